What follows belongs to an exercise in optimizing a design on an open flow for a short achievable clock period and few clock cycles; a production flow would make more cautious choices.
At most, simulation tests tie the RTL to the original design; equivalence was not proved.
Runs are listed by start time; runs that overlapped did not see each other's results, and the first one shown may already differ from the original design.
Some runs may be left out. An edit can pass the tests and still lose a function that they never use.
Function not checked in run 1: the RTL went through the layout flow alone.
Power and IR drop assume default switching activity.

**run.sh**
```bash
#!/bin/bash
# synth_recipe.tcl (not shown) runs the flow's synth.tcl, then flattens the netlist and writes it again
# the make line also repeats each setting of config.mk as NAME=value (left out here)
make -C /OpenROAD-flow-scripts/flow DESIGN_CONFIG=/design/flow/config.mk WORK_HOME=/design/flow/orfs CLKGATE_MAP_FILE= SYNTH_SCRIPT=/design/flow/synth_recipe.tcl finish
```
**config.mk**
```make
export PLATFORM = sky130hd
export DESIGN_NAME = toplevel
export DESIGN_NICKNAME = toplevel
export VERILOG_FILES = /design/flow/design.v
export SDC_FILE = /design/flow/constraint.sdc
export NUM_CORES = 4
export LEC_CHECK = 0
export ABC_CLOCK_PERIOD_IN_PS = 4000
export CAP_MARGIN = 20
export CORE_MARGIN = 2
export CORE_UTILIZATION = 40
export SETUP_SLACK_MARGIN = 5.0
export SLEW_MARGIN = 20
```
**constraint.sdc**
```tcl
create_clock -name core_clock -period 10.5 [get_ports {clk}]
set_input_delay 2.1000 -clock core_clock [delete_from_list [all_inputs] [get_ports {clk}]]
set_output_delay 2.1000 -clock core_clock [all_outputs]
set_load 0.01 [all_outputs]
```
**design.v**
```verilog
module alu(
    input [31:0] a, b,
    input [3:0] op,
    output logic [31:0] res
);
    wire [32:0] intermediate_addsub = a + {(b^{32{op[0]}})} + {31'b0, op[0]};
    always_comb begin : operation
        case(op[2:0])
        3'h0: res = op[3] ? {31'b0, intermediate_addsub[32]} : intermediate_addsub[31:0];
        3'h1: res = op[3] ? {31'b0, !intermediate_addsub[32]} : intermediate_addsub[31:0];
        3'h2: res = a & b;
        3'h3: res = a | b;
        3'h4: res = a ^ b;
        3'h5: res = a >> b[4:0];
        3'h6: res = $signed(a) >>> b[4:0];
        3'h7: res = a << b[4:0];
        endcase
    end
endmodule
module inst_rom(
    input [2:0] opcode,
    output is_alu, is_alui, is_lui, is_st, is_ld, is_jal, is_jalr, is_br,
    output writes_rd, uses_rs1, uses_rs2
);
    assign is_alu  = opcode == 3'd0;
    assign is_alui = opcode == 3'd1;
    assign is_lui  = opcode == 3'd2;
    assign is_st   = opcode == 3'd3;
    assign is_ld   = opcode == 3'd4;
    assign is_jal  = opcode == 3'd5;
    assign is_jalr = opcode == 3'd6;
    assign is_br   = opcode == 3'd7;
    assign writes_rd = !(is_st || is_br);
    assign uses_rs1 = is_alu || is_alui || is_st || is_ld || is_jalr || is_br;
    assign uses_rs2 = is_alu || is_st || is_br;
endmodule
module regfile(
    input clk, we,
    input [31:0] din,
    input [4:0] rs1_addr, rs2_addr, rd_addr,
    output [31:0] rs1, rs2
);
    reg [31:0] memory [31:0];
    always_ff @(posedge clk) if(we && rd_addr != 0) memory[rd_addr] <= din;
    assign rs1 = (rs1_addr != 0) ? memory[rs1_addr] : 32'h0;
    assign rs2 = (rs2_addr != 0) ? memory[rs2_addr] : 32'h0;
endmodule
module mem_adj(
    input [31:0] from_reg,
    input [3:0] fn4,
    input [1:0] addr_low,
    output logic [31:0] to_mem,
    output logic [3:0] mask
);
always_comb begin : OutputAdj_and_Mask
    to_mem = 32'h0;
    mask = 4'h0;
    if(fn4 == 0) begin
        to_mem = {4{from_reg[7:0]}};
        case(addr_low)
        2'h0: mask = 4'b1000;
        2'h1: mask = 4'b0100;
        2'h2: mask = 4'b0010;
        2'h3: mask = 4'b0001;
        endcase
    end else if(fn4 == 1) begin
        to_mem = {2{from_reg[15:0]}};
        mask = addr_low[1] ? 4'b0011 : 4'b1100;
    end else if((fn4 == 2) || (fn4 == 3)) begin to_mem = from_reg; mask = 4'b1111; end
end
endmodule
module fetch_stage(
    input clk, rst, clk_en,
    input [29:0] pc,
    output hit, taken,
    output [1:0] ctr,
    output [29:0] target,
    input we,
    input [29:0] w_pc, w_target,
    input [1:0] w_ctr
);
    reg        v   [0:31];
    reg [7:0]  tag [0:31];
    reg [29:0] tgt [0:31];
    reg [1:0]  cnt [0:31];
    wire [4:0] idx = pc[4:0];
    assign hit = v[idx] && (tag[idx] == pc[12:5]);
    assign ctr = cnt[idx];
    assign taken = hit && cnt[idx][1];
    assign target = tgt[idx];
    integer i;
    always_ff @(posedge clk) begin
        if(clk_en) begin
            if(rst) begin
                for(i = 0; i < 32; i = i + 1) v[i] <= 1'b0;
            end else if(we) begin
                v[w_pc[4:0]] <= 1'b1;
                tag[w_pc[4:0]] <= w_pc[12:5];
                tgt[w_pc[4:0]] <= w_target;
                cnt[w_pc[4:0]] <= w_ctr;
            end
        end
    end
endmodule
module decode_stage(
    input [31:0] inst,
    output [31:0] i12, s12,
    output [29:0] b10, j19, r10
);
    assign i12 = {{20{inst[11]}}, inst[11:0]};
    assign s12 = {{20{inst[25]}}, inst[25:21], inst[6:0]};
    assign b10 = {{20{inst[25]}}, inst[25:21], inst[6:2]};
    assign j19 = {{11{inst[20]}}, inst[20:2]};
    assign r10 = {{20{inst[11]}}, inst[11:2]};
endmodule
module exe_stage(
    input [31:0] a, b,
    input [3:0] fn4,
    output logic taken
);
    always_comb begin
        case(fn4[1:0])
        2'h0: taken = fn4[2] ^ (a == b);
        2'h1: taken = fn4[2] ^ (a < b);
        2'h2: taken = fn4[2] ^ ($signed(a) < $signed(b));
        default: taken = 1'b0;
        endcase
    end
endmodule
module writeback_stage(
    input [31:0] from_mem,
    input [3:0] ld_fn4,
    input [1:0] ld_addr_low,
    output logic [31:0] to_reg
);
logic [7:0] adj_byte;
logic [15:0] adj_word;
always_comb begin
    case(ld_addr_low)
    2'h0: adj_byte = from_mem[31:24];
    2'h1: adj_byte = from_mem[23:16];
    2'h2: adj_byte = from_mem[15:8];
    2'h3: adj_byte = from_mem[7:0];
    endcase
    adj_word = ld_addr_low[1] ? from_mem[15:0] : from_mem[31:16];
    case(ld_fn4[1:0])
    2'h0: to_reg = {{24{adj_byte[7] & ld_fn4[3]}}, adj_byte};
    2'h1: to_reg = {{16{adj_word[15] & ld_fn4[3]}}, adj_word};
    default: to_reg = from_mem;
    endcase
end
endmodule
module toplevel(
    input clk, clk_en, rst,
    input [31:0] inst_in, data_in,
    output mem_we, mem_req,
    output [3:0] mask,
    output [31:0] data_out,
    output [29:0] inst_addr, data_addr
);
    reg  [29:0] fpc;
    reg         dv, dbh, dbt, hold;
    reg  [1:0]  dctr;
    reg  [29:0] dpc;
    reg  [31:0] dir_h;
    reg         ev, efa, efb, efs;
    reg         e_ld, e_st, e_jal, e_jalr, e_br, e_wr, e_const, e_bh;
    reg  [1:0]  e_ctr;
    reg  [4:0]  erd;
    reg  [3:0]  efn;
    reg  [31:0] ea, eb, es, eimm, econst;
    reg  [29:0] epc, epc1, etgt, ejr, epred;
    reg         mv, mwr, mld;
    reg  [4:0]  mrd;
    reg  [31:0] mres;
    reg  [3:0]  mfn;
    reg  [1:0]  malow;
    reg         mreq_r, mwe_r;
    reg  [29:0] daddr_r;
    reg  [3:0]  mask_r;
    reg  [31:0] dout_r;
    reg         wv, wwr, wld;
    reg  [4:0]  wrd;
    reg  [31:0] wres;
    reg  [3:0]  wfn;
    reg  [1:0]  walow;
    assign inst_addr = fpc;
    assign mem_req = mreq_r & clk_en;
    assign mem_we = mwe_r & clk_en;
    assign data_addr = daddr_r;
    assign mask = mask_r;
    assign data_out = dout_r;
    wire [31:0] ld_val;
    writeback_stage wb(.from_mem(data_in), .ld_fn4(wfn), .ld_addr_low(walow), .to_reg(ld_val));
    wire [31:0] wdata = wld ? ld_val : wres;
    wire        wwe = wv & wwr;
    wire [31:0] dinst = hold ? dir_h : inst_in;
    wire [4:0]  rd  = dinst[25:21];
    wire [4:0]  rs1 = dinst[20:16];
    wire [4:0]  rs2 = dinst[11:7];
    wire [3:0]  fn4 = dinst[15:12];
    wire is_alu, is_alui, is_lui, is_st, is_ld, is_jal, is_jalr, is_br, writes_rd, uses_rs1, uses_rs2;
    inst_rom dec(.opcode(dinst[28:26]), .is_alu(is_alu), .is_alui(is_alui), .is_lui(is_lui),
        .is_st(is_st), .is_ld(is_ld), .is_jal(is_jal), .is_jalr(is_jalr), .is_br(is_br),
        .writes_rd(writes_rd), .uses_rs1(uses_rs1), .uses_rs2(uses_rs2));
    wire [31:0] i12, s12;
    wire [29:0] b10, j19, r10;
    decode_stage imm(.inst(dinst), .i12(i12), .s12(s12), .b10(b10), .j19(j19), .r10(r10));
    wire [31:0] rf1, rf2;
    regfile rf(.clk(clk), .we(wwe), .din(wdata), .rs1_addr(rs1), .rs2_addr(rs2),
               .rd_addr(wrd), .rs1(rf1), .rs2(rf2));
    wire hitE1 = ev & e_wr & (erd == rs1);
    wire hitM1 = mv & mwr & (mrd == rs1);
    wire hitW1 = wv & wwr & (wrd == rs1);
    wire hitE2 = ev & e_wr & (erd == rs2);
    wire hitM2 = mv & mwr & (mrd == rs2);
    wire hitW2 = wv & wwr & (wrd == rs2);
    wire [31:0] opa = hitM1 ? mres : hitW1 ? wdata : rf1;
    wire [31:0] opb = hitM2 ? mres : hitW2 ? wdata : rf2;
    wire stall = dv & ((uses_rs1 & ((hitE1 & e_ld) | (!hitE1 & hitM1 & mld))) |
                       (uses_rs2 & ((hitE2 & e_ld) | (!hitE2 & hitM2 & mld))));
    wire [29:0] dpc1 = dpc + 30'd1;
    wire [29:0] dtgt = dpc + (is_jal ? j19 : b10);
    wire is_ctrl = is_jal | is_jalr | is_br;
    wire static_taken = is_jal | (is_br & dinst[25]);
    wire dr_tgt = !dbh & static_taken;
    wire dr_seq = dbt & !is_ctrl;
    wire [29:0] dpred = dr_tgt ? dtgt : dr_seq ? dpc1 : fpc;
    wire [31:0] a  = efa ? mres : ea;
    wire [31:0] bb = efb ? mres : eb;    
    wire [31:0] sd = efs ? mres : es;    
    wire [31:0] alu_out;
    alu alu_inst(.a(a), .b(bb), .op(efn), .res(alu_out));
    wire [31:0] eres = e_const ? econst : alu_out;
    wire [31:0] addr = a + eimm;
    wire br_taken;
    exe_stage bc(.a(a), .b(sd), .fn4(efn), .taken(br_taken));
    wire [29:0] jr_tgt = ejr + a[31:2];
    wire taken = e_jal | e_jalr | (e_br & br_taken);
    wire [29:0] enext = e_jalr ? jr_tgt : (e_jal | (e_br & br_taken)) ? etgt : epc1;
    wire mis_tgt = etgt != epred;
    wire mis_seq = epc1 != epred;
    wire mis_jr  = jr_tgt != epred;
    wire mispred = e_jalr ? mis_jr : (e_jal | (e_br & br_taken)) ? mis_tgt : mis_seq;
    wire eredir = ev & mispred;
    wire [31:0] st_data;
    wire [3:0]  st_mask;
    mem_adj sadj(.from_reg(sd), .fn4(efn), .addr_low(addr[1:0]), .to_mem(st_data), .mask(st_mask));
    wire bt_hit, bt_taken;
    wire [1:0] bt_ctr;
    wire [29:0] bt_target;
    wire btb_we = ev & (e_jal | e_jalr | e_br) & (taken | e_bh);
    wire [1:0] btb_wctr = taken ? (e_bh ? ((e_ctr == 2'd3) ? 2'd3 : e_ctr + 2'd1) : 2'd3)
                                : ((e_ctr == 2'd0) ? 2'd0 : e_ctr - 2'd1);
    fetch_stage btb(.clk(clk), .rst(rst), .clk_en(clk_en), .pc(fpc),
        .hit(bt_hit), .taken(bt_taken), .ctr(bt_ctr), .target(bt_target),
        .we(btb_we), .w_pc(epc), .w_target(enext), .w_ctr(btb_wctr));
    wire [29:0] fnext = bt_taken ? bt_target : fpc + 30'd1;
    wire d_go = dv & !stall & !eredir;
    always_ff @(posedge clk) begin
        if(clk_en) begin
            if(rst) begin
                fpc <= 30'h0;
                dv <= 1'b0;
                hold <= 1'b0;
            end else if(eredir) begin
                fpc <= enext;
                dv <= 1'b0;
                hold <= 1'b0;
            end else if(stall) begin
                hold <= 1'b1;
                dir_h <= dinst;
            end else if(dv & (dr_tgt | dr_seq)) begin
                fpc <= dpred;
                dv <= 1'b0;
                hold <= 1'b0;
            end else begin
                fpc <= fnext;
                dv <= 1'b1;
                hold <= 1'b0;
                dpc <= fpc;
                dbh <= bt_hit;
                dbt <= bt_taken;
                dctr <= bt_ctr;
            end
            ev <= !rst & d_go;
            efa <= hitE1;
            efb <= hitE2 & is_alu;
            efs <= hitE2;
            e_ld <= is_ld;
            e_st <= is_st;
            e_jal <= is_jal;
            e_jalr <= is_jalr;
            e_br <= is_br;
            e_wr <= writes_rd & (rd != 5'd0);
            e_const <= is_lui | is_jal | is_jalr;
            e_bh <= dbh;
            e_ctr <= dctr;
            erd <= rd;
            efn <= (is_alu | is_alui | is_st | is_ld | is_br) ? fn4 : 4'h0;
            ea <= opa;
            eb <= is_alui ? i12 : opb;
            es <= opb;
            eimm <= is_st ? s12 : i12;
            econst <= is_lui ? {dinst[20:0], 11'h0} : {dpc1, 2'b00};
            epc <= dpc;
            epc1 <= dpc1;
            etgt <= dtgt;
            ejr <= dpc + r10;
            epred <= dpred;
            mv <= !rst & ev;
            mwr <= e_wr;
            mld <= e_ld;
            mrd <= erd;
            mres <= eres;
            mfn <= efn;
            malow <= addr[1:0];
            mreq_r <= !rst & ev & e_ld;
            mwe_r <= !rst & ev & e_st;
            daddr_r <= addr[31:2];
            mask_r <= st_mask;
            dout_r <= st_data;
            wv <= !rst & mv;
            wwr <= mwr;
            wld <= mld;
            wrd <= mrd;
            wres <= mres;
            wfn <= mfn;
            walow <= malow;
        end
    end
endmodule
```
==> results.yml, run 1 <==
yosys:
  synth_compound_area_share_pct: 8.45
  ys_top_cells_by_area: "edfxtp_1 (62%), mux4_2 (6.7%), nand2_1 (6.6%), nand3_1 (4.0%), a311oi_1 (2.3%)"
  synthArstFlopShare_pct: 0
  synth_top_family_by_area: "simple AND/OR/NAND/NOR gates"
  synth_flop_cell: "edfxtp_1"
  ys.warnings.count: 7
  yosys.area_share.simple_pct: 14.0
  synth_top_area_cell: "edfxtp_1"
  synth_edf_count: 2846
  syn_inst: 11300
  avgSynthCellArea_um2: 12.3
  netlist_area_mm2: 0.139
  synth-adder-area-share_pct: 2.29
  seq_area_frac_synth_pct: 62.1
  ys_ff_latch: 2883
  netlist.area_leader.share_pct: 61.6
  synthXorXnorAreaFrac_pct: 1.91
  synthMuxAreaShare_pct: 8.53
  synth.distinct_cells: 94
final_layout:
  areaGrowthSynthToFinish_pct: 16.8
  final_cell_mix: "edfxtp_1 (2846), nand2_1 (2440), nand3_1 (1106), mux4_2 (411), nor2_1 (380)"
  final_util_pct: 46.9
  layout-drive-gt1-share_pct: 16.0
  final_common_cell: "edfxtp_1"
  layout.nets: 11900
global_route:
  track_usage_pct: 27.6
  use_met1_pct: 36.2
  grtUsageMet2_pct: 43.6
  grt_max_degree: 157
  grt_overflow_total: 0
  met3_usage_pct: 5.25
  antenna_found_initial: 19
  top_usage_layer: "met2"
  grt_pass1_vias: 97700
  grt_pass1_wl_um: 703000
critical_path:
  critPathMaxStageDelay_ps: 440
  r2r-start: "efa"
  start_kind: "register"
  critPathRequiredTime_ps: 11150
  worstPathArrival_ps: 6810
  critPathMostFrequentCell: "buf_8"
  path_class: "reg -> reg"
  crit_slowest_cell: "a211o_4"
  worstPathMaxFanout: 8
  endpoint_kind: "register"
  path_delay_family: "buffers and inverters"
  crit_buf_inv: 12
  startpoint: "efa"
timing:
  fmax_mhz: 162
  min_period_ps: 6160
  finalMaxSlewViolations: 0
  fin_crit_sh_pct: 58.7
  hold_violations: 0
  max_slew_margin_pct: 15.3
  fin_tns_setup_ps: 0
  finalWorstSetupSlack_ps: 4340
  worstMarginPinSlew_ps: 1240
  rsz0062_at_grt: "yes"
  finalSetupViolCount: 0
  skew_ps: 95.6
floorplan:
  dieHeight_um: 593
  core_area_mm2: 0.346
  initial_utilization_pct: 40.1
  io_pins: 165
  die_width_um: 593
  dieArea_mm2: 0.352
  fp-row-count: 216
place:
  hpwlAfterDp_um: 299000
  routabilityCongestion: 0.910
  portBuffers: 161
  pre_cts_ws_ps: 1870
route:
  ant_nets: 0
  wl_per_cell_um: 30.8
  drt_pre_antenna_iters: 9
  wirelength_um: 505000
  drt_iter0_drc: 14200
  drc_errors: 0
  avgViaCountPerCell: 6.20
  vias: 102000
clocking:
  cts_inserted_buffers: 311
  cts_hold_buf: 0
  clk-insertion-delay-late_ps: 950
  clock-sinks: 2883
  clk_pin_slew_ps: 60
  cts-root-buf: "clkbuf_16"
  tritoncts: "built"
  clock_path_buffers: 4
  cts.htree.levels: 5
run_status:
  status: "finished clean"
min_path:
  worstHoldPathType: "reg -> reg"
  hp-start: "mfn[3]"
power:
  p_leak_nw: 56.3
  ir_drop_uv: 141
  power_density_mw_per_mm2: 182
run:
  cap_violations: 0
## power breakdown
| part | switching [mW] | internal, mW |
|---|---|---|
| Sequential | 0.294 | 13.2 |
| Clock | 4.68 | 6.10 |
| Combinational | 3.29 | 1.83 |
## Yosys cell counts, types with 101 or more instances
| master | count |
|---|---|
| nand3_1 | 1112 |
| ha_1 | 248 |
| a21o_1 | 109 |
| inv_1 | 224 |
| a31oi_1 | 108 |
| and3_1 | 168 |
| mux4_2 | 411 |
| edfxtp_1 | 2846 |
| a21oi_1 | 384 |
| o21ai_0 | 251 |
| nor2_1 | 454 |
| a311oi_1 | 362 |
| mux2i_1 | 190 |
| buf_1 | 101 |
| clkbuf_1 | 631 |
| xnor2_1 | 214 |
| nand2_1 | 2447 |
## sequential cells by signal (all words and copies together), names as in the netlist, 25 cells and up, named ones only
name	flops
rf.memory	1024
dout_r	32
fpc	30
dir_h	29
epred	30
etgt	30
ea	32
wres	32
btb.cnt	64
epc1	30
eb	32
mres	32
daddr_r	30
ejr	25
dpc	30
econst	30
btb.v	32
es	32
btb.tgt	960
btb.tag	256
## worst paths after layout
kind	end	slack, ps	depth (start not counted)
min	wfn[3]	420	0
min reg2reg	wfn[3]	420	0
max reg2reg	fpc[23]	4340	28
max	fpc[23]	4340	28
## per-stage QoR
step / instances / cell area, um^2 / power (mW) / hold WS [ps]
final: 16400 / 162000 / 29.4 / 421
after global placement: 15600 / 147000 / 18.3 / 402
after detailed placement: 15600 / 147000 / 18.4 / 409
after global routing: 16400 / 162000 / 30.3 / 437
after floorplan: 11300 / 140000 / 16.5 / 400
after CTS: 16300 / 161000 / 29.4 / 422
## cell families (layout without fill, tap and decap cells)
family,count (synthesis),after routing
AO/OA/AOI/OAI,1698,1699
other,1,39
buffers and inverters,983,1488
adder cells (fa/ha/maj),252,252
XOR/XNOR,298,298
multiplexers,660,661
AND/OR/NAND/NOR,4481,4497
flip-flops,2883,2883
## metal layers
| metal | up-vias | share of wire [%] |
|---|---|---|
| li1 | 43100 | - |
| met1 | 51000 | 38 |
| met5 | - | 0.0091 |
| met3 | 1248 | 10 |
| met2 | 6329 | 46 |
| met4 | 8 | 6.4 |
## what timing repair did
action	CTS	global route
endpoints found under the setup margin	2614	1358
pin swaps	76	75
cloned	39	13
resized for setup	377	154
setup buffers	134	72
## cell type report
cell class                 count  area (um^2)
tap                         4578         5730
clock inverter               184         1660
fill                       29900       184000
timing repair buffer         691         7400
inverter                     235          997
multi-input combinational   7439        51800
antenna                        7         17.5
clock buffer                 374         8190
timing repair inverter         4         40.0
sequential                  2883        86200
==> run 2: changes to the inputs <==
--- a/design.v
+++ b/design.v
@@ -73,31 +73,50 @@
     input clk, rst, clk_en,
     input [29:0] pc,
     output hit, taken,
-    output [1:0] ctr,
     output [29:0] target,
-    input we,
     input [29:0] w_pc, w_target,
-    input [1:0] w_ctr
+    input w_valid, w_taken
 );
-    reg        v   [0:31];
-    reg [7:0]  tag [0:31];
-    reg [29:0] tgt [0:31];
-    reg [1:0]  cnt [0:31];
+    reg        v    [0:31];
+    reg [7:0]  tag  [0:31];
+    reg [29:0] tgt  [0:31];
+    reg [1:0]  cnt  [0:31];
+    reg [3:0]  cur  [0:31];
+    reg [3:0]  last [0:31];
+    reg        lv   [0:31];
     wire [4:0] idx = pc[4:0];
     assign hit = v[idx] && (tag[idx] == pc[12:5]);
-    assign ctr = cnt[idx];
-    assign taken = hit && cnt[idx][1];
+    wire exit_f = lv[idx] && (cur[idx] == last[idx]);
+    assign taken = hit && cnt[idx][1] && !exit_f;
     assign target = tgt[idx];
+    wire [4:0] wi = w_pc[4:0];
+    wire w_hit = v[wi] && (tag[wi] == w_pc[12:5]);
+    wire [1:0] c = cnt[wi];
+    wire w_exit = lv[wi] && (cur[wi] == last[wi]) && c[1];
     integer i;
     always_ff @(posedge clk) begin
         if(clk_en) begin
             if(rst) begin
                 for(i = 0; i < 32; i = i + 1) v[i] <= 1'b0;
-            end else if(we) begin
-                v[w_pc[4:0]] <= 1'b1;
-                tag[w_pc[4:0]] <= w_pc[12:5];
-                tgt[w_pc[4:0]] <= w_target;
-                cnt[w_pc[4:0]] <= w_ctr;
+            end else if(w_valid) begin
+                if(w_taken) begin
+                    v[wi] <= 1'b1;
+                    tag[wi] <= w_pc[12:5];
+                    tgt[wi] <= w_target;
+                    if(w_hit) begin
+                        cnt[wi] <= (c == 2'd3) ? 2'd3 : c + 2'd1;
+                        cur[wi] <= (cur[wi] == 4'hf) ? 4'hf : cur[wi] + 4'd1;
+                    end else begin
+                        cnt[wi] <= 2'd3;
+                        cur[wi] <= 4'd1;
+                        lv[wi] <= 1'b0;
+                    end
+                end else if(w_hit) begin
+                    if(!w_exit) cnt[wi] <= (c == 2'd0) ? 2'd0 : c - 2'd1;
+                    last[wi] <= cur[wi];
+                    lv[wi] <= 1'b1;
+                    cur[wi] <= 4'd0;
+                end
             end
         end
     end
@@ -160,12 +179,10 @@
 );
     reg  [29:0] fpc;
     reg         dv, dbh, dbt, hold;
-    reg  [1:0]  dctr;
     reg  [29:0] dpc;
     reg  [31:0] dir_h;
     reg         ev, efa, efb, efs;
-    reg         e_ld, e_st, e_jal, e_jalr, e_br, e_wr, e_const, e_bh;
-    reg  [1:0]  e_ctr;
+    reg         e_ld, e_st, e_jal, e_jalr, e_br, e_wr, e_const;
     reg  [4:0]  erd;
     reg  [3:0]  efn;
     reg  [31:0] ea, eb, es, eimm, econst;
@@ -240,21 +257,18 @@
     wire [29:0] enext = e_jalr ? jr_tgt : (e_jal | (e_br & br_taken)) ? etgt : epc1;
     wire mis_tgt = etgt != epred;
     wire mis_seq = epc1 != epred;
-    wire mis_jr  = jr_tgt != epred;
+    wire [29:0] jcmp = epred - ejr;
+    wire mis_jr  = a[31:2] != jcmp;
     wire mispred = e_jalr ? mis_jr : (e_jal | (e_br & br_taken)) ? mis_tgt : mis_seq;
     wire eredir = ev & mispred;
     wire [31:0] st_data;
     wire [3:0]  st_mask;
     mem_adj sadj(.from_reg(sd), .fn4(efn), .addr_low(addr[1:0]), .to_mem(st_data), .mask(st_mask));
     wire bt_hit, bt_taken;
-    wire [1:0] bt_ctr;
     wire [29:0] bt_target;
-    wire btb_we = ev & (e_jal | e_jalr | e_br) & (taken | e_bh);
-    wire [1:0] btb_wctr = taken ? (e_bh ? ((e_ctr == 2'd3) ? 2'd3 : e_ctr + 2'd1) : 2'd3)
-                                : ((e_ctr == 2'd0) ? 2'd0 : e_ctr - 2'd1);
     fetch_stage btb(.clk(clk), .rst(rst), .clk_en(clk_en), .pc(fpc),
-        .hit(bt_hit), .taken(bt_taken), .ctr(bt_ctr), .target(bt_target),
-        .we(btb_we), .w_pc(epc), .w_target(enext), .w_ctr(btb_wctr));
+        .hit(bt_hit), .taken(bt_taken), .target(bt_target),
+        .w_pc(epc), .w_target(enext), .w_valid(ev & (e_jal | e_jalr | e_br)), .w_taken(taken));
     wire [29:0] fnext = bt_taken ? bt_target : fpc + 30'd1;
     wire d_go = dv & !stall & !eredir;
     always_ff @(posedge clk) begin
@@ -269,7 +283,6 @@
                 hold <= 1'b0;
             end else if(stall) begin
                 hold <= 1'b1;
-                dir_h <= dinst;
             end else if(dv & (dr_tgt | dr_seq)) begin
                 fpc <= dpred;
                 dv <= 1'b0;
@@ -278,10 +291,12 @@
                 fpc <= fnext;
                 dv <= 1'b1;
                 hold <= 1'b0;
+            end
+            dir_h <= dinst;
+            if(!stall) begin
                 dpc <= fpc;
                 dbh <= bt_hit;
                 dbt <= bt_taken;
-                dctr <= bt_ctr;
             end
             ev <= !rst & d_go;
             efa <= hitE1;
@@ -294,8 +309,6 @@
             e_br <= is_br;
             e_wr <= writes_rd & (rd != 5'd0);
             e_const <= is_lui | is_jal | is_jalr;
-            e_bh <= dbh;
-            e_ctr <= dctr;
             erd <= rd;
             efn <= (is_alu | is_alui | is_st | is_ld | is_br) ? fn4 : 4'h0;
             ea <= opa;
==> run 2 against run 1 <==
Clock skew decreased by 1.8 ps. Area after synthesis up 13%. Global-route usage fell by 0.47 points. Critical endpoint is now fpc[1]. Critical path type unchanged. Combinational power up 46%. Wire length up 11%. Sequential share of layout area is 0.98 points lower. Register-to-register slack improved by 500 ps. Synthesized cell count increased by 9.3%. Core utilization is 0.35 points lower.
==> results.yml, run 2 <==
run_status:
  status: "finished clean"
place:
  routabilityCongestion: 0.967
  placed_area_mm2: 0.165
  hpwlAfterDp_um: 341000
  dp.cells: 17200
  portBuffers: 161
yosys:
  seq_area_frac_synth_pct: 60.5
  netlist_area_mm2: 0.156
  synth_flop_cell: "edfxtp_1"
  synth.distinct_cells: 86
  ys_top_cells_by_area: "edfxtp_1 (60%), mux4_2 (10%), nand2_1 (5.9%), nand3_1 (3.6%), ha_1 (2.2%)"
  ys_ff_latch: 3159
  ys.warnings.count: 7
  syn_inst: 12300
  synth_top_area_cell: "edfxtp_1"
  avgSynthCellArea_um2: 12.7
  synth_edf_count: 3117
  yosysMostFrequentCell: "edfxtp_1"
  synthTopCellsByCount: "edfxtp_1 (3117), nand2_1 (2447), nand3_1 (1121)"
  netlist.area_leader.share_pct: 59.9
  synthArstFlopShare_pct: 0
global_route:
  track_usage_pct: 27.2
  grt_overflow_total: 0
  grt_max_degree: 124
  grt_pass1_wl_um: 779000
  grt_pass1_vias: 105000
  antenna_found_initial: 19
route:
  ant_nets: 0
  drt_pre_antenna_iters: 7
  wirelength_um: 559000
  drt_iter0_drc: 15900
  vias: 112000
  drc_errors: 0
  avgViaCountPerCell: 6.19
  wl_per_cell_um: 31.0
critical_path:
  path_class: "reg -> reg"
  worstPathMaxFanout: 5
  endpoint_kind: "register"
  worstPathArrival_ps: 6380
  critPathRequiredTime_ps: 11220
  start_kind: "register"
timing:
  skew_ps: 93.9
  worstMarginPinSlew_ps: 1310
  hold-worst-slack_ps: 437
  finalSetupViolCount: 0
  finalMaxSlewViolations: 0
  min_period_ps: 5660
  max_slew_margin_pct: 11.7
  fin_tns_setup_ps: 0
  hold_violations: 0
  fmax_mhz: 177
  fin_crit_sh_pct: 53.9
  rsz0062_at_grt: "yes"
floorplan:
  dieArea_mm2: 0.395
  initial_utilization_pct: 40.2
  die_width_um: 629
  fp-row-count: 229
  dieHeight_um: 629
  io_pins: 165
  core_area_mm2: 0.389
final_layout:
  multi_input_area_mm2: 0.0604
  layout-drive-gt1-share_pct: 17.6
  areaGrowthSynthToFinish_pct: 15.8
  seqCellArea_mm2: 0.0945
  stdcell_count: 18000
  fin_area_mm2: 0.181
  fillers: 34200
  final_common_cell: "edfxtp_1"
  final_cell_mix: "edfxtp_1 (3117), nand2_1 (2443), nand3_1 (1116), mux4_2 (691), nor2_1 (447)"
  layout.nets: 12900
  regMostFlops: "rf.memory"
  largest_register_ffs: 1024
power:
  power_frac_comb_pct: 21.5
  swShare_pct: 29.9
  p_leak_nw: 62.0
  switching_power_mw: 10.4
  p_total_mw: 34.9
  power_density_mw_per_mm2: 193
  p_int_mw: 24.4
  ir_drop_uv: 160
  seqPwrFrac_pct: 43.6
  pwr-share-clk_pct: 34.9
clocking:
  clk_pin_slew_ps: 60
  clock-sinks: 3159
  cts.htree.levels: 5
  cts-root-buf: "clkbuf_16"
  cts_inserted_buffers: 344
  cts_hold_buf: 0
  clock_path_buffers: 4
  tritoncts: "built"
  clk-insertion-delay-late_ps: 980
min_path:
  worstHoldPathType: "reg -> reg"
run:
  cap_violations: 0
run 2: power by group through the flow:
stage	Combinational (mW)	Sequential [mW]	Clock, mW
3_5_place_dp	6.90	15.4	0
3_3_place_gp	6.89	15.4	0
6_report	7.48	15.2	12.2
2_1_floorplan	4.32	15.2	0
5_1_grt	7.89	15.2	12.8
4_1_cts	7.18	15.2	12.3
run 2: path summary, 6_finish.rpt:
| check | cells past startpoint | slack [ps] | to | from |
|---|---|---|---|---|
| setup / recovery | 25 | 4840 | fpc[1] | efa |
| hold / removal | 0 | 440 | wfn[3] | mfn[3] |
| setup reg to reg | 25 | 4840 | fpc[1] | efa |
| hold reg to reg | 0 | 440 | wfn[3] | mfn[3] |
run 2: area by class of cell:
| type | instances | area share (%) |
|---|---|---|
| flip-flops and latches | 3159 | 52.2 |
| repair inverters | 2 | 0.00692 |
| clock buffers | 412 | 4.99 |
| clock inverters | 209 | 1.15 |
| inverters | 268 | 0.632 |
| multi-input cells | 8077 | 33.4 |
| repair buffers | 711 | 4.02 |
| well taps | 5197 | 3.59 |
| diodes | 11 | 0.0152 |
run 2: what timing repair did:
item | 4_1_cts | 5_1_grt
setup endpoints to repair | 3002 | 1265
buffers inserted | 120 | 74
cloned | 17 | 13
pin swaps | 41 | 68
gates resized for setup | 254 | 220
run 2: layer usage:
layer,GRT usage [%],routed length (um),up-vias
li1,-,-,47400
met1,36.3,214000,56200
met2,41.7,251000,6730
met3,5.36,59100,1356
met4,15.0,35800,6
met5,0,42,-
run 2: logic make-up after synthesis:
group                    count (synthesis)  share of synthesized area, %
multiplexers                           971                          11.8
flip-flops                            3159                          60.5
other                                    1                       0.00240
XOR/XNOR                               352                          1.97
buffers and inverters                 1102                          2.70
AND/OR/NAND/NOR                       4643                          12.8
adder cells (fa/ha/maj)                283                          2.29
AO/OA/AOI/OAI                         1789                          7.88
run 2: stage by stage:
stage	setup WS [ps]	utilization [%]
6_report	4840	46.5
3_5_place_dp	2150	42.5
5_1_grt	4720	46.5
3_3_place_gp	2230	42.5
2_1_floorplan	4700	-
4_1_cts	4800	46.0
run 2: critical path, cell delays in order (launching register included):
cell	delay (ps)
edfxtp_1	410
buf_6	180
buf_6	130
buf_6	120
mux2i_1	160
buf_4	180
clkinvlp_4	170
ha_4	250
nand4_1	110
nor2_1	60
a22o_1	240
or4_4	590
a221o_2	420
nand4_1	170
nand3_4	170
buf_12	190
mux2_4	330
a221oi_2	260
nand4_1	150
buf_6	160
o21a_4	220
o31ai_4	200
buf_4	150
buf_6	100
clkinvlp_4	130
clkbuf_16	190
Testbench counts for the RTL of run 2, summed over its fixed seeds: cycles 116,940.
==> run 3: changes to the inputs <==
--- a/design.v
+++ b/design.v
@@ -1,13 +1,44 @@
+module pfx_add #(parameter W = 32) (
+    input [W-1:0] a, b,
+    input cin,
+    output [W-1:0] s,
+    output cout
+);
+    localparam L = (W > 32) ? 6 : (W > 16) ? 5 : (W > 8) ? 4 : (W > 4) ? 3 : 2;
+    wire [W-1:0] g [0:L];
+    wire [W-1:0] p [0:L];
+    wire [W-1:0] hp = a ^ b;
+    assign g[0] = (a & b) | {{(W-1){1'b0}}, hp[0] & cin};
+    assign p[0] = hp;
+    genvar k, i;
+    generate
+        for(k = 0; k < L; k = k + 1) begin : lvl
+            for(i = 0; i < W; i = i + 1) begin : bit_
+                if(i >= (1 << k)) begin : pg
+                    assign g[k+1][i] = g[k][i] | (p[k][i] & g[k][i-(1<<k)]);
+                    assign p[k+1][i] = p[k][i] & p[k][i-(1<<k)];
+                end else begin : pass
+                    assign g[k+1][i] = g[k][i];
+                    assign p[k+1][i] = p[k][i];
+                end
+            end
+        end
+    endgenerate
+    assign s = hp ^ {g[L][W-2:0], cin};
+    assign cout = g[L][W-1];
+endmodule
 module alu(
     input [31:0] a, b,
     input [3:0] op,
     output logic [31:0] res
 );
-    wire [32:0] intermediate_addsub = a + {(b^{32{op[0]}})} + {31'b0, op[0]};
+    wire [31:0] sum;
+    wire carry;
+    pfx_add #(32) addsub(.a(a), .b(b ^ {32{op[0]}}), .cin(op[0]), .s(sum), .cout(carry));
     always_comb begin : operation
         case(op[2:0])
-        3'h0: res = op[3] ? {31'b0, intermediate_addsub[32]} : intermediate_addsub[31:0];
-        3'h1: res = op[3] ? {31'b0, !intermediate_addsub[32]} : intermediate_addsub[31:0];
+        3'h0: res = op[3] ? {31'b0, carry} : sum;
+        3'h1: res = op[3] ? {31'b0, !carry} : sum;
         3'h2: res = a & b;
         3'h3: res = a | b;
         3'h4: res = a ^ b;
@@ -137,11 +168,17 @@
     input [3:0] fn4,
     output logic taken
 );
+    wire [31:0] diff;
+    wire nborrow;    
+    pfx_add #(32) sub(.a(a), .b(~b), .cin(1'b1), .s(diff), .cout(nborrow));
+    wire eq = (a == b);
+    wire ltu = !nborrow;
+    wire lts = (a[31] ^ b[31]) ? a[31] : ltu;
     always_comb begin
         case(fn4[1:0])
-        2'h0: taken = fn4[2] ^ (a == b);
-        2'h1: taken = fn4[2] ^ (a < b);
-        2'h2: taken = fn4[2] ^ ($signed(a) < $signed(b));
+        2'h0: taken = fn4[2] ^ eq;
+        2'h1: taken = fn4[2] ^ ltu;
+        2'h2: taken = fn4[2] ^ lts;
         default: taken = 1'b0;
         endcase
     end
@@ -182,6 +219,8 @@
     reg  [29:0] dpc;
     reg  [31:0] dir_h;
     reg         ev, efa, efb, efs;
+    reg         r_redir;         
+    reg  [29:0] r_tgt;           
     reg         e_ld, e_st, e_jal, e_jalr, e_br, e_wr, e_const;
     reg  [4:0]  erd;
     reg  [3:0]  efn;
@@ -234,10 +273,39 @@
     wire hitW2 = wv & wwr & (wrd == rs2);
     wire [31:0] opa = hitM1 ? mres : hitW1 ? wdata : rf1;
     wire [31:0] opb = hitM2 ? mres : hitW2 ? wdata : rf2;
-    wire stall = dv & ((uses_rs1 & ((hitE1 & e_ld) | (!hitE1 & hitM1 & mld))) |
-                       (uses_rs2 & ((hitE2 & e_ld) | (!hitE2 & hitM2 & mld))));
-    wire [29:0] dpc1 = dpc + 30'd1;
-    wire [29:0] dtgt = dpc + (is_jal ? j19 : b10);
+    function automatic stall_of(input [31:0] ins, input ev_, e_wr_, e_ld_, mv_, mwr_, mld_,
+                                input [4:0] erd_, mrd_);
+        logic [2:0] op;
+        logic u1, u2, e1, e2, m1, m2;
+        op = ins[28:26];
+        u1 = (op != 3'd2) && (op != 3'd5);
+        u2 = (op == 3'd0) || (op == 3'd3) || (op == 3'd7);
+        e1 = ev_ & e_wr_ & (erd_ == ins[20:16]);
+        e2 = ev_ & e_wr_ & (erd_ == ins[11:7]);
+        m1 = mv_ & mwr_ & (mrd_ == ins[20:16]) & mld_;
+        m2 = mv_ & mwr_ & (mrd_ == ins[11:7]) & mld_;
+        stall_of = (u1 & ((e1 & e_ld_) | (!e1 & m1))) |
+                   (u2 & ((e2 & e_ld_) | (!e2 & m2)));
+    endfunction
+    wire stall_h = stall_of(dir_h, ev, e_wr, e_ld, mv, mwr, mld, erd, mrd);
+    wire stall_i = stall_of(inst_in, ev, e_wr, e_ld, mv, mwr, mld, erd, mrd);
+    wire stall = dv & (hold ? stall_h : stall_i);
+    wire [29:0] dpc1;
+    pfx_add #(30) a_dpc1(.a(dpc), .b(30'd0), .cin(1'b1), .s(dpc1), .cout());
+    wire [29:0] j19_i = {{11{inst_in[20]}}, inst_in[20:2]};
+    wire [29:0] b10_i = {{20{inst_in[25]}}, inst_in[25:21], inst_in[6:2]};
+    wire [29:0] j19_h = {{11{dir_h[20]}}, dir_h[20:2]};
+    wire [29:0] b10_h = {{20{dir_h[25]}}, dir_h[25:21], dir_h[6:2]};
+    wire [29:0] dtgt_ji, dtgt_bi, dtgt_jh, dtgt_bh;
+    pfx_add #(30) a_tji(.a(dpc), .b(j19_i), .cin(1'b0), .s(dtgt_ji), .cout());
+    pfx_add #(30) a_tbi(.a(dpc), .b(b10_i), .cin(1'b0), .s(dtgt_bi), .cout());
+    pfx_add #(30) a_tjh(.a(dpc), .b(j19_h), .cin(1'b0), .s(dtgt_jh), .cout());
+    pfx_add #(30) a_tbh(.a(dpc), .b(b10_h), .cin(1'b0), .s(dtgt_bh), .cout());
+    wire [29:0] dtgt_i = (inst_in[28:26] == 3'd5) ? dtgt_ji : dtgt_bi;
+    wire [29:0] dtgt_h = (dir_h[28:26] == 3'd5) ? dtgt_jh : dtgt_bh;
+    wire [29:0] dpc_r10;
+    pfx_add #(30) a_r10(.a(dpc), .b(r10), .cin(1'b0), .s(dpc_r10), .cout());
+    wire [29:0] dtgt = hold ? dtgt_h : dtgt_i;
     wire is_ctrl = is_jal | is_jalr | is_br;
     wire static_taken = is_jal | (is_br & dinst[25]);
     wire dr_tgt = !dbh & static_taken;
@@ -249,18 +317,28 @@
     wire [31:0] alu_out;
     alu alu_inst(.a(a), .b(bb), .op(efn), .res(alu_out));
     wire [31:0] eres = e_const ? econst : alu_out;
-    wire [31:0] addr = a + eimm;
-    wire br_taken;
-    exe_stage bc(.a(a), .b(sd), .fn4(efn), .taken(br_taken));
-    wire [29:0] jr_tgt = ejr + a[31:2];
+    wire [31:0] addr;
+    pfx_add #(32) a_addr(.a(a), .b(eimm), .cin(1'b0), .s(addr), .cout());
+    wire bt_rr, bt_mr, bt_rm;
+    exe_stage bc_rr(.a(ea), .b(es), .fn4(efn), .taken(bt_rr));
+    exe_stage bc_mr(.a(mres), .b(es), .fn4(efn), .taken(bt_mr));
+    exe_stage bc_rm(.a(ea), .b(mres), .fn4(efn), .taken(bt_rm));
+    wire bt_mm = (efn[1:0] == 2'h3) ? 1'b0 : efn[2] ^ (efn[1:0] == 2'h0);
+    wire br_taken = efa ? (efs ? bt_mm : bt_mr) : (efs ? bt_rm : bt_rr);
+    wire [29:0] jr_tgt_r, jr_tgt_m;
+    pfx_add #(30) a_jr(.a(ejr), .b(ea[31:2]), .cin(1'b0), .s(jr_tgt_r), .cout());
+    pfx_add #(30) a_jm(.a(ejr), .b(mres[31:2]), .cin(1'b0), .s(jr_tgt_m), .cout());
+    wire [29:0] jr_tgt = efa ? jr_tgt_m : jr_tgt_r;
     wire taken = e_jal | e_jalr | (e_br & br_taken);
     wire [29:0] enext = e_jalr ? jr_tgt : (e_jal | (e_br & br_taken)) ? etgt : epc1;
     wire mis_tgt = etgt != epred;
     wire mis_seq = epc1 != epred;
-    wire [29:0] jcmp = epred - ejr;
-    wire mis_jr  = a[31:2] != jcmp;
+    wire [29:0] jcmp;
+    pfx_add #(30) a_jc(.a(epred), .b(~ejr), .cin(1'b1), .s(jcmp), .cout());
+    wire mis_jr  = efa ? (mres[31:2] != jcmp) : (ea[31:2] != jcmp);
     wire mispred = e_jalr ? mis_jr : (e_jal | (e_br & br_taken)) ? mis_tgt : mis_seq;
-    wire eredir = ev & mispred;
+    wire ev_e = ev & !r_redir;
+    wire eredir = ev_e & mispred;
     wire [31:0] st_data;
     wire [3:0]  st_mask;
     mem_adj sadj(.from_reg(sd), .fn4(efn), .addr_low(addr[1:0]), .to_mem(st_data), .mask(st_mask));
@@ -268,30 +346,22 @@
     wire [29:0] bt_target;
     fetch_stage btb(.clk(clk), .rst(rst), .clk_en(clk_en), .pc(fpc),
         .hit(bt_hit), .taken(bt_taken), .target(bt_target),
-        .w_pc(epc), .w_target(enext), .w_valid(ev & (e_jal | e_jalr | e_br)), .w_taken(taken));
-    wire [29:0] fnext = bt_taken ? bt_target : fpc + 30'd1;
-    wire d_go = dv & !stall & !eredir;
+        .w_pc(epc), .w_target(enext), .w_valid(ev_e & (e_jal | e_jalr | e_br)), .w_taken(taken));
+    wire [29:0] fpc1;
+    pfx_add #(30) a_fpc1(.a(fpc), .b(30'd0), .cin(1'b1), .s(fpc1), .cout());
+    wire [29:0] fnext = bt_taken ? bt_target : fpc1;
+    wire d_go = dv & !stall & !r_redir;
+    wire d_redir = dv & (dr_tgt | dr_seq);
+    wire f_adv = !stall | r_redir;
+    wire [29:0] fpc_adv = r_redir ? r_tgt : d_redir ? dpred : fnext;
+    wire dv_n = !rst & !r_redir & (stall | !d_redir);
+    wire hold_n = !rst & !r_redir & stall;
     always_ff @(posedge clk) begin
         if(clk_en) begin
-            if(rst) begin
-                fpc <= 30'h0;
-                dv <= 1'b0;
-                hold <= 1'b0;
-            end else if(eredir) begin
-                fpc <= enext;
-                dv <= 1'b0;
-                hold <= 1'b0;
-            end else if(stall) begin
-                hold <= 1'b1;
-            end else if(dv & (dr_tgt | dr_seq)) begin
-                fpc <= dpred;
-                dv <= 1'b0;
-                hold <= 1'b0;
-            end else begin
-                fpc <= fnext;
-                dv <= 1'b1;
-                hold <= 1'b0;
-            end
+            if(rst) fpc <= 30'h0;
+            else if(f_adv) fpc <= fpc_adv;
+            dv <= dv_n;
+            hold <= hold_n;
             dir_h <= dinst;
             if(!stall) begin
                 dpc <= fpc;
@@ -299,6 +369,8 @@
                 dbt <= bt_taken;
             end
             ev <= !rst & d_go;
+            r_redir <= !rst & eredir;
+            r_tgt <= enext;
             efa <= hitE1;
             efb <= hitE2 & is_alu;
             efs <= hitE2;
@@ -319,17 +391,17 @@
             epc <= dpc;
             epc1 <= dpc1;
             etgt <= dtgt;
-            ejr <= dpc + r10;
+            ejr <= dpc_r10;
             epred <= dpred;
-            mv <= !rst & ev;
+            mv <= !rst & ev_e;
             mwr <= e_wr;
             mld <= e_ld;
             mrd <= erd;
             mres <= eres;
             mfn <= efn;
             malow <= addr[1:0];
-            mreq_r <= !rst & ev & e_ld;
-            mwe_r <= !rst & ev & e_st;
+            mreq_r <= !rst & ev_e & e_ld;
+            mwe_r <= !rst & ev_e & e_st;
             daddr_r <= addr[31:2];
             mask_r <= st_mask;
             dout_r <= st_data;
==> flow/run.sh (new file) <==
#!/bin/bash
# The standard layout, with repair_timing asked for a larger setup margin
# (it stops at the target otherwise) and limited to the worst endpoints.
set -o pipefail
bash standard.sh SETUP_SLACK_MARGIN=5.9 TNS_END_PERCENT=20 finish 2>&1 | tee standard_flow.log
==> standard.sh (new file) <==
#!/bin/bash
# synth_recipe.tcl (not shown) runs the flow's synth.tcl, then flattens the netlist and writes it again
# the make line also repeats each setting of config.mk as NAME=value (left out here)
make -C /OpenROAD-flow-scripts/flow DESIGN_CONFIG=/design/flow/config.mk WORK_HOME=/design/flow/orfs CLKGATE_MAP_FILE= SYNTH_SCRIPT=/design/flow/synth_recipe.tcl "${@:-finish}"
--- a/config.mk
+++ b/config.mk
@@ -5,7 +5,6 @@
 export SDC_FILE = /design/flow/constraint.sdc
 export NUM_CORES = 4
 export LEC_CHECK = 0
-export ABC_CLOCK_PERIOD_IN_PS = 4000
 export CAP_MARGIN = 20
 export CORE_MARGIN = 2
 export CORE_UTILIZATION = 40
removed: run.sh
==> run 3 against run 2 <==
Global-route usage is 1.2 points higher. Wire length is 12% higher. Worst hold slack worse by 15 ps. First-iteration DRC count is 18% higher. Area after synthesis is 6.3% higher. Clock-buffer cell count is 11 higher. Register-to-register slack better by 890 ps. Largest cell class unchanged. Largest power group unchanged. Highest routed layer unchanged.
==> results.yml, run 3 <==
place:
  pre_cts_ws_ps: 3090
  dp.cells: 18800
  placed_area_mm2: 0.175
  hpwlAfterDp_um: 364000
  routabilityCongestion: 0.965
  portBuffers: 161
global_route:
  track_usage_pct: 28.4
  antenna_found_initial: 48
  grt_max_degree: 145
  grt_pass1_vias: 115000
  grt_pass1_wl_um: 858000
  grt_overflow_total: 0
critical_path:
  endpoint_kind: "primary output"
  start_kind: "register"
  cp.depth: 1
  r2r-end: "btb.cnt[27][0]"
  worstPathCellList: "clkdlybuf4s50_1"
  startpoint: "fpc[7]"
  critPathMaxStageDelay_ps: 1060
  crit_slowest_cell: "edfxtp_1"
  path_delay_family: "flip-flops"
  worstPathArrival_ps: 2800
  crit_buf_inv: 1
  rr_worst_depth: 17
  rrSetupSlack_ps: 5730
  worstPathMaxFanout: 9
  critPathRequiredTime_ps: 8400
  path_class: "reg -> out"
  crit_path_end: "inst_addr[7]"
route:
  avgViaCountPerCell: 6.33
  wirelength_um: 624000
  drt_pre_antenna_iters: 7
  wl_per_cell_um: 31.5
  drt_iter0_drc: 18700
  ant_nets: 0
  vias: 126000
  drc_errors: 0
final_layout:
  areaGrowthSynthToFinish_pct: 17.0
  stdcell_count: 19800
  largest_register_ffs: 1024
  final_util_pct: 47.0
  final_common_cell: "edfxtp_1"
  fin_area_mm2: 0.194
  layout.nets: 14600
  regMostFlops: "rf.memory"
  final_cell_mix: "edfxtp_1 (3153), nand2_1 (2550), nand3_1 (1143), mux4_2 (652), nor2_1 (526)"
  layout-drive-gt1-share_pct: 17.4
clocking:
  clk-insertion-delay-late_ps: 1010
  cts_hold_buf: 0
  cts_inserted_buffers: 346
  cts-root-buf: "clkbuf_16"
  tritoncts: "built"
  clock-sinks: 3195
  clk_pin_slew_ps: 60
  clock_path_buffers: 4
  cts.htree.levels: 5
timing:
  max_slew_margin_pct: 15.8
  fin_tns_setup_ps: 0
  worstMarginPinSlew_ps: 1250
  hold_violations: 0
  fmax_mhz: 204
  finalSetupViolCount: 0
  fin_crit_sh_pct: 46.7
  rsz0062_at_grt: "yes"
  hold-worst-slack_ps: 422
  skew_ps: 79.9
  finalMaxSlewViolations: 0
  min_period_ps: 4900
  finalWorstSetupSlack_ps: 5600
floorplan:
  fp-row-count: 236
  io_pins: 165
  initial_utilization_pct: 40.2
  die_width_um: 648
  dieHeight_um: 648
  dieArea_mm2: 0.420
  core_area_mm2: 0.413
yosys:
  seq_area_frac_synth_pct: 57.5
  ys_top_cells_by_area: "edfxtp_1 (57%), mux4_2 (8.8%), nand2_1 (5.8%), nand3_1 (3.5%), ha_1 (3.4%)"
  synthArstFlopShare_pct: 0
  netlist_area_mm2: 0.166
  synth_flop_cell: "edfxtp_1"
  synth_edf_count: 3153
  ys.warnings.count: 9
  syn_inst: 13700
  ys_ff_latch: 3195
  yosysMostFrequentCell: "edfxtp_1"
  synth.distinct_cells: 94
  synth_top_area_cell: "edfxtp_1"
  netlist.area_leader.share_pct: 57.0
  synthTopCellsByCount: "edfxtp_1 (3153), nand2_1 (2554), nand3_1 (1145)"
  avgSynthCellArea_um2: 12.1
min_path:
  worstHoldPathType: "reg -> reg"
power:
  p_total_mw: 36.0
  ir_drop_uv: 185
  power_density_mw_per_mm2: 185
  p_leak_nw: 68.2
run_status:
  status: "finished clean"
run:
  cap_violations: 0
-- run 3: cell count changes after synthesis, sizes merged, moves of 75 or more --
cell / delta
o21ai: +134
nor2: +101
ha: +175
a21oi: +133
xor2: +90
nand2: +107
a21o: +75
-- run 3: logic make-up after synthesis --
family	after synthesis	share of synthesized area [%]
buffers and inverters	1214	2.87
other	1	0.00226
DFF	3195	57.5
xor gates and xnor gates	463	2.44
adders and majority gates	461	3.51
and+or+nand+nor	5023	13.2
muxes	947	10.7
AOI/OAI and AO/OA	2384	9.75
-- run 3: where the power goes --
group	internal (mW)	switching (mW)	leakage [nW]	total, mW
combinational	3.05	5.31	33.4	8.36
sequential	14.9	0.370	29.3	15.2
clock	7.13	5.23	5.48	12.4
total	25.0	10.9	68.2	36.0
-- run 3: worst min path at each step --
stage / startpoint / slack, ps / endpoint / cells after the start
floorplan: malow[0] / 400 / walow[0] / 0
global placement: mfn[3] / 410 / wfn[3] / 0
detailed placement: mfn[3] / 420 / wfn[3] / 0
CTS: mfn[3] / 420 / wfn[3] / 0
global route: mfn[3] / 440 / wfn[3] / 0
finish: mfn[3] / 420 / wfn[3] / 0
-- run 3: layout make-up --
class	count	area, um^2
Timing Repair Buffer	838	9570
Timing Repair inverter	8	66.3
Multi-Input combinational cell	9318	69500
Tap cell	5474	6850
Inverter	342	1430
Clock inverter	206	2140
Sequential cell	3195	95600
Antenna cell	35	87.6
Clock buffer	423	9140
Fill cell	36400	219000
-- run 3: what timing repair did --
item / in CTS / in global routing
gates resized for setup: 569 / 330
pin swaps: 50 / 82
endpoints found under the setup margin: 3184 / 3038
setup buffers: 154 / 126
gates cloned: 48 / 22
hold endpoints to repair: 0 / 0
-- run 3: layer usage --
metal / global-route usage [%] / part of all wire [%] / up-vias
met5: 0 / 0.015 / -
met1: 38.5 / 38 / 62900
met4: 15.1 / 6.4 / 12
li1: - / - / 53000
met2: 43.3 / 44 / 8151
met3: 5.45 / 11 / 1498
Testbench counts for the RTL of run 3, summed over its fixed seeds: cycles 118,853.
==> run 4: changes to the inputs <==
--- a/design.v
+++ b/design.v
@@ -214,7 +214,9 @@
     output [31:0] data_out,
     output [29:0] inst_addr, data_addr
 );
-    reg  [29:0] fpc;
+    reg  [29:0] fpc;       
+    reg  [29:0] fpc_inv;   
+    wire [29:0] pc_f = ~fpc_inv;
     reg         dv, dbh, dbt, hold;
     reg  [29:0] dpc;
     reg  [31:0] dir_h;
@@ -310,7 +312,7 @@
     wire static_taken = is_jal | (is_br & dinst[25]);
     wire dr_tgt = !dbh & static_taken;
     wire dr_seq = dbt & !is_ctrl;
-    wire [29:0] dpred = dr_tgt ? dtgt : dr_seq ? dpc1 : fpc;
+    wire [29:0] dpred = dr_tgt ? dtgt : dr_seq ? dpc1 : pc_f;
     wire [31:0] a  = efa ? mres : ea;
     wire [31:0] bb = efb ? mres : eb;    
     wire [31:0] sd = efs ? mres : es;    
@@ -344,11 +346,11 @@
     mem_adj sadj(.from_reg(sd), .fn4(efn), .addr_low(addr[1:0]), .to_mem(st_data), .mask(st_mask));
     wire bt_hit, bt_taken;
     wire [29:0] bt_target;
-    fetch_stage btb(.clk(clk), .rst(rst), .clk_en(clk_en), .pc(fpc),
+    fetch_stage btb(.clk(clk), .rst(rst), .clk_en(clk_en), .pc(pc_f),
         .hit(bt_hit), .taken(bt_taken), .target(bt_target),
         .w_pc(epc), .w_target(enext), .w_valid(ev_e & (e_jal | e_jalr | e_br)), .w_taken(taken));
     wire [29:0] fpc1;
-    pfx_add #(30) a_fpc1(.a(fpc), .b(30'd0), .cin(1'b1), .s(fpc1), .cout());
+    pfx_add #(30) a_fpc1(.a(pc_f), .b(30'd0), .cin(1'b1), .s(fpc1), .cout());
     wire [29:0] fnext = bt_taken ? bt_target : fpc1;
     wire d_go = dv & !stall & !r_redir;
     wire d_redir = dv & (dr_tgt | dr_seq);
@@ -358,13 +360,18 @@
     wire hold_n = !rst & !r_redir & stall;
     always_ff @(posedge clk) begin
         if(clk_en) begin
-            if(rst) fpc <= 30'h0;
-            else if(f_adv) fpc <= fpc_adv;
+            if(rst) begin
+                fpc <= 30'h0;
+                fpc_inv <= ~30'h0;
+            end else if(f_adv) begin
+                fpc <= fpc_adv;
+                fpc_inv <= ~fpc_adv;
+            end
             dv <= dv_n;
             hold <= hold_n;
             dir_h <= dinst;
             if(!stall) begin
-                dpc <= fpc;
+                dpc <= pc_f;
                 dbh <= bt_hit;
                 dbt <= bt_taken;
             end
==> run 4 against run 3 <==
Sequential share of layout area increased by 0.15 points. Highest routed layer unchanged. Critical path depth increased by 9. Clock-buffer cell count increased by 8. Area after synthesis increased by 0.20%. Power decreased by 1.8%. Cell area increased by 0.51%. Still clean on timing, DRC and antenna. Worst setup slack improved by 37 ps. Via count decreased by 0.13%. Final cell count decreased by 0.42%.
==> results.yml, run 4 <==
timing:
  skew_ps: 93.9
  finalSetupViolCount: 0
  hold_violations: 0
  hold-worst-slack_ps: 435
  max_slew_margin_pct: 22.0
  finalMaxSlewViolations: 0
  rsz0062_at_grt: "yes"
  fin_crit_sh_pct: 46.3
  worstMarginPinSlew_ps: 1140
  fin_tns_setup_ps: 0
  min_period_ps: 4860
  fmax_mhz: 206
min_path:
  hold_depth: 0
  hp-start: "mfn[3]"
  hold-path-endpoint: "wfn[3]"
  worstHoldPathType: "reg -> reg"
yosys:
  yosys.area_share.simple_pct: 13.0
  netlist.area_leader.share_pct: 57.4
  seq_area_frac_synth_pct: 57.9
  synthMuxAreaShare_pct: 10.9
  synthArstFlopShare_pct: 0
  ys_ff_latch: 3220
  avgSynthCellArea_um2: 12.3
  yosysMostFrequentCell: "edfxtp_1"
  synth-adder-area-share_pct: 3.50
  synth_edf_count: 3183
  synth.distinct_cells: 94
  synth_top_family_by_area: "simple AND/OR/NAND/NOR gates"
  synthTopCellsByCount: "edfxtp_1 (3183), nand2_1 (2517), nand3_1 (1153)"
  syn_inst: 13500
  ys.warnings.count: 9
  ys_top_cells_by_area: "edfxtp_1 (57%), mux4_2 (9.4%), nand2_1 (5.7%), nand3_1 (3.5%), ha_1 (3.4%)"
  netlist_area_mm2: 0.166
  synth_flop_cell: "edfxtp_1"
  synthXorXnorAreaFrac_pct: 2.37
  synth_compound_area_share_pct: 9.41
  synth_top_area_cell: "edfxtp_1"
global_route:
  grt_overflow_total: 0
  grt_pass1_vias: 116000
  grtUsageMet2_pct: 42.9
  met3_usage_pct: 5.18
  top_usage_layer: "met2"
  track_usage_pct: 28.6
  grt_max_degree: 127
  use_met1_pct: 38.7
  grt_pass1_wl_um: 871000
  antenna_found_initial: 41
critical_path:
  critPathRequiredTime_ps: 11190
  rr_worst_depth: 17
  r2r-end: "btb.tgt[8][0]"
  start_kind: "input port"
  startpoint: "data_in[31]"
  path_class: "in -> reg"
  r2r-start: "efn[0]"
  worstPathMaxFanout: 16
  rrSetupSlack_ps: 5730
  worstPathArrival_ps: 5550
  endpoint_kind: "register"
final_layout:
  areaGrowthSynthToFinish_pct: 17.4
  final_common_cell: "edfxtp_1"
  regMostFlops: "rf.memory"
  layout.nets: 14500
  largest_register_ffs: 1024
  layout-drive-gt1-share_pct: 18.4
  final_cell_mix: "edfxtp_1 (3183), nand2_1 (2515), nand3_1 (1143), mux4_2 (692), nor2_1 (537)"
route:
  vias: 125000
  drt_pre_antenna_iters: 6
  avgViaCountPerCell: 6.35
  wirelength_um: 635000
  wl_per_cell_um: 32.1
  drc_errors: 0
  drt_iter0_drc: 19800
  ant_nets: 0
place:
  portBuffers: 161
  routabilityCongestion: 0.979
  hpwlAfterDp_um: 374000
clocking:
  cts.htree.levels: 5
  cts-root-buf: "clkbuf_16"
  clk-insertion-delay-late_ps: 1000
  cts_inserted_buffers: 348
  tritoncts: "built"
  clk_pin_slew_ps: 60
  cts_hold_buf: 0
  clock_path_buffers: 4
  clock-sinks: 3220
floorplan:
  io_pins: 165
  dieArea_mm2: 0.421
  core_area_mm2: 0.414
  initial_utilization_pct: 40.2
  die_width_um: 649
  dieHeight_um: 649
  fp-row-count: 236
run_status:
  status: "finished clean"
power:
  p_leak_nw: 68.5
  power_density_mw_per_mm2: 181
  ir_drop_uv: 150
run:
  cap_violations: 0
## run 4: repair_timing
item	in CTS	in global routing
buffers inserted	192	124
gates cloned	45	34
pin swaps	72	115
endpoints found under the setup margin	3334	3313
resized for setup	452	429
## run 4: cell type report
| class | instances | area, um^2 |
|---|---|---|
| antenna | 34 | 85.1 |
| clock buffer | 431 | 9100 |
| clock inverter | 191 | 1750 |
| fill | 36200 | 218000 |
| inverter | 365 | 1630 |
| multi-input combinational | 9137 | 69300 |
| sequential | 3220 | 96300 |
| tap | 5474 | 6850 |
| timing repair buffer | 886 | 10200 |
| timing repair inverter | 17 | 125 |
## run 4: cells by family after synthesis
logic type | count (synthesis)
AND/OR/NAND/NOR | 4961
flip-flops | 3220
AO/OA/AOI/OAI | 2284
buffers and inverters | 1229
multiplexers | 941
adder cells (fa/ha/maj) | 461
XOR/XNOR | 451
other | 1
## run 4: worst max path at each step
stage	endpoint	depth (start not counted)	slack, ps
after floorplan	ejr[29]	18	5290
after global placement	btb.cur[11][1]	17	3000
after detailed placement	btb.cur[24][3]	17	3020
after CTS	mem_req	4	5650
after global routing	fpc[26]	15	5650
final	eb[30]	10	5640
## run 4: report_power, final
group	switching [mW]	internal (mW)	total, mW
clock	5.32	6.68	12.0
combinational	5.10	2.88	7.98
sequential	0.358	15.0	15.3
## run 4: metal layers
metal	share of wire, %	wire length (um)
met1	37	238000
met2	44	280000
met3	11	72600
met4	7.0	44400
met5	0.011	72
## run 4: worst max-delay path, cell delays in order
cell and delay [ps]:
clkdlybuf4s50_1 630, mux4_2 540, nor3b_1 180, o21ai_0 270
nand2_2 250, a21o_1 240, o21ai_1 540, o221ai_2 360
o21a_1 250, a21o_1 160
## run 4: metrics by stage
| stage | area [um^2] | cells | setup slack [ps] | utilization, % | power, mW |
|---|---|---|---|---|---|
| floorplan | 167000 | 13600 | 5290 | - | 19.8 |
| global placement | 176000 | 18700 | 3000 | 42.5 | 22.5 |
| detailed placement | 176000 | 18700 | 3020 | 42.5 | 22.5 |
| CTS | 192000 | 19600 | 5650 | 46.3 | 34.8 |
| global route | 195000 | 19800 | 5650 | 47.2 | 36.3 |
| finish | 195000 | 19800 | 5640 | 47.2 | 35.3 |
Testbench counts for the RTL of run 4, summed over its fixed seeds: cycles 118,853.
==> run 5: changes to the inputs <==
--- a/design.v
+++ b/design.v
@@ -220,7 +220,7 @@
     reg         dv, dbh, dbt, hold;
     reg  [29:0] dpc;
     reg  [31:0] dir_h;
-    reg         ev, efa, efb, efs;
+    reg         ev, efa, efb, efs, efs_w;
     reg         r_redir;         
     reg  [29:0] r_tgt;           
     reg         e_ld, e_st, e_jal, e_jalr, e_br, e_wr, e_const;
@@ -287,7 +287,7 @@
         m1 = mv_ & mwr_ & (mrd_ == ins[20:16]) & mld_;
         m2 = mv_ & mwr_ & (mrd_ == ins[11:7]) & mld_;
         stall_of = (u1 & ((e1 & e_ld_) | (!e1 & m1))) |
-                   (u2 & ((e2 & e_ld_) | (!e2 & m2)));
+                   (u2 & ((e2 & e_ld_) | (!e2 & m2 & (op != 3'd3))));
     endfunction
     wire stall_h = stall_of(dir_h, ev, e_wr, e_ld, mv, mwr, mld, erd, mrd);
     wire stall_i = stall_of(inst_in, ev, e_wr, e_ld, mv, mwr, mld, erd, mrd);
@@ -315,7 +315,7 @@
     wire [29:0] dpred = dr_tgt ? dtgt : dr_seq ? dpc1 : pc_f;
     wire [31:0] a  = efa ? mres : ea;
     wire [31:0] bb = efb ? mres : eb;    
-    wire [31:0] sd = efs ? mres : es;    
+    wire [31:0] sd = efs ? mres : efs_w ? ld_val : es;    
     wire [31:0] alu_out;
     alu alu_inst(.a(a), .b(bb), .op(efn), .res(alu_out));
     wire [31:0] eres = e_const ? econst : alu_out;
@@ -381,6 +381,7 @@
             efa <= hitE1;
             efb <= hitE2 & is_alu;
             efs <= hitE2;
+            efs_w <= !hitE2 & hitM2 & mld;
             e_ld <= is_ld;
             e_st <= is_st;
             e_jal <= is_jal;
==> run 5 against run 4 <==
Worst hold slack worse by 15 ps. Power is essentially flat. Core utilization decreased by 0.31 points. Area after synthesis up 0.34%. Critical path depth increased by 5. Highest routed layer unchanged. Largest cell class unchanged. Still clean on timing, DRC and antenna. Fmax is 3.2% lower. Via count down 0.50%. Worst setup slack lost 160 ps. Non-clock buffer count fell by 58. Final cell count is 0.33% higher.
==> results.yml, run 5 <==
clocking:
  clock_path_buffers: 4
  cts_hold_buf: 0
  clk_pin_slew_ps: 60
  clk-insertion-delay-late_ps: 980
  clock-sinks: 3221
  tritoncts: "built"
  cts.htree.levels: 5
  cts-root-buf: "clkbuf_16"
  cts_inserted_buffers: 343
power:
  p_leak_nw: 68.5
  seqPwrFrac_pct: 43.6
  power_frac_comb_pct: 22.2
  power_density_mw_per_mm2: 181
  ir_drop_uv: 139
  swShare_pct: 30.3
  pwr-share-clk_pct: 34.3
  switching_power_mw: 10.7
  p_int_mw: 24.6
  p_total_mw: 35.3
global_route:
  grt_max_degree: 139
  grt_pass1_wl_um: 861000
  track_usage_pct: 27.9
  grt_overflow_total: 0
  grt_pass1_vias: 117000
  antenna_found_initial: 32
critical_path:
  rrSetupSlack_ps: 5530
  critPathMostFrequentCell: "a21o_1"
  endpoint_kind: "register"
  worstPathCellList: "buf_12 > ha_4 > fa_2 > a21o_1 > a21o_4 > a21o_1 > o41a_1 > o211ai_1 > o21ai_2 > o41ai_2 > xnor2_1 > a21oi_2 > a32oi_4 > o221a_4 > a221o_1"
  start_kind: "input port"
  rr_worst_depth: 14
  critPathRequiredTime_ps: 11190
  critPathMaxStageDelay_ps: 420
  path_class: "in -> reg"
  worstPathMaxFanout: 3
  worstPathArrival_ps: 5710
  crit_slowest_cell: "a221o_1"
yosys:
  avgSynthCellArea_um2: 12.2
  synth.distinct_cells: 93
  netlist.area_leader.share_pct: 57.3
  synthArstFlopShare_pct: 0
  yosysMostFrequentCell: "edfxtp_1"
  synth_edf_count: 3184
  synthTopCellsByCount: "edfxtp_1 (3184), nand2_1 (2526), nand3_1 (1134)"
  ys_top_cells_by_area: "edfxtp_1 (57%), mux4_2 (9.4%), nand2_1 (5.7%), nand3_1 (3.4%), ha_1 (3.4%)"
  synth_top_area_cell: "edfxtp_1"
  ys_ff_latch: 3221
  netlist_area_mm2: 0.167
  synth_flop_cell: "edfxtp_1"
  syn_inst: 13700
  seq_area_frac_synth_pct: 57.7
  ys.warnings.count: 9
timing:
  worstMarginPinSlew_ps: 1310
  fmax_mhz: 199
  skew_ps: 97.8
  max_slew_margin_pct: 12.5
  finalWorstSetupSlack_ps: 5480
  finalMaxSlewViolations: 0
  fin_crit_sh_pct: 47.8
  hold-worst-slack_ps: 420
  min_period_ps: 5020
  rsz0062_at_grt: "yes"
  hold_violations: 0
  finalSetupViolCount: 0
  fin_tns_setup_ps: 0
final_layout:
  final_common_cell: "edfxtp_1"
  layout-drive-gt1-share_pct: 17.8
  final_cell_mix: "edfxtp_1 (3184), nand2_1 (2521), nand3_1 (1131), mux4_2 (698), a21oi_1 (541)"
  layout.nets: 14500
  fillers: 36500
  multi_input_area_mm2: 0.0695
  largest_register_ffs: 1024
  areaGrowthSynthToFinish_pct: 16.9
  final_util_pct: 46.9
  seqCellArea_mm2: 0.0964
  regMostFlops: "rf.memory"
route:
  wl_per_cell_um: 31.1
  drc_errors: 0
  drt_iter0_drc: 18700
  drt_pre_antenna_iters: 9
  vias: 125000
  avgViaCountPerCell: 6.29
  ant_nets: 0
  wirelength_um: 617000
min_path:
  worstHoldPathType: "reg -> reg"
  hold_depth: 0
floorplan:
  initial_utilization_pct: 40.1
  core_area_mm2: 0.416
  dieArea_mm2: 0.423
  die_width_um: 650
  io_pins: 165
  fp-row-count: 237
  dieHeight_um: 650
place:
  hpwlAfterDp_um: 356000
  routabilityCongestion: 0.972
  portBuffers: 161
  pre_cts_ws_ps: 3060
run:
  cap_violations: 0
run_status:
  status: "finished clean"
## run 5: cell types whose count changed after synthesis, sizes merged, moves of 20 or more
cell    delta
a21oi    +137
clkbuf    +47
nor3      -38
a31oi     -36
inv       +33
o21a      +28
a311oi    -26
o221ai    +20
or2       -20
## run 5: cells by family after synthesis
kind of cell	after synthesis	synth area share, %
AND/OR/NAND/NOR	4918	12.9
flip-flops	3221	57.7
AO/OA/AOI/OAI	2369	9.55
buffers and inverters	1292	3.03
multiplexers	956	11.0
adder cells (fa/ha/maj)	461	3.49
XOR/XNOR	446	2.34
other	1	0.00225
## run 5: worst paths after layout
path	start	endpoint
max	inst_in[2]	fpc[26]
min	mfn[3]	wfn[3]
max reg2reg	dpc[4]	fpc[21]
min reg2reg	mfn[3]	wfn[3]
## run 5: through the flow
step,std cells,area (um^2)
floorplan,13700,167000
global placement,18800,176000
detailed placement,18800,176000
CTS,19700,193000
global route,19800,195000
finish,19800,195000
## run 5: power by group through the flow
stage / logic (mW) / registers, mW / clock network (mW)
finish: 7.83 / 15.4 / 12.1
CTS: 7.44 / 15.4 / 12.2
global route: 8.28 / 15.4 / 12.7
floorplan: 4.36 / 15.5 / 0
detailed placement: 6.78 / 15.7 / 0
global placement: 6.74 / 15.7 / 0
## run 5: layer usage
layer	GRT usage, %	part of all wire [%]	wire length [um]	vias up
li1	-	-	-	52900
met1	37.8	38	234000	62300
met2	42.8	45	276000	8012
met3	5.48	11	69600	1590
met4	14.5	6.1	37500	14
met5	0	0.016	98	-
## run 5: worst max-delay path: cells and delay by family
family | cells | cell delay [ps]
AO/OA/AOI/OAI | 11 | 2800
XOR/XNOR | 1 | 150
buffers and inverters | 1 | 120
adder cells (fa/ha/maj) | 2 | 530
## run 5: cell type report
type,instances,share of cell area (%)
Timing Repair inverter,11,0.0385
Clock inverter,198,1.07
Multi-Input combinational cell,9195,35.6
Clock buffer,422,4.57
Tap cell,5497,3.52
Inverter,397,0.866
Timing Repair Buffer,828,4.87
Sequential cell,3221,49.4
Antenna cell,52,0.0667
## run 5: what timing repair did
item                                    4_1_cts  5_1_grt
pin swaps                                   126       41
resized for setup                           784      184
endpoints found under the hold margin         0        0
setup buffers                               232       56
endpoints found under the setup margin     3554     3023
cloned                                       61       20
Testbench counts for the RTL of run 5, summed over its fixed seeds: cycles 118,110.
==> run 6: changes to the inputs <==
==> flow/run.sh (replaced) <==
#!/bin/bash
# The standard layout, with repair_timing asked for a larger setup margin
# (it stops at the target otherwise) and limited to the worst endpoints.
set -o pipefail
bash standard.sh SETUP_SLACK_MARGIN=6.2 TNS_END_PERCENT=30 finish 2>&1 | tee standard_flow.log
==> run 6 against run 5 <==
The layout now fails its checks (max-capacitance violations, max-slew violations). Wire length grew 20%. Sequential power is essentially flat. Area after synthesis is the same. Non-clock buffer count grew 628. Fmax shrank 1.2%. Largest cell class unchanged. Highest routed layer unchanged.
==> results.yml, run 6 <==
run_status:
  status: "failed layout checks"
  layout.failed_checks: "max-capacitance violations, max-slew violations"
power:
  p_total_mw: 36.4
  ir_drop_uv: 147
  p_leak_nw: 74.3
  power_density_mw_per_mm2: 174
timing:
  hold_violations: 0
  finalWorstSetupSlack_ps: 5420
  fmax_mhz: 197
  fin_tns_setup_ps: 0
  min_period_ps: 5080
  worstMarginPinSlew_ps: 2030
  finalMaxSlewViolations: 3
  skew_ps: 182
  rsz0062_at_grt: "yes"
  fin_crit_sh_pct: 48.4
  finalSetupViolCount: 0
  max_slew_margin_pct: -39.2
min_path:
  worstHoldPathType: "reg -> reg"
yosys:
  synth_edf_count: 3184
  synthTopCellsByCount: "edfxtp_1 (3184), nand2_1 (2526), nand3_1 (1134)"
  synthXorXnorAreaFrac_pct: 2.34
  synthMuxAreaShare_pct: 11.0
  ys.warnings.count: 9
  synth_top_family_by_area: "simple AND/OR/NAND/NOR gates"
  yosysMostFrequentCell: "edfxtp_1"
  netlist.area_leader.share_pct: 57.3
  yosys.area_share.simple_pct: 12.9
  seq_area_frac_synth_pct: 57.7
  netlist_area_mm2: 0.167
  synth_top_area_cell: "edfxtp_1"
  synthArstFlopShare_pct: 0
  syn_inst: 13700
  synth.distinct_cells: 93
  ys_top_cells_by_area: "edfxtp_1 (57%), mux4_2 (9.4%), nand2_1 (5.7%), nand3_1 (3.4%), ha_1 (3.4%)"
  synth_compound_area_share_pct: 9.55
  ys_ff_latch: 3221
  synth_flop_cell: "edfxtp_1"
  avgSynthCellArea_um2: 12.2
  synth-adder-area-share_pct: 3.49
route:
  wirelength_um: 737000
  vias: 135000
  avgViaCountPerCell: 6.58
  drt_iter0_drc: 22700
  drt_pre_antenna_iters: 9
  wl_per_cell_um: 36.0
  drc_errors: 0
  ant_nets: 0
clocking:
  cts_inserted_buffers: 347
  cts.htree.levels: 5
  cts-root-buf: "clkbuf_16"
  clk_pin_slew_ps: 70
  clk-insertion-delay-late_ps: 1130
  clock_path_buffers: 4
  tritoncts: "built"
  clock-sinks: 3221
floorplan:
  dieHeight_um: 650
  die_width_um: 650
  dieArea_mm2: 0.423
  core_area_mm2: 0.416
  fp-row-count: 237
  initial_utilization_pct: 40.1
  io_pins: 165
place:
  portBuffers: 161
  placed_area_mm2: 0.176
  pre_cts_ws_ps: 3280
  routabilityCongestion: 0.971
  hpwlAfterDp_um: 365000
run:
  cap_violations: 1
global_route:
  track_usage_pct: 31.3
  grt_overflow_total: 0
  grt_pass1_vias: 122000
  grt_pass1_wl_um: 947000
  antenna_found_initial: 56
  grt_max_degree: 141
final_layout:
  final_util_pct: 50.2
  areaGrowthSynthToFinish_pct: 25.1
  final_common_cell: "edfxtp_1"
  fin_area_mm2: 0.209
  largest_register_ffs: 1024
  layout.nets: 15200
  final_cell_mix: "edfxtp_1 (3184), nand2_1 (2515), nand3_1 (1129), mux4_2 (698), buf_4 (586)"
  regMostFlops: "rf.memory"
  layout-drive-gt1-share_pct: 22.7
  fillers: 34700
critical_path:
  path_delay_family: "multiplexers"
  worstPathMaxFanout: 16
  worstPathCellList: "buf_12 > buf_16 > buf_16 > mux4_2 > mux4_2 > mux2i_4 > xnor2_1 > nand3_2 > nor4_4 > buf_6 > nand2_8 > buf_6 > buf_12 > a21oi_1 > a21oi_1 > a21oi_1 > o22a_4"
  crit_slowest_cell: "a21oi_1"
  path_class: "reg -> reg"
  endpoint_kind: "register"
  start_kind: "register"
  worstPathArrival_ps: 5980
  critPathMaxStageDelay_ps: 580
  critPathRequiredTime_ps: 11400
  critPathMostFrequentCell: "a21oi_1"
  crit_buf_inv: 6
## run 6: cell counts after synthesis
Identical to the previous run, type by type.
## run 6: timing repair
action / CTS / global route
setup endpoints to repair: 3974 / 3792
gates resized for setup: 1290 / 600
setup buffers: 449 / 223
pin swaps: 242 / 167
endpoints found under the hold margin: 0 / 0
gates cloned: 230 / 91
hold buffers: 0 / 0
## run 6: power breakdown
group          switching (mW)  internal [mW]  total (mW)
combinational            5.49           3.16        8.66
sequential              0.364           15.0        15.4
clock                    5.61           6.81        12.4
## run 6: final cells by class
type / instances / area, um^2 / area share (%)
repair buffers: 1456 / 21400 / 10.2
inverters: 397 / 1710 / 0.819
repair inverters: 13 / 108 / 0.0515
clock buffers: 420 / 9040 / 4.33
well taps: 5497 / 6880 / 3.29
flip-flops and latches: 3221 / 96400 / 46.1
clock inverters: 207 / 1980 / 0.947
diodes: 64 / 160 / 0.0767
multi-input cells: 9200 / 71300 / 34.1
## run 6: stage by stage
stage / hold slack, ps / cells
detailed placement: 406 / 18800
global route: 421 / 20400
floorplan: 400 / 13700
finish: 412 / 20500
global placement: 403 / 18800
CTS: 393 / 20100
## run 6: logic make-up (layout without fill, tap and decap cells)
group / after synthesis / after routing
and+or+nand+nor: 4918 / 4927
DFF: 3221 / 3221
AOI/OAI and AO/OA: 2369 / 2378
buffers and inverters: 1292 / 2493
muxes: 956 / 956
adders and majority gates: 461 / 461
xor gates and xnor gates: 446 / 446
other: 1 / 96
## run 6: layer usage
layer | vias up | share of wire (%) | wire (um) | track usage [%]
met5 | - | 0.047 | 347 | 0
met4 | 20 | 8.7 | 64100 | 19.8
met3 | 2715 | 14 | 103000 | 7.80
met2 | 11300 | 43 | 316000 | 47.1
met1 | 66400 | 34 | 254000 | 40.6
li1 | 54200 | - | - | -
## run 6: worst paths after layout
| kind | startpoint | end | slack, ps | cells past startpoint |
|---|---|---|---|---|
| max | fpc_inv[0] | fpc[28] | 5420 | 17 |
| min | mfn[3] | wfn[3] | 410 | 0 |
| min reg2reg | mfn[3] | wfn[3] | 410 | 0 |
| max reg2reg | fpc_inv[0] | fpc[28] | 5420 | 17 |

==> re-timing with driven ports <==
The flow's constraints put no driver on any port. The routed layouts listed below were extracted and timed again, unchanged, in two steps. Step 1: set_driving_cell puts a clkbuf_16 on clk and a buf_2 on each other input, an assumption about the parent block. Step 2 moves the port delays by t, midway between the first and last clock arrival at a register: inputs arrive t later, outputs are due t later. That takes back most of the time a late clock gives input paths. Slacks: ideal ports / drivers / drivers and shift; pairs: ideal ports / drivers.
run | t (ns) | setup slack, ns | hold slack, ns | clock arrival spread, ns | worst slew at a driven data input, ns
run 1 | 1.014 | 4.341 / 4.341 / 3.565 | 0.421 / 0.421 / 0.421 | 0.109 / 0.109 | 0.28
run 2 | 1.039 | 4.837 / 4.837 / 3.858 | 0.437 / 0.437 / 0.437 | 0.107 / 0.107 | 0.08
run 3 | 1.059 | 5.600 / 5.177 / 4.564 | 0.422 / 0.422 / 0.422 | 0.084 / 0.084 | 0.54
run 4 | 1.075 | 5.637 / 5.492 / 4.560 | 0.435 / 0.435 / 0.435 | 0.097 / 0.097 | 0.26
run 5 | 1.054 | 5.479 / 5.371 / 4.398 | 0.420 / 0.420 / 0.420 | 0.098 / 0.098 | 0.59
run 6 | 1.163 | 5.420 / 5.370 / 4.206 | 0.412 / 0.412 / 0.412 | 0.182 / 0.183 | 0.50
For run 6, which loses most, drivers alone change the setup slack by -0.050 ns; drivers and shift together by -1.214 ns.
